Context: an optimization exercise on an open-source flow, tuned for small area. The choices shown serve that exercise and are no tape-out recipe.
At most, simulation tests tie the RTL to the original design; equivalence was not proved.
Runs are listed by start time; runs that overlapped did not see each other's results, and the first one shown may already differ from the original design.
Not every run is shown, and edits may drop behaviour that the tests do not exercise.
The RTL of run 1 was laid out without a check of its function.
No activity file was given, so power comes from the tool's default toggle rates.

`run.sh`:
```
#!/bin/bash
# synth_recipe.tcl (not shown) runs the flow's synth.tcl, then flattens the netlist and writes it again
# the make line also repeats each setting of config.mk as NAME=value (left out here)
make -C /OpenROAD-flow-scripts/flow DESIGN_CONFIG=/design/flow/config.mk WORK_HOME=/design/flow/orfs CLKGATE_MAP_FILE= SYNTH_SCRIPT=/design/flow/synth_recipe.tcl finish
```
`config.mk`:
```
export PLATFORM = sky130hd
export DESIGN_NAME = FullyAssociative
export DESIGN_NICKNAME = FullyAssociative
export VERILOG_FILES = /design/flow/design.v
export SDC_FILE = /design/flow/constraint.sdc
export NUM_CORES = 4
export LEC_CHECK = 0
export CAP_MARGIN = 20
export CORE_MARGIN = 2
export CORE_UTILIZATION = 40
export SLEW_MARGIN = 20
```
`constraint.sdc`:
```
create_clock -name core_clock -period 12.0 [get_ports {clk}]
set_input_delay 2.4000 -clock core_clock [delete_from_list [all_inputs] [get_ports {clk}]]
set_output_delay 2.4000 -clock core_clock [all_outputs]
set_load 0.01 [all_outputs]
```
`design.v`:
```
module Compare #(parameter VALUE_WIDTH = 32
                ,parameter INDEX_WIDTH = 32
                )
                (input [VALUE_WIDTH-1:0] value_A_i
                ,input [VALUE_WIDTH-1:0] value_B_i
                ,input [INDEX_WIDTH-1:0] index_A_i
                ,input [INDEX_WIDTH-1:0] index_B_i
                ,output [VALUE_WIDTH-1:0] value_out_o
                ,output [INDEX_WIDTH-1:0] index_out_o
                );
   assign value_out_o = value_A_i > value_B_i ? value_A_i : value_B_i;
   assign index_out_o = value_A_i > value_B_i ? index_A_i : index_B_i;
endmodule 
module LRU #(parameter LENGTH = 32
            )
            (input clk
            ,input rst
            ,input access
            ,input [$clog2(LENGTH)-1:0] index_i
            ,output [$clog2(LENGTH)-1:0] index_o
            );
   (* mem2reg *) reg [$clog2(LENGTH)-1:0] lru [0:LENGTH-1];
   wire [$clog2(LENGTH)-1:0] value[0:LENGTH-2];
   wire [$clog2(LENGTH)-1:0] index[0:LENGTH-2];
   genvar gen_i, gen_j;
   generate
      for(gen_i = 0; gen_i < LENGTH; gen_i = gen_i + 2) begin : loop1
         parameter [$clog2(LENGTH)-1:0] i = gen_i;
         parameter [$clog2(LENGTH)-1:0] i_plus1 = gen_i + 1;
         Compare  #(.VALUE_WIDTH($clog2(LENGTH))
                   ,.INDEX_WIDTH($clog2(LENGTH))
                   )
                   cmp1(.value_A_i(lru[i])
                       ,.value_B_i(lru[i_plus1])
                       ,.index_A_i(i)
                       ,.index_B_i(i_plus1)
                       ,.value_out_o(value[i/2])
                       ,.index_out_o(index[i/2])
                       );
      end
   endgenerate 
   generate
      for(gen_i = 1; gen_i < $clog2(LENGTH); gen_i = gen_i + 1) begin : loop2_1
         parameter param_r = LENGTH - (LENGTH >> (gen_i-1));   
         parameter param_w = LENGTH - (LENGTH >> gen_i);       
         parameter param_s = (LENGTH >> gen_i);  
         for(gen_j = 0; gen_j < param_s; gen_j = gen_j + 2) begin : loop2_2
            parameter [$clog2(LENGTH)-1:0] j = gen_j;
            parameter [$clog2(LENGTH)-1:0] j_plus1 = gen_j+1;
            Compare #(.VALUE_WIDTH($clog2(LENGTH))
                     ,.INDEX_WIDTH($clog2(LENGTH))
                     )
                      cmp2(.value_A_i(value[param_r + j])
                          ,.value_B_i(value[param_r + j_plus1])
                          ,.index_A_i(index[param_r + j])
                          ,.index_B_i(index[param_r + j_plus1])
                          ,.value_out_o(value[param_w + (j/2)])
                          ,.index_out_o(index[param_w + (j/2)])
                          );
         end
      end
   endgenerate
   assign index_o = index[LENGTH-2];    
   always_ff@(posedge clk) begin
      if(rst) begin
         for(integer i = 0; i < LENGTH; i = i + 1) begin
            lru[i] <= i;
         end
      end
      else begin
         if(access) begin
            for(integer i = 0; i < LENGTH; i = i + 1) begin
               if(index_i == i) begin
                  lru[index_i] <= 0;
               end
               else begin   
                  if(lru[i] != {$clog2(LENGTH){1'b1}}) begin
                     lru[i] <= lru[i] + 1;
                  end
               end
            end  
         end  
      end   
   end  
endmodule 
module FullyAssociative #(parameter WIDTH = 32
                         ,parameter C = 128      
                         ,parameter B = 4        
                         ,parameter A = C/B      
                         )
                         (input clk
                         ,input rst
                         ,input [WIDTH-1:0] address_i
                         ,input [B*8-1:0] data_i
                         ,input wen_i
                         ,input ren_i
                         ,output reg hit_o
                         ,output [WIDTH-1:0] data_o
                         );
   localparam WIDTH_VALID   = 1'b1;
   localparam WIDTH_DIRTY   = 1'b1;
   localparam WIDTH_OFFSET = $clog2(B);
   localparam WIDTH_INDEX  = 1'b0;
   localparam WIDTH_TAG    = WIDTH - WIDTH_OFFSET - WIDTH_INDEX;
   localparam WIDTH_ROW    = WIDTH_VALID + WIDTH_DIRTY + WIDTH_TAG + B*8;
   localparam OFFSET_DATA_LSB = 0;
   localparam OFFSET_DATA_MSB = B*8-1; 
   localparam OFFSET_TAG_LSB  = B*8;
   localparam OFFSET_TAG_MSB  = B*8+WIDTH_TAG-1;
   localparam OFFSET_DIRTY    = WIDTH_ROW-2;
   localparam OFFSET_VALID    = WIDTH_ROW-1;
   (* mem2reg *) reg [WIDTH_ROW-1:0] cache [0:A-1];
   wire [WIDTH_TAG-1:0]    tag;
   wire [WIDTH_OFFSET-1:0] offset;
   assign offset = address_i[WIDTH_OFFSET-1:0];
   assign tag    = address_i[WIDTH-1:WIDTH_OFFSET];
   reg [$clog2(A)-1:0] hit_index;
   always_comb begin 
      hit_o     = 1'b0;
      hit_index = 1'b0;
      for(integer i = 0; i < A; i = i + 1) begin
         if(!hit_o && cache[i][OFFSET_TAG_MSB:OFFSET_TAG_LSB] == tag) begin
            hit_o = 1'b1;
            hit_index = i;
         end
      end
   end
   reg [$clog2(A)-1:0] lru_index_i;
   reg [$clog2(A)-1:0] lru_index_o;
   wire lru_access_i;
   assign lru_access_i = ren_i & hit_o | wen_i;
   LRU #(.LENGTH(A)
        )
        lru (.clk(clk)
            ,.rst(rst)
            ,.access(lru_access_i)
            ,.index_i(lru_index_i)
            ,.index_o(lru_index_o)
            );
   assign data_o = cache[hit_index] << ((offset>>2)*(1<<$clog2(WIDTH)));
   assign lru_index_i = rst ? 0
                            : ren_i ? hit_index 
                                    : lru_index_o; 
   always_ff @(posedge clk) begin
      if(rst) begin
         for(integer i = 0; i < A; i = i + 1) begin
            cache[i] <= 0;
         end
      end
      else begin
         if(wen_i && !hit_o) begin
            cache[lru_index_o] <= {1'b1, 1'b1, tag, data_i};
         end
      end
   end  
endmodule
```
==> summary.md, run 1 <==
| Metric | Value |
|---|---|
| Status | finished clean |
| Fraction of synthesized area in multiplexers | 17.7% |
| Routability congestion estimate | around 0.93 |
| Post-synth top area cell | dfxtp_1 |
| Avg Cell Area, Syn | 9.07 um2 |
| Routed WL | approximately 330 mm |
| Type of the worst min-delay path | flop to flop |
| Reg clk slew, reported paths | around 0.060 ns |
| CP max-delay cell | nor2_1 |
| Detail Placement HPWL | 212 mm |
| Post-synth EDFFs | 0 |
| Inserted Clock Buffers | 224 |
| Antenna violations before repair | 13 |
| GRT Total Usage | around a quarter |
| Detailed Route Iter0 Violations | 7967 |
| Cell variety after synth | 78 |
| Post-DRT Antenna Nets | 0 |
| Worst skew pair latency | approximately 0.9 ns |
| First-pass iteration count of the detailed router | 10 |
| Top cells by count, synth | dfxtp_1, nor2_1, mux2i_1, nand2_1, clkbuf_1 |
| CP Max Fanout | 30 |
| CP endpoint kind | output pin |
| DP Area | ~110000 um2 |
| CP bufs+invs | 2 |
| Share of cells above drive strength 1 | under 10% |
| Most frequent cell after synthesis | dfxtp_1 |
| Post-Synth Adder-Cell Area | ~2.3% |
| Total core area | between 200000 and 300000 um2 |
| Sequential area share after synthesis | between 40 and 50% |
| Clock Sinks | ~2100 |
| Number of buffers added on ports | around 100 |
| Initial core utilization | approximately two fifths |
| Site row count | 185 |
| Largest net degree at the start of global routing | 236 |
| Largest family of logic cells by synthesized area | multiplexers |
| CP top delay family | simple AND/OR/NAND/NOR gates |
| Overflow after GRT | 0 |
| Via count | 82000 |
| Final setup viols | 0 |
| WL per Instance | about 23 um |
| Slew Viols, Final | 0 |
| Die area | between 200000 and 300000 um2 |
| Async SR Flop Fraction | 0% |
| Chip width | slightly above 500 um |
| Design area | about 110000 um2 |
| First-pass GRT wire length | ~490 mm |
| Crit path DAT | slightly above 9 ns |
| Xor and xnor fraction of the mapped netlist area | roughly 8.5% |
| CP required | around 9.6 ns |
| CTS tree | yes |
| CTS root buf | clkbuf_16 |
| Compound-cell area share of the yosys netlist | roughly 8.6% |
| Register bit total from synthesis | 2144 |
| Final Hold Vio Count | 0 |
| Synthesized cell area | about 100000 um2 |
| CP startpoint kind | input pin |
| Final Util | between 40% and 50% |
| Post-Syn Nets | between 10000 and 15000 |
| Vias in the first global route | 78500 |
| Max_slew headroom | about an eighth |
| Crit path cell chain | buf_4 > xor2_1 > nor4_1 > nand4_1 > nor2_1 > nor2_1 > or2_2 > o221ai_1 > nor3b_1 > a41oi_1 > o2111a_1 > a2111oi_0 > nor2_1 > clkdlybuf4s50_1 |
| Post-layout minimum cycle time | between 10 and 15 ns |
| Layout Nets | between 10000 and 15000 |
| Actual slew at the worst max-slew pin | between 1 and 1.5 ns |
| H-tree depth | 4 |
| Layout Skew | 0.0488 ns |
| Period Utilization, post-route | a little over nine tenths |
| Number of remaining DRC errors | 0 |
| Top cell by count, worst path | nor2_1 |
| Slowest cell delay on critical path | ~0.99 ns |
| I/O pins | between 100 and 150 |
| Layout area overhead | 11.7% |
| CTS Buffer Depth | 3 |
| Max Clk Rate | 85.2 MHz |
| Post-Synth Simple-Gate Area | 15.9% |
| Post-synthesis cell count | 11200 |
| Max_cap viols | 0 |
| Yosys warning count | 3 |
| Top_reg_cell synth | dfxtp_1 |
| Vias/cell | between 5 and 6 |
| Synth top area share | roughly 42% |
| Crit Path Class | input pin to output pin |
| Synth area leaders | dfxtp_1, mux2i_1, nor2_1, xnor2_1, xor2_1 |
| DIE HEIGHT | just over 500 um |
## tightest hold or removal path: stages (launching register included)
cell,delay (ns)
dfxtp_1,0.31
nand2_1,0.05
a21oi_1,0.05
## flip-flops by register name, summed over array words and instances (netlist names)
signal / cells
cache: 1984
lru.lru: 160
## final cells by class
class,instances,area [um2]
clock inverters,92,1200
fillers,24000,140000
multi-input cells,7979,54500
clock buffers,317,6460
well taps,3366,4210
repair buffers,460,3940
diodes,10,25.0
flip-flops and latches,2144,42900
inverters,174,653
## layer usage
layer | global-route usage (%) | vias to the layer above | share of wire [%]
met1 | 32.0 | 40300 | 43
met2 | 40.1 | 2818 | 46
met5 | 0 | - | 0.036
li1 | - | 38300 | -
met4 | 9.95 | 6 | 4.1
met3 | 4.00 | 637 | 7.0
## metrics by stage
step | setup WS [ns] | std cells | hold slack (ns) | setup TNS, ns
3_5_place_dp | 0.558 | 14100 | 0.446 | 0
5_1_grt | -0.0250 | 14500 | 0.468 | -0.140
2_1_floorplan | 2.78 | 11200 | 0.427 | 0
4_1_cts | 0.439 | 14500 | 0.453 | 0
3_3_place_gp | 0.230 | 14100 | 0.437 | 0
6_report | 0.263 | 14500 | 0.451 | 0
## cell families after synthesis
group                      after synthesis
and+or+nand+nor                       3698
DFF                                   2144
muxes                                 1795
AOI/OAI and AO/OA                     1305
buffers and inverters                 1112
xor gates and xnor gates               993
adders and majority gates              188
## placed cells by master, fill, tap and decap left out, drive strengths merged, types with 13 or more instances in the layout
cell	n
dfxtp	2144
nor2	1871
mux2i	1771
nand2	970
xnor2	542
a21oi	517
xor2	451
buf	401
clkbuf	317
nand4	268
ha	188
nor4	180
inv	179
a22oi	148
o21ai	125
nor3	100
a222oi	79
nand3	74
a22o	69
and3	68
clkdlybuf4s50	59
and4	58
clkinv	58
a221oi	50
a21o	38
a32oi	37
nor2b	34
a2111oi	31
a41oi	25
o21a	24
mux2	24
a31oi	22
a211oi	22
bufinv	21
o22ai	20
and2	18
o2111ai	15
o211ai	14
nand2b	13
## what timing repair did
action | in CTS | in global routing
resized for setup | 0 | 4
hold buffers | 0 | 0
setup buffers | 0 | 4
endpoints found under the setup margin | 0 | 1109
endpoints found under the hold margin | 0 | 0
## path summary, 6_finish.rpt
check,cells past startpoint,slack [ns],endpoint,start
setup / recovery,14,0.26,data_o[23],address_i[17]
hold / removal,2,0.45,cache[3][12],cache[3][12]
setup reg to reg,41,0.72,cache[31][11],lru.lru[13][3]
hold reg to reg,2,0.45,cache[3][12],cache[3][12]
Power of run 1 is left out: the tool's default activity adds up to more than one toggle a clock period on the data nets, which glitch-free logic cannot reach.
==> run 2, diff against run 1 <==
==> design.v (replaced) <==
module Compare #(parameter WIDTH = 30
                )
                (input  [WIDTH-1:0] tag_a_i
                ,input  [WIDTH-1:0] tag_b_i
                ,output             match_o
                );
   assign match_o = (tag_a_i == tag_b_i);
endmodule
module LRU #(parameter LENGTH = 32
            )
            (input clk
            ,input rst
            ,input access
            ,input  [LENGTH-1:0] sel_i
            ,output [LENGTH-1:0] victim_o
            );
   localparam W = $clog2(LENGTH);
   reg [W-1:0]      age [0:LENGTH-1];
   wire [LENGTH-1:0] sat;
   genvar g, k;
   generate
      for (g = 0; g < LENGTH; g = g + 1) begin : way
         wire [W-1:0] a = age[g];
         assign sat[g] = &a;
         wire [W-1:0] t;
         assign t[0] = access & ~sat[g];
         for (k = 1; k < W; k = k + 1) begin : carry
            assign t[k] = t[k-1] & a[k-1];
         end
         wire clr = access & sel_i[g];
         always_ff @(posedge clk) begin
            if (rst)
               age[g] <= g;
            else
               age[g] <= (a ^ t) & {W{~clr}};
         end
      end
   endgenerate
   reg [LENGTH-1:0] victim;
   reg              seen;
   always_comb begin
      seen = 1'b0;
      for (integer i = LENGTH-1; i >= 0; i = i - 1) begin
         victim[i] = sat[i] & ~seen;
         seen      = seen | sat[i];
      end
   end
   assign victim_o = victim;
endmodule
module FullyAssociative #(parameter WIDTH = 32
                         ,parameter C = 128      
                         ,parameter B = 4        
                         ,parameter A = C/B      
                         )
                         (input clk
                         ,input rst
                         ,input [WIDTH-1:0] address_i
                         ,input [B*8-1:0] data_i
                         ,input wen_i
                         ,input ren_i
                         ,output reg hit_o
                         ,output [WIDTH-1:0] data_o
                         );
   localparam WIDTH_OFFSET = $clog2(B);
   localparam WIDTH_TAG    = WIDTH - WIDTH_OFFSET;
   localparam WIDTH_DATA   = B*8;
   wire [WIDTH_TAG-1:0] tag = address_i[WIDTH-1:WIDTH_OFFSET];
   reg  [WIDTH_TAG-1:0]  tags  [0:A-1];
   reg  [WIDTH_DATA-1:0] datas [0:A-1];
   wire [A-1:0] match;
   wire [A-1:0] victim;
   wire [WIDTH_TAG-1:0]  tag_in  = rst ? {WIDTH_TAG{1'b0}}  : tag;
   wire [WIDTH_DATA-1:0] data_in = rst ? {WIDTH_DATA{1'b0}} : data_i;
   genvar g;
   generate
      for (g = 0; g < A; g = g + 1) begin : way
         Compare #(.WIDTH(WIDTH_TAG))
            cmp (.tag_a_i(tags[g])
                ,.tag_b_i(tag)
                ,.match_o(match[g])
                );
         wire ld = rst | (wen_i & ~hit_o & victim[g]);
         wire hd = ~rst & ~(wen_i & ~hit_o & victim[g]);
         always_ff @(posedge clk) begin
            tags[g]  <= (tags[g]  & {WIDTH_TAG{hd}})  | (tag_in  & {WIDTH_TAG{ld}});
            datas[g] <= (datas[g] & {WIDTH_DATA{hd}}) | (data_in & {WIDTH_DATA{ld}});
         end
      end
   endgenerate
   reg [A-1:0] first;
   reg         seen;
   always_comb begin
      seen = 1'b0;
      for (integer i = 0; i < A; i = i + 1) begin
         first[i] = match[i] & ~seen;
         seen     = seen | match[i];
      end
      hit_o = seen;
   end
   reg [WIDTH_DATA-1:0] rdata;
   always_comb begin
      rdata = 0;
      for (integer i = 0; i < A; i = i + 1)
         rdata = rdata | (datas[i] & {WIDTH_DATA{match[i]}});
   end
   assign data_o = rdata;
   wire [A-1:0] hit_sel = {first[A-1:1], first[0] | ~hit_o};
   wire [A-1:0] lru_sel = ren_i ? hit_sel : victim;
   wire         lru_access = ren_i & hit_o | wen_i;
   LRU #(.LENGTH(A)
        )
        lru (.clk(clk)
            ,.rst(rst)
            ,.access(lru_access)
            ,.sel_i(lru_sel)
            ,.victim_o(victim)
            );
endmodule
--- a/config.mk
+++ b/config.mk
@@ -9,3 +9,6 @@
 export CORE_MARGIN = 2
-export CORE_UTILIZATION = 40
+export CORE_UTILIZATION = 60
+export CTS_BUF_LIST = sky130_fd_sc_hd__clkbuf_16
+export CTS_CLUSTER_DIAMETER = 60
+export CTS_CLUSTER_SIZE = 30
 export SLEW_MARGIN = 20
==> summary.md, run 2 <==
| Metric | Value |
|---|---|
| Vias in the first global route | 46600 |
| Routed WL | ~260 mm |
| Most frequent cells in the layout | edfxtp_1, xor2_1, xnor2_1 |
| Detail Placement HPWL | roughly 130 mm |
| Die area | 146000 um2 |
| Unrepaired setup endpoints after global routing | no |
| Share of cells above drive strength 1 | 11.1% |
| Number of buffers added on ports | 98 |
| Overflow after GRT | 0 |
| Clock Sinks | ~2100 |
| DR WL met2 | ~120 mm |
| Chip width | between 300 and 400 um |
| Post-synthesis cell count | roughly 5200 |
| Fin cells | between 7000 and 8000 |
| Post-layout minimum cycle time | around 9.3 ns |
| Worst vdd ir | roughly 0.16 mV |
| First-pass iteration count of the detailed router | 5 |
| Detailed Route Iter0 Violations | between 7000 and 8000 |
| Fin Setup TNS | 0 ns |
| # fillers | 9751 |
| Max_cap viols | 0 |
| CTS Buffer Depth | 3 |
| Largest net degree at the start of global routing | around 100 |
| Final Hold Vio Count | 0 |
| Metal3 WL | approximately 32 mm |
| GRT Total Usage | between 30% and 40% |
| Post-synth EDFFs | ~2000 |
| Max layer used | met4 |
| Most common library cell in the layout ignoring fill and taps | edfxtp_1 |
| Sequential area share after synthesis | 73.4% |
| First-pass GRT wire length | ~360 mm |
| Crit path DAT | 6.91 ns |
| H-tree depth | 4 |
| Final setup viols | 0 |
| Synth area leaders | edfxtp_1, xor2_1, dfxtp_1, xnor2_1, a22oi_1 |
| CTS tree | yes |
| Via count | 49900 |
| Yosys warning count | 7 |
| Layout Nets | 5536 |
| CP required | ~9.6 ns |
| Vias/cell | between 6 and 7 |
| Cell variety after synth | 63 |
| Cts hold-fix bufs | 0 |
| DIE HEIGHT | around 380 um |
| Worst skew pair latency | 0.82 ns |
| Synthesized cell area | 85600 um2 |
| Type of the worst min-delay path | flop to flop |
| Hold_ws | 0.527 ns |
| Initial core utilization | roughly 60% |
| Crit Path Class | input pin to output pin |
| Reg clk slew, reported paths | 0.07 ns |
| Resized Gates After CTS | 0 |
| Synth top area share | 69.6% |
| Layout Skew | 0.0475 ns |
| Avg Cell Area, Syn | ~17 um2 |
| Total core area | ~140000 um2 |
| CTS root buf | clkbuf_16 |
| Actual slew at the worst max-slew pin | 1.11 ns |
| Register bit total from synthesis | roughly 2100 |
| Top_reg_cell synth | edfxtp_1 |
| Max_slew headroom | approximately a quarter |
| I/O pins | around 100 |
| WL met1 | 105 mm |
| Period Utilization, post-route | around 78% |
| Async SR Flop Fraction | 0% |
| Leak | between 0.03 and 0.04 uW |
| Max Clk Rate | 107 MHz |
| Cell count after placement | about 7100 |
| Most frequent cell after synthesis | edfxtp_1 |
| Post-DRT Antenna Nets | 0 |
| Site row count | about 140 |
| Post-synth top area cell | edfxtp_1 |
| Status | finished clean |
| Buffer count from post-CTS setup fixing | 0 |
| R2R setup slack | 6.45 ns |
| Pwr dens | 167 nW/um2 |
| Layout area overhead | 10.6% |
| Post-Syn Nets | roughly 5400 |
| Antenna violations before repair | 8 |
| Routability congestion estimate | roughly 0.80 |
| CP Max Fanout | 36 |
| Number of remaining DRC errors | 0 |
| WL per Instance | approximately 36 um |
| CP startpoint kind | input pin |
| Slew Viols, Final | 0 |
| Top cells by count, synth | edfxtp_1, xor2_1, xnor2_1, a22oi_1, nand3_1 |
| Inserted Clock Buffers | 144 |
| CP endpoint kind | output pin |
run 2: stage by stage:
stage	utilization [%]	setup slack (ns)	area, um2	total power, uW
after floorplan	-	2.52	85600	9960
after global placement	63.1	2.82	89400	10400
after detailed placement	63.2	2.84	89400	10500
after CTS	66.8	2.83	94500	15800
after global routing	66.8	2.57	94600	16200
final	66.8	2.69	94600	15800
run 2: kinds of logic (layout without fill, tap and decap cells):
group / Yosys count / count (layout) / synth area share (%)
AND/OR/NAND/NOR: 989 / 989 / 6.88
other: 0 / 1 / 0
XOR/XNOR: 992 / 992 / 10.2
flip-flops: 2144 / 2144 / 73.4
buffers and inverters: 278 / 574 / 1.87
adder cells (fa/ha/maj): 128 / 128 / 1.87
AO/OA/AOI/OAI: 635 / 635 / 5.85
run 2: area by class of cell:
type | instances | area (um2) | area share [%]
clock buffers | 153 | 3830 | 4.05
diodes | 1 | 2.50 | 0.00264
multi-input cells | 2744 | 21900 | 23.2
inverters | 19 | 73.8 | 0.0780
clock inverters | 115 | 1290 | 1.36
well taps | 1890 | 2360 | 2.50
repair buffers | 287 | 2380 | 2.52
flip-flops and latches | 2144 | 62800 | 66.3
run 2: worst max-delay path: stages:
cell and delay (ns):
buf_2 0.74, buf_4 0.35, buf_4 0.34, xor2_1 0.11
nor4_1 0.43, nand4_1 0.22, nor4_4 0.17, buf_4 0.72
a22o_1 0.23, a221oi_1 0.05, nand3_1 0.14, or4_1 0.28
clkdlybuf4s50_1 0.60
run 2: path summary, 6_finish.rpt:
path	cells past startpoint	end	from
setup / recovery	13	data_o[1]	address_i[30]
hold / removal	2	lru.age[6][4]	lru.age[6][4]
setup reg to reg	11	flop	flop
hold reg to reg	2	lru.age[6][4]	lru.age[6][4]
run 2: power breakdown:
part           internal (uW)  switching, uW
combinational            382            954
clock                   2710           2730
sequential              8810            193
total                  11900           3880
run 2: layer usage:
metal | global-route usage (%) | vias up
met5 | 0 | -
met4 | 10.1 | 0
met3 | 6.65 | 459
met2 | 54.5 | 3243
met1 | 54.2 | 25900
li1 | - | 20300
==> run 3, diff against run 2 <==
--- a/design.v
+++ b/design.v
@@ -7,2 +7,14 @@
    assign match_o = (tag_a_i == tag_b_i);
+endmodule
+module Select3 (input  [2:0] match_i
+               ,input  [2:0] data_i
+               ,output       data_n_o
+               );
+   assign data_n_o = ~|(match_i & data_i);
+endmodule
+module Select2 (input  [1:0] match_i
+               ,input  [1:0] data_i
+               ,output       data_n_o
+               );
+   assign data_n_o = ~|(match_i & data_i);
 endmodule
@@ -17,21 +29,20 @@
    localparam W = $clog2(LENGTH);
-   reg [W-1:0]      age [0:LENGTH-1];
+   (* mem2reg *) reg [W-1:0] age [0:LENGTH-1];
    wire [LENGTH-1:0] sat;
-   genvar g, k;
+   genvar g;
    generate
       for (g = 0; g < LENGTH; g = g + 1) begin : way
-         wire [W-1:0] a = age[g];
-         assign sat[g] = &a;
-         wire [W-1:0] t;
-         assign t[0] = access & ~sat[g];
-         for (k = 1; k < W; k = k + 1) begin : carry
-            assign t[k] = t[k-1] & a[k-1];
-         end
-         wire clr = access & sel_i[g];
-         always_ff @(posedge clk) begin
-            if (rst)
-               age[g] <= g;
-            else
-               age[g] <= (a ^ t) & {W{~clr}};
-         end
+         wire [W-1:0] nxt;
+         AgeNext #(.W(W)
+                  ,.INIT(g)
+                  )
+                  upd (.age_i(age[g])
+                      ,.rst(rst)
+                      ,.access(access)
+                      ,.sel_i(sel_i[g])
+                      ,.age_o(nxt)
+                      ,.sat_o(sat[g])
+                      );
+         always_ff @(posedge clk)
+            age[g] <= nxt;
       end
@@ -48,2 +59,24 @@
    assign victim_o = victim;
+endmodule
+module AgeNext #(parameter W = 5
+                ,parameter [W-1:0] INIT = 0
+                )
+                (input  [W-1:0] age_i
+                ,input          rst
+                ,input          access
+                ,input          sel_i
+                ,output [W-1:0] age_o
+                ,output         sat_o
+                );
+   assign sat_o = &age_i;
+   wire [W-1:0] t;
+   assign t[0] = access & ~sat_o;
+   genvar k;
+   generate
+      for (k = 1; k < W; k = k + 1) begin : carry
+         assign t[k] = t[k-1] & age_i[k-1];
+      end
+   endgenerate
+   wire clr = access & sel_i;
+   assign age_o = rst ? INIT : (age_i ^ t) & {W{~clr}};
 endmodule
@@ -67,5 +100,6 @@
    wire [WIDTH_TAG-1:0] tag = address_i[WIDTH-1:WIDTH_OFFSET];
-   reg  [WIDTH_TAG-1:0]  tags  [0:A-1];
-   reg  [WIDTH_DATA-1:0] datas [0:A-1];
+   (* mem2reg *) reg [WIDTH_TAG-1:0]  tags  [0:A-1];
+   (* mem2reg *) reg [WIDTH_DATA-1:0] datas [0:A-1];
    wire [A-1:0] match;
+   wire [WIDTH_DATA-1:0] rdata;
    wire [A-1:0] victim;
@@ -81,7 +115,8 @@
                 );
-         wire ld = rst | (wen_i & ~hit_o & victim[g]);
-         wire hd = ~rst & ~(wen_i & ~hit_o & victim[g]);
+         wire we = rst | (wen_i & ~hit_o & victim[g]);
          always_ff @(posedge clk) begin
-            tags[g]  <= (tags[g]  & {WIDTH_TAG{hd}})  | (tag_in  & {WIDTH_TAG{ld}});
-            datas[g] <= (datas[g] & {WIDTH_DATA{hd}}) | (data_in & {WIDTH_DATA{ld}});
+            if (we) begin
+               tags[g]  <= tag_in;
+               datas[g] <= data_in;
+            end
          end
@@ -99,8 +134,22 @@
    end
-   reg [WIDTH_DATA-1:0] rdata;
-   always_comb begin
-      rdata = 0;
-      for (integer i = 0; i < A; i = i + 1)
-         rdata = rdata | (datas[i] & {WIDTH_DATA{match[i]}});
-   end
+   localparam NSEL = (A + 2) / 3;
+   genvar j, k;
+   generate
+      for (j = 0; j < WIDTH_DATA; j = j + 1) begin : rbit
+         wire [NSEL-1:0] part_n;
+         for (k = 0; k < A / 3; k = k + 1) begin : s3
+            Select3 sel (.match_i(match[3*k+2:3*k])
+                        ,.data_i({datas[3*k+2][j], datas[3*k+1][j], datas[3*k][j]})
+                        ,.data_n_o(part_n[k])
+                        );
+         end
+         if (A % 3 == 2) begin : s2
+            Select2 sel (.match_i(match[A-1:A-2])
+                        ,.data_i({datas[A-1][j], datas[A-2][j]})
+                        ,.data_n_o(part_n[NSEL-1])
+                        );
+         end
+         assign rdata[j] = ~&part_n;
+      end
+   endgenerate
    assign data_o = rdata;
==> flow/run.sh (new file) <==
#!/bin/bash
export CTS_ARGS="-sink_clustering_enable -repair_clock_nets -sink_clustering_size 16 -sink_clustering_max_diameter 50 -buf_list sky130_fd_sc_hd__clkbuf_8 -dont_use_dummy_load"
bash standard.sh > standard.log 2>&1
==> standard.sh (new file) <==
#!/bin/bash
# synth_recipe.tcl (not shown) runs the flow's synth.tcl, then flattens the netlist and writes it again
# the make line also repeats each setting of config.mk as NAME=value (left out here)
make -C /OpenROAD-flow-scripts/flow DESIGN_CONFIG=/design/flow/config.mk WORK_HOME=/design/flow/orfs CLKGATE_MAP_FILE= SYNTH_SCRIPT=/design/flow/synth_recipe.tcl "${@:-finish}"
--- a/config.mk
+++ b/config.mk
@@ -7,8 +7,6 @@
 export LEC_CHECK = 0
-export CAP_MARGIN = 20
+export CAP_MARGIN = 10
 export CORE_MARGIN = 2
 export CORE_UTILIZATION = 60
-export CTS_BUF_LIST = sky130_fd_sc_hd__clkbuf_16
-export CTS_CLUSTER_DIAMETER = 60
-export CTS_CLUSTER_SIZE = 30
-export SLEW_MARGIN = 20
+export SLEW_MARGIN = 10
+export SYNTH_HIERARCHICAL = 1
removed: run.sh
==> summary.md, run 3 <==
| Metric | Value |
|---|---|
| Most frequent cells in the layout | edfxtp_1, xor2_1, xnor2_1 |
| Antenna violations before repair | 9 |
| Vias/cell | around 6.7 |
| Reg clk slew, reported paths | 0.07 ns |
| Initial core utilization | a little over 60% |
| DIE HEIGHT | ~380 um |
| Worst Slack Setup Final | around 2.3 ns |
| WL per Instance | roughly 31 um |
| Max_slew headroom | approximately 15% |
| Cts hold-fix bufs | 0 |
| Max_cap viols | 0 |
| Worst skew pair latency | between 0.9 and 1 ns |
| Routed WL | between 200 and 250 mm |
| Via count | between 40000 and 50000 |
| Worst vdd ir | ~0.12 mV |
| Crit Path Class | input pin to output pin |
| Synthesized cell area | between 80000 and 90000 um2 |
| Register bit total from synthesis | ~2100 |
| CP startpoint kind | input pin |
| Post-synthesis cell count | approximately 4700 |
| Layout Nets | about 5300 |
| Clock Sinks | approximately 2100 |
| Sequential cell area | roughly 63000 um2 |
| Actual slew at the worst max-slew pin | roughly 1.3 ns |
| Post-Syn Nets | just under 5000 |
| Share of cells above drive strength 1 | between 10% and 20% |
| Avg Cell Area, Syn | roughly 18 um2 |
| Routability congestion estimate | just over 0.8 |
| CP endpoint kind | output pin |
| Top reg by flops | datas |
| Number of remaining DRC errors | 0 |
| Post-layout minimum cycle time | roughly 10 ns |
| Synth area leaders | edfxtp_1, xor2_1, a222oi_1, dfxtp_1, xnor2_1 |
| Max FFs per register | a little over 1000 |
| Overflow after GRT | 0 |
| Vias in the first global route | 43500 |
| Number of buffers added on ports | between 90 and 100 |
| Most common library cell in the layout ignoring fill and taps | edfxtp_1 |
| Total core area | between 100000 and 150000 um2 |
| Final Hold Vio Count | 0 |
| DP Area | ~89000 um2 |
| Layout Skew | just under 0.1 ns |
| Yosys warning count | 8 |
| Compound-cell area share of the yosys netlist | between 6 and 7% |
| Largest regs | datas (1024), tags (960), lru.age (160) |
| Final Power | 13800 uW |
| Top_reg_cell synth | edfxtp_1 |
| Largest family of logic cells by synthesized area | XOR/XNOR gates |
| Fin Setup TNS | 0 ns |
| Unrepaired setup endpoints after global routing | no |
| CTS Buffer Depth | 3 |
| Post-Synth Simple-Gate Area | about 6% |
| Post-DRT Antenna Nets | 0 |
| Post-synth EDFFs | just under 2000 |
| I/O pins | 101 |
| Pwr dens | between 150 and 200 nW/um2 |
| First-pass GRT wire length | roughly 310 mm |
| Crit path DAT | approximately 7.3 ns |
| Detailed Route Iter0 Violations | 6834 |
| Hold_ws | 0.571 ns |
| Status | finished clean |
| Period Utilization, post-route | 81.0% |
| Type of the worst min-delay path | flop to flop |
| GRT Total Usage | ~30% |
| Post-synth top area cell | edfxtp_1 |
| Layout area overhead | 8.84% |
| Leak | around 0.031 uW |
| Slew Viols, Final | 0 |
| Xor and xnor fraction of the mapped netlist area | a little over 10% |
| Post-place setup slack | roughly 2.5 ns |
| Die area | 142000 um2 |
| Async SR Flop Fraction | 0% |
| Inserted Clock Buffers | 180 |
| Multi-input gate area | ~22000 um2 |
| Sequential area share after synthesis | ~75% |
| Top cells by count, synth | edfxtp_1, xor2_1, xnor2_1, a222oi_1, nand4_1 |
| CP required | 9.60 ns |
| CTS root buf | clkbuf_8 |
| Site row count | approximately 140 |
| Most frequent cell after synthesis | edfxtp_1 |
| # fillers | around 9600 |
| CTS tree | yes |
| H-tree depth | 4 |
| Synth top area share | 71.2% |
| Buffer count from post-CTS setup fixing | 0 |
| Max Clk Rate | between 100 and 150 MHz |
| Post-Synth Adder-Cell Area | ~1.9% |
| Fraction of synthesized area in multiplexers | less than 1% |
| Chip width | 377 um |
| Largest net degree at the start of global routing | 93 |
| Detail Placement HPWL | ~120 mm |
| Cell variety after synth | 57 |
| Final setup viols | 0 |
| Design area | ~90000 um2 |
| CP Max Fanout | 35 |
| First-pass iteration count of the detailed router | 6 |
| Resized Gates After CTS | 0 |
run 3: cell count changes in the layout (fill, tap and decap cells not counted), sizes merged, moves of 31 or more:
cell    change
a222oi    +320
a22oi     -226
nand3     -141
a221oi    -129
a22o      -124
nand4      +92
nor2       -63
inv        -58
a21o       +51
and2       +46
buf        -45
clkinv     -38
o21a       +31
run 3: power breakdown:
group          internal, uW  leakage (uW)  switching (uW)  total, uW
registers              8870        0.0209             213       9080
logic                   391       0.00905             802       1190
clock network          1340       0.00129            2190       3530
total                 10600        0.0312            3210      13800
run 3: worst max-delay path: stages:
cell and delay [ns]:
buf_2 0.57, xor2_1 0.15, nor4_1 1.03, nand4_1 0.57, nor4_4 0.63, buf_4 0.50, or3_1 0.25, nor4_4 0.05
and2_4 0.36, nand2_1 0.17, clkdlybuf4s50_1 0.55
run 3: layout make-up:
type                       count  area share (%)
antenna                        5          0.0137
clock buffer                 180            2.72
inverter                      12          0.0495
multi-input combinational   2503            23.6
sequential                  2144            69.0
tap                         1794            2.47
timing repair buffer         241            2.12
run 3: cell families after synthesis:
group	after synthesis
AOI/OAI and AO/OA	556
xor gates and xnor gates	992
adders and majority gates	128
buffers and inverters	40
DFF	2144
muxes	1
and+or+nand+nor	826
run 3: layer usage:
metal	track usage (%)	vias to the layer above	share of wire, %	wire length (um)
li1	-	19600	-	-
met1	46.1	23300	42	90700
met2	44.2	2551	43	93300
met3	6.77	351	12	25000
met4	8.38	0	2.8	5930
met5	0	-	0	0
run 3: per-stage QoR:
stage / std cells / utilization [%]
finish: 6879 / 66.0
global route: 6876 / 66.0
CTS: 6874 / 66.0
detailed placement: 6694 / 64.2
global placement: 6694 / 64.2
floorplan: 4687 / -
run 3: worst paths after layout:
check	cells after the start	endpoint	start	slack (ns)
worst min-delay path	2	lru.age[13][4]	lru.age[13][4]	0.57
worst min register to register	2	lru.age[13][4]	lru.age[13][4]	0.57
worst max register to register	17	lru.age[6][4]	tags[18][14]	5.56
worst max-delay path	11	hit_o	address_i[12]	2.28
run 3: modules after synthesis (local to each module, per instance), a selection:
module	times used	area, um2	flops+latches	cells inside
Select2	32	12.5	0	1
FullyAssociative	1	61900	1984	2336
Select3	320	10.0	0	1
==> run 4, diff against run 3 <==
==> flow/run.sh (replaced) <==
#!/bin/bash
export CTS_ARGS="-sink_clustering_enable -repair_clock_nets -sink_clustering_size 18 -sink_clustering_max_diameter 50 -buf_list sky130_fd_sc_hd__clkbuf_8 -dont_use_dummy_load"
export BUFFER_PORTS_ARGS="-buffer_cell sky130_fd_sc_hd__buf_1"
bash standard.sh > standard.log 2>&1
==> summary.md, run 4 <==
| Metric | Value |
|---|---|
| Status | finished clean |
| Hold EP | lru.age[11][4] |
| Share of cells above drive strength 1 | 10.5% |
| Final Hold Vio Count | 0 |
| Synthesized cell area | about 84000 um2 |
| Fin Setup TNS | 0 ns |
| R2r endpoint | lru.age[14][4] |
| CTS Buffer Depth | 3 |
| Synth area leaders | edfxtp_1, xor2_1, a222oi_1, dfxtp_1, xnor2_1 |
| Fraction of synthesized area in multiplexers | 0.0135% |
| CP startpoint kind | input pin |
| DIE HEIGHT | between 300 and 400 um |
| CTS tree | yes |
| Antenna violations before repair | 5 |
| Design area | about 90000 um2 |
| WL per Instance | between 30 and 40 um |
| Avg Cell Area, Syn | roughly 18 um2 |
| Top reg by flops | datas |
| Crit path DAT | 6.87 ns |
| Top_reg_cell synth | edfxtp_1 |
| Min-delay src | lru.age[11][4] |
| Worst skew pair latency | just over 0.9 ns |
| Layout Nets | about 5300 |
| Number of remaining DRC errors | 0 |
| Post-Synth Adder-Cell Area | between 1.5 and 2% |
| Layout area overhead | 8.14% |
| Largest family of logic cells by synthesized area | XOR/XNOR gates |
| Routability congestion estimate | between 0.7 and 0.8 |
| CP endpoint kind | output pin |
| Actual slew at the worst max-slew pin | about 1.2 ns |
| Crit Path Class | input pin to output pin |
| CP Max Fanout | 32 |
| First-pass GRT wire length | between 200 and 300 mm |
| Buffer count from post-CTS setup fixing | 0 |
| Die area | 142000 um2 |
| Overflow after GRT | 0 |
| Period Utilization, post-route | 77.2% |
| DP Area | just under 90000 um2 |
| Post-layout minimum cycle time | 9.27 ns |
| Register bit total from synthesis | between 2000 and 2500 |
| Yosys warning count | 8 |
| Resized Gates After CTS | 0 |
| H-tree depth | 4 |
| R2r worst-path depth | 17 |
| Chip width | around 380 um |
| Site row count | between 100 and 150 |
| GRT Total Usage | between 20% and 30% |
| Detailed Route Iter0 Violations | roughly 6700 |
| Compound-cell area share of the yosys netlist | 6.29% |
| Unrepaired setup endpoints after global routing | no |
| Type of the worst min-delay path | flop to flop |
| Reg2reg start | tags[20][14] |
| Final setup viols | 0 |
| Layout Skew | just under 0.09 ns |
| Reg clk slew, reported paths | approximately 0.06 ns |
| Slowest cell delay on critical path | about 0.65 ns |
| Initial core utilization | between 60% and 70% |
| Post-Synth Simple-Gate Area | 6.05% |
| Synth top area share | 71.2% |
| Most common library cell in the layout ignoring fill and taps | edfxtp_1 |
| Cts hold-fix bufs | 0 |
| CP bufs+invs | 4 |
| Max_cap viols | 0 |
| CP top delay family | simple AND/OR/NAND/NOR gates |
| Top cells by count, synth | edfxtp_1, xor2_1, xnor2_1, a222oi_1, nand4_1 |
| Post-DRT Antenna Nets | 0 |
| Post-Syn Nets | 4883 |
| Xor and xnor fraction of the mapped netlist area | about a tenth |
| Via count | 45400 |
| First-pass iteration count of the detailed router | 8 |
| Sequential area share after synthesis | between 70% and 80% |
| Post-synthesis cell count | 4687 |
| Max_slew headroom | between 10% and 20% |
| Max Clk Rate | between 100 and 150 MHz |
| Max FFs per register | a little over 1000 |
| Most frequent cell after synthesis | edfxtp_1 |
| Leak | slightly above 0.03 uW |
| Post-synth top area cell | edfxtp_1 |
| Crit path cell chain | clkbuf_2 > buf_4 > xor2_1 > nor4_1 > nand4_1 > nor4_4 > buf_4 > a222oi_1 > nand4_1 > nor2_1 > nand4_1 > buf_1 |
| Largest regs | datas (1024), tags (960), lru.age (160) |
| Most frequent cells in the layout | edfxtp_1, xor2_1, xnor2_1 |
| Async SR Flop Fraction | 0% |
| Largest net degree at the start of global routing | roughly 140 |
| Worst hold path depth | 2 |
| Vias/cell | around 6.6 |
| I/O pins | 101 |
| Slew Viols, Final | 0 |
| CTS root buf | clkbuf_8 |
| Worst vdd ir | approximately 0.11 mV |
| R2R setup slack | ~6.3 ns |
| CP max-delay cell | nor4_4 |
| Clock Sinks | 2144 |
| Number of buffers added on ports | 98 |
| Post-synth EDFFs | roughly 2000 |
| Vias in the first global route | 43100 |
| Detail Placement HPWL | ~120 mm |
| Total core area | 138000 um2 |
| Final Util | 65.6% |
| CP required | around 9.6 ns |
| Routed WL | around 210 mm |
| Inserted Clock Buffers | 176 |
| Top cell by count, worst path | nand4_1 |
| Pwr dens | roughly 150 nW/um2 |
| Cell variety after synth | between 50 and 60 |
-- run 4: cell types whose count changed in the layout (fill, tap and decap cells not counted), sizes merged --
cell	previous run	this run
clkdlybuf4s50	66	0
clkbuf	180	208
buf	175	197
diode	5	3
-- run 4: cells by family after synthesis --
family                   Yosys count
adder cells (fa/ha/maj)          128
multiplexers                       1
flip-flops                      2144
buffers and inverters             40
AND/OR/NAND/NOR                  826
XOR/XNOR                         992
AO/OA/AOI/OAI                    556
-- run 4: per-layer routing --
metal	GRT usage [%]	routed length [um]	part of all wire, %	up-vias
li1	-	-	-	19600
met1	46.5	91600	43	23200
met2	42.9	91800	43	2362
met3	5.61	23100	11	305
met4	7.41	4800	2.3	0
met5	0	0	0	-
-- run 4: power by group --
group / internal (uW) / switching, uW / leakage, uW / total [uW]
Sequential: 8870 / 213 / 0.0209 / 9080
Combinational: 385 / 792 / 0.00882 / 1180
Clock: 1310 / 2170 / 0.00127 / 3470
Total: 10600 / 3170 / 0.0310 / 13700
-- run 4: how the worst max path moves through the flow --
stage / from / to / slack, ns / depth (start not counted)
final: address_i[5] / data_o[19] / 2.73 / 12
after global routing: address_i[5] / data_o[17] / 2.76 / 12
after CTS: address_i[5] / data_o[19] / 2.87 / 12
after detailed placement: address_i[5] / data_o[19] / 2.86 / 12
after global placement: address_i[5] / data_o[19] / 2.87 / 12
after floorplan: address_i[26] / lru.age[7][4] / 0.43 / 16
-- run 4: final cells by class --
type	instances	area, um2
multi-input cells	2503	21500
clock buffers	176	2420
fillers	9631	47400
well taps	1794	2240
diodes	3	7.51
repair buffers	229	1410
inverters	12	45.0
flip-flops and latches	2144	62800
-- run 4: tightest hold or removal path, stage by stage (launching register included) --
cell	delay [ns]
dfxtp_1	0.35
xnor2_1	0.14
a211oi_2	0.03
-- run 4: metrics by stage --
step	setup WS (ns)	hold WS, ns	std cells	total power, uW
6_report	2.73	0.565	6861	13700
5_1_grt	2.76	0.583	6859	14200
4_1_cts	2.87	0.567	6857	13800
3_5_place_dp	2.86	0.551	6681	10400
3_3_place_gp	2.87	0.544	6681	10400
2_1_floorplan	0.433	0.529	4687	9930
-- run 4: Yosys stat by module (local to each module, per instance), excerpt --
module	copies in the design	flops+latches	cells inside	cell area, um2
Select2	32	0	1	12.5
Select3	320	0	1	10.0
FullyAssociative	1	1984	2336	61900
==> run 5, diff against run 4 <==
==> flow/run.sh (replaced) <==
#!/bin/bash
export CTS_ARGS="-sink_clustering_enable -repair_clock_nets -sink_clustering_size 20 -sink_clustering_max_diameter 60 -buf_list sky130_fd_sc_hd__clkbuf_8 -dont_use_dummy_load"
export BUFFER_PORTS_ARGS="-buffer_cell sky130_fd_sc_hd__buf_1"
bash standard.sh > standard.log 2>&1
--- a/config.mk
+++ b/config.mk
@@ -9,3 +9,3 @@
 export CORE_MARGIN = 2
-export CORE_UTILIZATION = 60
+export CORE_UTILIZATION = 70
 export SLEW_MARGIN = 10
==> summary.md, run 5 <==
| Metric | Value |
|---|---|
| Status | finished clean |
| Layout Skew | between 0.09 and 0.1 ns |
| R2r worst-path depth | 17 |
| Top_reg_cell synth | edfxtp_1 |
| Synthesized cell area | 83600 um2 |
| Cts hold-fix bufs | 0 |
| Avg Cell Area, Syn | between 15 and 20 um2 |
| Overflow after GRT | 0 |
| Via count | 45900 |
| Final setup viols | 0 |
| Unrepaired setup endpoints after global routing | no |
| Most frequent cells in the layout | edfxtp_1, xor2_1, xnor2_1 |
| Post-synth EDFFs | around 2000 |
| CP bufs+invs | 4 |
| Share of cells above drive strength 1 | 9.99% |
| DIE HEIGHT | 350 um |
| Top reg by flops | datas |
| Max Clk Rate | roughly 110 MHz |
| CTS Buffer Depth | 3 |
| Actual slew at the worst max-slew pin | 1.27 ns |
| Final Hold Vio Count | 0 |
| Resized Gates After CTS | 0 |
| # fillers | a little under 7000 |
| Max_slew headroom | 14.9% |
| Yosys warning count | 8 |
| Die area | 122000 um2 |
| CP startpoint kind | input pin |
| Seq pwr share | 67.7% |
| Layout area overhead | 7.23% |
| Cell variety after synth | 57 |
| CTS root buf | clkbuf_8 |
| Most frequent cell after synthesis | edfxtp_1 |
| Clock Sinks | between 2000 and 2500 |
| I/O pins | ~100 |
| Comb power frac | 8.8% |
| Chip width | 350 um |
| Type of the worst min-delay path | flop to flop |
| Routed WL | 204 mm |
| Antenna violations before repair | 5 |
| CP endpoint kind | output pin |
| Synth top area share | a little under three quarters |
| Number of buffers added on ports | a little under 100 |
| Period Utilization, post-route | roughly 78% |
| CP top delay family | simple AND/OR/NAND/NOR gates |
| Leak | 0.0307 uW |
| Pwr dens | around 150 nW/um2 |
| Internal | just over 10000 uW |
| Fin cells | approximately 6600 |
| Most common library cell in the layout ignoring fill and taps | edfxtp_1 |
| Clock Power Share | between 20% and 30% |
| Sequential cell area | ~63000 um2 |
| CP Capture Point | data_o[2] |
| CP max-delay cell | nor4_4 |
| Post-synthesis cell count | approximately 4700 |
| Sw Share | approximately 23% |
| GRT Total Usage | 33.6% |
| Routability congestion estimate | 0.785 |
| Crit Path Class | input pin to output pin |
| R2R setup slack | roughly 6.3 ns |
| Crit path depth | 12 |
| Fin Setup TNS | 0 ns |
| Launch point of the critical path | address_i[2] |
| Detailed Route Iter0 Violations | approximately 8000 |
| Largest regs | datas (1024), tags (960), lru.age (160) |
| Async SR Flop Fraction | 0% |
| Final Util | between 70 and 80% |
| Worst skew pair latency | around 0.90 ns |
| Post-Syn Nets | slightly below 5000 |
| Vias/cell | 6.97 |
| Initial core utilization | about 71% |
| WL per Instance | 31.0 um |
| Number of remaining DRC errors | 0 |
| Reg clk slew, reported paths | around 0.050 ns |
| Buffer count from post-CTS setup fixing | 0 |
| Post-layout minimum cycle time | about 9.3 ns |
| CP Max Fanout | 31 |
| Post-DRT Antenna Nets | 0 |
| Largest net degree at the start of global routing | 130 |
| Worst vdd ir | 0.128 mV |
| Multi-input gate area | approximately 21000 um2 |
| Top cell by count, worst path | nand4_1 |
| R2r endpoint | lru.age[14][4] |
| Detail Placement HPWL | roughly 110 mm |
| First-pass iteration count of the detailed router | 8 |
| First-pass GRT wire length | between 200 and 300 mm |
| Crit path DAT | around 6.9 ns |
| Psw | 3100 uW |
| Post-synth top area cell | edfxtp_1 |
| Site row count | roughly 130 |
| Inserted Clock Buffers | around 140 |
| Slowest cell delay on critical path | 0.84 ns |
| Sequential area share after synthesis | between 70% and 80% |
| Synth area leaders | edfxtp_1, xor2_1, a222oi_1, dfxtp_1, xnor2_1 |
| Cell count after placement | about 6400 |
| Max_cap viols | 0 |
| Total core area | about 120000 um2 |
| Slew Viols, Final | 0 |
| Register bit total from synthesis | about 2100 |
| CP required | between 9 and 10 ns |
| Reg2reg start | tags[17][14] |
| Crit path cell chain | clkbuf_2 > buf_4 > xor2_1 > nor4_1 > nand4_1 > nor4_4 > buf_4 > a222oi_1 > nand4_1 > nor2_1 > nand4_1 > buf_1 |
| Max FFs per register | 1024 |
| CTS tree | yes |
| Vias in the first global route | 44200 |
| Layout Nets | between 5000 and 6000 |
| Top cells by count, synth | edfxtp_1, xor2_1, xnor2_1, a222oi_1, nand4_1 |
| H-tree depth | 4 |
-- run 5: layout make-up --
class                   count  share of cell area, %
repair buffers            242                   1.68
well taps                1536                   2.14
clock buffers             143                   2.19
inverters                  12                 0.0502
diodes                      6                 0.0167
flip-flops and latches   2144                   70.0
multi-input cells        2503                   23.9
-- run 5: kinds of logic after synthesis --
family                   Yosys count  share of synthesized area, %
buffers and inverters             40                         0.268
multiplexers                       1                        0.0135
AND/OR/NAND/NOR                  826                          6.05
XOR/XNOR                         992                          10.4
flip-flops                      2144                          75.1
AO/OA/AOI/OAI                    556                          6.29
adder cells (fa/ha/maj)          128                          1.92
-- run 5: worst reg2reg max path, cell delays in order, from the launching register on --
cell and delay (ns):
edfxtp_1 0.38, xor2_1 0.15, nor4_1 0.91, nand4_1 0.54, nor4_4 0.28, buf_4 0.64, or3_1 0.36, nor4_4 0.05
and2_4 0.37, a31oi_4 0.25, buf_4 0.55, o21a_1 0.25, ha_1 0.15, ha_1 0.16, ha_1 0.14, ha_1 0.16
xnor2_1 0.14, a211oi_2 0.05
-- run 5: power groups by stage --
| stage | Sequential, uW | Clock [uW] | Combinational, uW |
|---|---|---|---|
| after floorplan | 9220 | 0 | 709 |
| after global placement | 9220 | 0 | 1130 |
| after detailed placement | 9260 | 0 | 1170 |
| after CTS | 9090 | 3190 | 1180 |
| after global routing | 9140 | 3430 | 1280 |
| final | 9090 | 3160 | 1180 |
-- run 5: Yosys stat by module (local to each module, per instance), a selection --
module | cells inside | cell area [um2] | flops+latches
Select3 | 1 | 10.0 | 0
FullyAssociative | 2336 | 61900 | 1984
Select2 | 1 | 12.5 | 0
-- run 5: stage by stage --
stage / hold WS (ns) / total power, uW / setup slack, ns / instance area [um2]
after floorplan: 0.529 / 9930 / 0.433 / 83600
final: 0.563 / 13400 / 2.68 / 89700
after detailed placement: 0.553 / 10400 / 2.86 / 87700
after CTS: 0.561 / 13500 / 2.86 / 89600
after global placement: 0.545 / 10400 / 2.90 / 87700
after global routing: 0.586 / 13900 / 2.56 / 89700
-- run 5: routing by layer --
metal	vias to the layer above	track usage (%)	share of wire, %
met2	2869	50.0	45
met5	-	0	0.021
met3	395	7.90	13
li1	19500	-	-
met1	23100	49.7	39
met4	6	11.3	3.3
-- run 5: how the worst min path moves through the flow --
stage	to	from	slack, ns	cells after the start
3_3_place_gp	lru.age[14][4]	lru.age[14][4]	0.55	2
5_1_grt	lru.age[13][4]	lru.age[13][4]	0.59	2
2_1_floorplan	lru.age[11][4]	lru.age[11][4]	0.53	2
6_report	lru.age[13][4]	lru.age[13][4]	0.56	2
4_1_cts	lru.age[13][4]	lru.age[13][4]	0.56	2
3_5_place_dp	lru.age[13][4]	lru.age[13][4]	0.55	2
==> run 6, diff against run 5 <==
--- a/design.v
+++ b/design.v
@@ -107,3 +107,3 @@
    wire [WIDTH_DATA-1:0] data_in = rst ? {WIDTH_DATA{1'b0}} : data_i;
-   genvar g;
+   genvar g, j, k;
    generate
@@ -115,8 +115,17 @@
                 );
-         wire we = rst | (wen_i & ~hit_o & victim[g]);
+         wire ld = rst | (wen_i & ~hit_o & victim[g]);
+         wire hd = ~ld;
+         wire [WIDTH_TAG-1:0]  tag_d;
+         wire [WIDTH_DATA-1:0] data_d;
+         for (j = 0; j < WIDTH_TAG; j = j + 1) begin : wt
+            WritePort #(.WIDTH(1))
+               wp (.q_i(tags[g][j]), .d_i(tag_in[j]), .hold_i(hd), .load_i(ld), .q_o(tag_d[j]));
+         end
+         for (j = 0; j < WIDTH_DATA; j = j + 1) begin : wd
+            WritePort #(.WIDTH(1))
+               wp (.q_i(datas[g][j]), .d_i(data_in[j]), .hold_i(hd), .load_i(ld), .q_o(data_d[j]));
+         end
          always_ff @(posedge clk) begin
-            if (we) begin
-               tags[g]  <= tag_in;
-               datas[g] <= data_in;
-            end
+            tags[g]  <= tag_d;
+            datas[g] <= data_d;
          end
@@ -135,3 +144,2 @@
    localparam NSEL = (A + 2) / 3;
-   genvar j, k;
    generate
@@ -167 +175,11 @@
 endmodule
+module WritePort #(parameter WIDTH = 32
+                  )
+                  (input  [WIDTH-1:0] q_i
+                  ,input  [WIDTH-1:0] d_i
+                  ,input              hold_i
+                  ,input              load_i
+                  ,output [WIDTH-1:0] q_o
+                  );
+   assign q_o = (q_i & {WIDTH{hold_i}}) | (d_i & {WIDTH{load_i}});
+endmodule
==> flow/run.sh (replaced) <==
#!/bin/bash
export CTS_ARGS="-sink_clustering_enable -repair_clock_nets -sink_clustering_size 18 -sink_clustering_max_diameter 50 -buf_list sky130_fd_sc_hd__clkbuf_8 -dont_use_dummy_load"
export BUFFER_PORTS_ARGS="-buffer_cell sky130_fd_sc_hd__buf_1"
bash standard.sh > standard.log 2>&1
--- a/config.mk
+++ b/config.mk
@@ -9,3 +9,3 @@
 export CORE_MARGIN = 2
-export CORE_UTILIZATION = 70
+export CORE_UTILIZATION = 60
 export SLEW_MARGIN = 10
==> summary.md, run 6 <==
| Metric | Value |
|---|---|
| Initial core utilization | 60.4% |
| First-pass iteration count of the detailed router | 13 |
| WL per Instance | ~31 um |
| Seq pwr share | between 50% and 60% |
| Crit path cell chain | clkbuf_2 > buf_4 > xor2_1 > nor4_1 > nand4_1 > nor4_4 > buf_4 > nor4_2 > nand2_1 > and4bb_4 > nand2_1 > buf_1 |
| Pwr dens | about 160 nW/um2 |
| Vias in the first global route | roughly 60000 |
| Resized Gates After CTS | 0 |
| First-pass GRT wire length | 401 mm |
| Buffer count from post-CTS setup fixing | 0 |
| Largest net degree at the start of global routing | roughly 120 |
| Cell count after placement | 8735 |
| Via count | 64500 |
| Internal | ~10000 uW |
| Max FFs per register | ~1000 |
| Detailed Route Iter0 Violations | roughly 9300 |
| Cts hold-fix bufs | 0 |
| Layout Skew | 0.0976 ns |
| Comb power frac | between 10 and 15% |
| H-tree depth | 4 |
| Type of the worst min-delay path | flop to flop |
| Crit path DAT | 6.76 ns |
| Leak | ~0.036 uW |
| Period Utilization, post-route | 76.3% |
| Final Power | between 10000 and 15000 uW |
| Fin Setup TNS | 0 ns |
| Actual slew at the worst max-slew pin | 1.32 ns |
| Chip width | between 300 and 400 um |
| Top_reg_cell synth | dfxtp_1 |
| Post-layout minimum cycle time | approximately 9.2 ns |
| Status | finished clean |
| Post-synth top area cell | dfxtp_1 |
| Avg Cell Area, Syn | between 10 and 15 um2 |
| Overflow after GRT | 0 |
| Register bit total from synthesis | about 2100 |
| CTS root buf | clkbuf_8 |
| Sw Share | between 20 and 30% |
| Total core area | 135000 um2 |
| CP max-delay cell | buf_4 |
| Layout area overhead | 8.94% |
| Psw | between 3000 and 4000 uW |
| Layout Nets | roughly 7300 |
| Cell variety after synth | 58 |
| Clock Power Share | a little over a quarter |
| Async SR Flop Fraction | 0% |
| I/O pins | 101 |
| Final Util | 65.8% |
| Site row count | approximately 140 |
| Synth area leaders | dfxtp_1, a22o_1, xor2_1, a222oi_1, xnor2_1 |
| CP Max Fanout | 36 |
| Post-synthesis cell count | ~6700 |
| CP startpoint kind | input pin |
| Max_cap viols | 0 |
| Worst vdd ir | between 0.1 and 0.15 mV |
| CP bufs+invs | 4 |
| CP top delay family | simple AND/OR/NAND/NOR gates |
| Number of buffers added on ports | just under 100 |
| Crit Path Class | input pin to output pin |
| Post-Syn Nets | a little under 7000 |
| Reg clk slew, reported paths | 0.07 ns |
| Vias/cell | 7.23 |
| # fillers | approximately 11000 |
| Slew Viols, Final | 0 |
| Detail Placement HPWL | 145 mm |
| Most common library cell in the layout ignoring fill and taps | dfxtp_1 |
| Final setup viols | 0 |
| Synth top area share | roughly 53% |
| CTS Buffer Depth | 3 |
| Worst skew pair latency | 0.98 ns |
| Max_slew headroom | 11.6% |
| GRT Total Usage | about 38% |
| Most frequent cells in the layout | dfxtp_1, a22o_1, xor2_1 |
| Post-DRT Antenna Nets | 0 |
| CP required | 9.60 ns |
| Final Hold Vio Count | 0 |
| Max Clk Rate | 109 MHz |
| Slowest cell delay on critical path | 0.68 ns |
| DIE HEIGHT | 373 um |
| Sequential area share after synthesis | 52.6% |
| Antenna violations before repair | 2 |
| Synthesized cell area | 81700 um2 |
| Share of cells above drive strength 1 | under 10% |
| Top cells by count, synth | dfxtp_1, a22o_1, xor2_1, xnor2_1, a222oi_1 |
| Post-synth EDFFs | 0 |
| Unrepaired setup endpoints after global routing | no |
| Routed WL | 274 mm |
| Most frequent cell after synthesis | dfxtp_1 |
| Largest regs | datas (1024), tags (960), lru.age (160) |
| CTS tree | yes |
| Die area | roughly 140000 um2 |
| Routability congestion estimate | roughly 0.83 |
| Yosys warning count | 8 |
| Inserted Clock Buffers | 180 |
| CP endpoint kind | output pin |
| Clock Sinks | 2144 |
| Number of remaining DRC errors | 0 |
| Fin cells | between 8000 and 9000 |
| Top reg by flops | datas |
## run 6: cell types whose count changed in the layout (fill, tap and decap cells not counted), moves of 32 or more
cell | previous run | this run
a41o_4 | 32 | 0
dfxtp_1 | 160 | 2144
a22o_1 | 5 | 1988
edfxtp_1 | 1984 | 0
a41oi_4 | 0 | 32
buf_4 | 143 | 179
a41o_2 | 0 | 32
clkbuf_8 | 143 | 180
## run 6: cells by family after synthesis
| kind of cell | count (synthesis) | synth area share (%) |
|---|---|---|
| AOI/OAI and AO/OA | 2572 | 28.3 |
| and+or+nand+nor | 827 | 6.19 |
| buffers and inverters | 54 | 0.374 |
| adders and majority gates | 128 | 1.96 |
| DFF | 2144 | 52.6 |
| muxes | 1 | 0.0138 |
| xor gates and xnor gates | 992 | 10.6 |
## run 6: metal layers
layer,wire [um],vias up,track usage (%)
li1,-,27900,-
met1,115000,32200,52.1
met2,119000,3718,57.2
met3,28100,711,8.26
met4,11700,4,15.5
met5,176,-,0.280
## run 6: worst paths after layout
path,depth (start not counted),end,slack [ns],startpoint
setup / recovery,12,hit_o,2.84,address_i[23]
hold / removal,1,datas[27][18],0.49,datas[27][18]
setup reg to reg,12,datas[13][30],6.24,tags[26][9]
hold reg to reg,1,datas[27][18],0.49,datas[27][18]
## run 6: stage by stage
stage / cell area (um2) / hold slack [ns] / worst slack [ns]
3_5_place_dp: 86400 / 0.469 / 3.11
4_1_cts: 88900 / 0.487 / 3.10
6_report: 89000 / 0.487 / 2.84
5_1_grt: 89000 / 0.498 / 2.82
3_3_place_gp: 86400 / 0.464 / 3.14
2_1_floorplan: 81700 / 0.455 / 0.357
## run 6: power groups by stage
stage               Clock, uW  Sequential (uW)  Combinational (uW)
CTS                      3650             8180                2000
finish                   3620             8200                2040
detailed placement          0             8340                1990
global route             3910             8260                2170
global placement            0             8310                1940
floorplan                   0             8250                1360
## run 6: layout make-up
cell class | count | area, um2 | share of cell area [%]
inverter | 12 | 45.0 | 0.0506
timing repair buffer | 278 | 1780 | 2.00
clock buffer | 180 | 2480 | 2.78
multi-input combinational | 4520 | 39500 | 44.4
antenna | 4 | 10.0 | 0.0113
sequential | 2144 | 42900 | 48.2
tap | 1781 | 2230 | 2.50
## run 6: per-module statistics from Yosys, one instance, submodules excluded, excerpt
module / cell area [um2] / cells inside
FullyAssociative: 42500 / 2383
Select3: 10.0 / 1
Select2: 12.5 / 1
==> run 7, diff against run 6 <==
--- a/config.mk
+++ b/config.mk
@@ -9,3 +9,3 @@
 export CORE_MARGIN = 2
-export CORE_UTILIZATION = 60
+export CORE_UTILIZATION = 70
 export SLEW_MARGIN = 10
==> summary.md, run 7 <==
| Metric | Value |
|---|---|
| Status | finished clean |
| Site row count | about 130 |
| Initial core utilization | 70.5% |
| R2r worst-path depth | 12 |
| Chip width | between 300 and 400 um |
| Actual slew at the worst max-slew pin | 1.37 ns |
| Resized Gates After CTS | 0 |
| Top cell by count, worst path | buf_4 |
| Yosys warning count | 8 |
| Buffer count from post-CTS setup fixing | 0 |
| Overflow after GRT | 0 |
| Fin Setup TNS | 0 ns |
| Leak | roughly 0.036 uW |
| Reg clk slew, reported paths | 0.05 ns |
| Cell count after placement | 8472 |
| Layout area overhead | 8.15% |
| CP bufs+invs | 4 |
| Max Clk Rate | ~100 MHz |
| Final Util | 76.2% |
| Top cells by count, synth | dfxtp_1, a22o_1, xor2_1, xnor2_1, a222oi_1 |
| Crit path DAT | approximately 7.5 ns |
| GRT Total Usage | 42.7% |
| Launch point of the critical path | address_i[14] |
| Hold_ws | 0.487 ns |
| Vias in the first global route | between 60000 and 70000 |
| Via count | roughly 66000 |
| Antenna violations before repair | 1 |
| CP required | around 9.6 ns |
| Register bit total from synthesis | 2144 |
| Worst skew pair latency | 0.91 ns |
| Top_reg_cell synth | dfxtp_1 |
| Crit Path Class | input pin to output pin |
| Sequential area share after synthesis | around 53% |
| Synthesized cell area | about 82000 um2 |
| Post-synthesis cell count | 6718 |
| I/O pins | roughly 100 |
| CTS tree | yes |
| Avg Cell Area, Syn | between 10 and 15 um2 |
| Synth top area share | between 50% and 60% |
| Period Utilization, post-route | 82.0% |
| Max FFs per register | roughly 1000 |
| Most common library cell in the layout ignoring fill and taps | dfxtp_1 |
| Largest regs | datas (1024), tags (960), lru.age (160) |
| CTS root buf | clkbuf_8 |
| First-pass iteration count of the detailed router | 12 |
| Post-DRT Antenna Nets | 0 |
| Most frequent cell after synthesis | dfxtp_1 |
| CP max-delay cell | nor3_1 |
| WL per Instance | a little over 30 um |
| Min-delay src | datas[7][28] |
| Cell variety after synth | 58 |
| Post-layout minimum cycle time | just under 10 ns |
| Clock Sinks | around 2100 |
| Worst hold path depth | 1 |
| Max_cap viols | 0 |
| Layout Nets | 7306 |
| Fin cells | roughly 8600 |
| Hold EP | datas[7][28] |
| Post-Syn Nets | between 6000 and 7000 |
| Reg2reg start | tags[28][26] |
| Most frequent cells in the layout | dfxtp_1, a22o_1, xor2_1 |
| Routability congestion estimate | 0.830 |
| Pwr dens | between 150 and 200 nW/um2 |
| Vias/cell | ~7.6 |
| H-tree depth | 4 |
| Final setup viols | 0 |
| Largest net degree at the start of global routing | approximately 120 |
| CTS Buffer Depth | 3 |
| Unrepaired setup endpoints after global routing | no |
| Routed WL | 268 mm |
| DIE HEIGHT | 346 um |
| Worst vdd ir | roughly 0.13 mV |
| Layout Skew | roughly 0.08 ns |
| Post-synth EDFFs | 0 |
| CP top delay family | simple AND/OR/NAND/NOR gates |
| Detail Placement HPWL | approximately 140 mm |
| Inserted Clock Buffers | 160 |
| CP startpoint kind | input pin |
| Top reg by flops | datas |
| Max_slew headroom | under 10% |
| Post-synth top area cell | dfxtp_1 |
| Type of the worst min-delay path | flop to flop |
| First-pass GRT wire length | 394 mm |
| Synth area leaders | dfxtp_1, a22o_1, xor2_1, a222oi_1, xnor2_1 |
| # fillers | between 7000 and 8000 |
| Number of remaining DRC errors | 0 |
| CP Max Fanout | 38 |
| R2r endpoint | tags[13][3] |
| Slowest cell delay on critical path | 1.13 ns |
| CP endpoint kind | output pin |
| Total core area | around 120000 um2 |
| Final Hold Vio Count | 0 |
| Cts hold-fix bufs | 0 |
| Detailed Route Iter0 Violations | between 10000 and 15000 |
| Slew Viols, Final | 0 |
| Final Power | 13700 uW |
| Crit path cell chain | clkbuf_2 > buf_4 > xor2_1 > nor4_1 > nand4_1 > nor4_4 > buf_4 > nor3_1 > nor3b_1 > and4bb_4 > nand2_1 > buf_1 |
| Share of cells above drive strength 1 | 8.55% |
| Number of buffers added on ports | a little under 100 |
| R2R setup slack | approximately 5.5 ns |
| Async SR Flop Fraction | 0% |
| Die area | 119000 um2 |
run 7: changes by cell type in the layout (fill, tap and decap cells not counted):
| cell | before | now |
|---|---|---|
| buf_4 | 179 | 173 |
| clkbuf_8 | 180 | 160 |
| diode_2 | 4 | 2 |
run 7: final cells by class:
type                       count  area, um2  area share, %
clock buffer                 160       2200           2.49
tap                         1524       1910           2.16
timing repair buffer         272       1730           1.96
multi-input combinational   4520      39500           44.7
sequential                  2144      42900           48.6
inverter                      12       45.0         0.0510
antenna                        2       5.00        0.00567
run 7: through the flow:
step | setup slack [ns] | cell area [um2]
2_1_floorplan | 0.357 | 81700
3_3_place_gp | 2.44 | 86000
3_5_place_dp | 2.39 | 86000
4_1_cts | 2.38 | 88200
5_1_grt | 2.19 | 88300
6_report | 2.15 | 88300
run 7: cell families after synthesis:
group / share of synthesized area, %
AO/OA/AOI/OAI: 28.3
flip-flops: 52.6
XOR/XNOR: 10.6
AND/OR/NAND/NOR: 6.19
adder cells (fa/ha/maj): 1.96
buffers and inverters: 0.374
multiplexers: 0.0138
run 7: routing by layer:
| metal | GRT usage [%] | up-vias | share of wire, % |
|---|---|---|---|
| met5 | 0.200 | - | 0 |
| met4 | 20.8 | 0 | 5.1 |
| met3 | 10.2 | 872 | 12 |
| met2 | 63.8 | 4550 | 43 |
| met1 | 58.1 | 32600 | 40 |
| li1 | - | 27800 | - |
run 7: power breakdown:
group,switching (uW),internal (uW),total [uW],leakage [uW]
combinational,1170,878,2050,0.0168
clock,2210,1200,3410,0.00115
sequential,421,7790,8210,0.0178
total,3810,9860,13700,0.0357
run 7: worst max-delay path by stage:
| stage | endpoint | cells after the start |
|---|---|---|
| floorplan | lru.age[7][4] | 16 |
| global placement | hit_o | 12 |
| detailed placement | hit_o | 12 |
| CTS | hit_o | 12 |
| global route | hit_o | 12 |
| finish | hit_o | 12 |
run 7: modules after synthesis, one instance, submodules excluded, a selection:
| module | copies in the design | flops+latches | cells inside |
|---|---|---|---|
| Select2 | 32 | 0 | 1 |
| FullyAssociative | 1 | 1984 | 2383 |
| Select3 | 320 | 0 | 1 |
run 7: worst reg2reg max path, stage by stage (launching register included):
cell and delay (ns):
dfxtp_1 0.36, xor2_1 0.18, nor4_1 0.09, nand3_1 0.35, nor4_4 0.08, buf_4 0.37, nor3_1 1.14, nor3b_1 0.46
and4bb_4 0.90, buf_4 0.65, a41o_2 0.90, buf_4 0.72, a22o_1 0.25
==> run 8, diff against run 7 <==
--- a/config.mk
+++ b/config.mk
@@ -7,6 +7,6 @@
 export LEC_CHECK = 0
-export CAP_MARGIN = 10
+export CAP_MARGIN = 5
 export CORE_MARGIN = 2
-export CORE_UTILIZATION = 70
-export SLEW_MARGIN = 10
+export CORE_UTILIZATION = 75
+export SLEW_MARGIN = 5
 export SYNTH_HIERARCHICAL = 1
==> summary.md, run 8 <==
| Metric | Value |
|---|---|
| I/O pins | a little over 100 |
| Actual slew at the worst max-slew pin | 1.54 ns |
| Antenna violations before repair | 4 |
| Final Hold Vio Count | 0 |
| Inserted Clock Buffers | between 150 and 200 |
| Top_reg_cell synth | dfxtp_1 |
| Fin cells | around 8500 |
| Site row count | approximately 120 |
| Period Utilization, post-route | between 70 and 80% |
| Post-DRT Antenna Nets | 0 |
| Async SR Flop Fraction | 0% |
| Most frequent cell after synthesis | dfxtp_1 |
| Resized Gates After CTS | 0 |
| Seq pwr share | about 60% |
| Max_slew headroom | -2.74% |
| Vias in the first global route | about 64000 |
| Clock Power Share | 24.7% |
| Routability congestion estimate | about 0.84 |
| Most common library cell in the layout ignoring fill and taps | dfxtp_1 |
| Max Clk Rate | approximately 110 MHz |
| Sequential cell area | around 43000 um2 |
| Worst skew pair latency | between 0.9 and 1 ns |
| R2r worst-path depth | 11 |
| Layout Skew | 0.0742 ns |
| Sw Share | 27.8% |
| CP endpoint kind | output pin |
| H-tree depth | 4 |
| GRT Total Usage | between 40% and 50% |
| Design area | ~88000 um2 |
| Clock Sinks | around 2100 |
| Sequential area share after synthesis | between 50% and 60% |
| Synthesized cell area | a little over 80000 um2 |
| Leak | between 0.03 and 0.04 uW |
| CP startpoint kind | input pin |
| Max_cap viols | 2 |
| First-pass iteration count of the detailed router | 14 |
| Top cells by count, synth | dfxtp_1, a22o_1, xor2_1, xnor2_1, a222oi_1 |
| R2r endpoint | tags[8][9] |
| Register bit total from synthesis | approximately 2100 |
| CTS Buffer Depth | 3 |
| Final setup viols | 0 |
| Via count | 66600 |
| Post-Syn Nets | 6914 |
| Crit path DAT | roughly 7 ns |
| DIE HEIGHT | ~330 um |
| Layout Nets | around 7300 |
| Post-synth EDFFs | 0 |
| Most frequent cells in the layout | dfxtp_1, a22o_1, xor2_1 |
| WL per Instance | 31.1 um |
| # fillers | 6688 |
| Reg2reg start | tags[9][19] |
| Synth area leaders | dfxtp_1, a22o_1, xor2_1, a222oi_1, xnor2_1 |
| Layout area overhead | 7.87% |
| Buffer count from post-CTS setup fixing | 0 |
| Die area | ~110000 um2 |
| Top reg by flops | datas |
| Comb power frac | between 10% and 20% |
| Unrepaired setup endpoints after global routing | no |
| Max FFs per register | slightly above 1000 |
| Psw | between 3000 and 4000 uW |
| CTS tree | yes |
| Synth top area share | roughly 53% |
| Worst vdd ir | between 0.1 and 0.15 mV |
| Avg Cell Area, Syn | 12.2 um2 |
| First-pass GRT wire length | a little under 400 mm |
| Number of buffers added on ports | 98 |
| Vias/cell | 7.80 |
| Largest net degree at the start of global routing | 77 |
| Crit Path Class | input pin to output pin |
| Fin Setup TNS | 0 ns |
| Internal | 9840 uW |
| Worst hold path depth | 1 |
| Post-synthesis cell count | about 6700 |
| Cell variety after synth | 58 |
| Cts hold-fix bufs | 0 |
| Total core area | 108000 um2 |
| Slew Viols, Final | between 50 and 60 |
| Detailed Route Iter0 Violations | around 11000 |
| Share of cells above drive strength 1 | 8.54% |
| Number of remaining DRC errors | 0 |
| CP required | around 9.6 ns |
| Min-delay src | datas[25][18] |
| Post-synth top area cell | dfxtp_1 |
| Hold EP | datas[25][18] |
| DP Area | 85900 um2 |
| Yosys warning count | 8 |
| Overflow after GRT | 0 |
| Reg clk slew, reported paths | 0.07 ns |
| Pwr dens | between 150 and 200 nW/um2 |
| Largest regs | datas (1024), tags (960), lru.age (160) |
| Post-place setup slack | a little under 3 ns |
| CTS root buf | clkbuf_8 |
| Status | complete, but fails checks |
| CP Max Fanout | 33 |
| Final Power | approximately 14000 uW |
| R2R setup slack | around 5.5 ns |
| Routed WL | around 270 mm |
| Cell count after placement | ~8400 |
| Failed Checks | max-capacitance violations, max-slew violations |
| Chip width | around 330 um |
| Detail Placement HPWL | ~140 mm |
| Type of the worst min-delay path | flop to flop |
| Post-layout minimum cycle time | between 9 and 10 ns |
| Multi-input gate area | about 40000 um2 |
| Initial core utilization | about three quarters |
| Worst Slack Setup Final | ~2.5 ns |
## run 8: cell types whose count changed in the layout (fill, tap and decap cells not counted), sizes merged
cell	previous run	this run
clkbuf	192	189
diode	2	8
buf	240	242
## run 8: how the worst max path moves through the flow
stage	start	end	slack, ns	cells past startpoint
2_1_floorplan	address_i[26]	lru.age[7][4]	0.36	16
3_3_place_gp	address_i[21]	data_o[10]	2.93	12
3_5_place_dp	address_i[18]	data_o[10]	2.97	12
4_1_cts	address_i[18]	data_o[10]	2.96	12
5_1_grt	address_i[18]	data_o[10]	2.75	12
6_report	address_i[18]	data_o[10]	2.54	12
## run 8: logic make-up (layout without fill, tap and decap cells)
| group | Yosys count | count (layout) | synth area share (%) |
|---|---|---|---|
| xor gates and xnor gates | 992 | 992 | 10.6 |
| AOI/OAI and AO/OA | 2572 | 2572 | 28.3 |
| other | 0 | 8 | 0 |
| DFF | 2144 | 2144 | 52.6 |
| adders and majority gates | 128 | 128 | 1.96 |
| and+or+nand+nor | 827 | 827 | 6.19 |
| muxes | 1 | 1 | 0.0138 |
| buffers and inverters | 54 | 443 | 0.374 |
## run 8: layout make-up
| cell class | count | share of cell area [%] |
|---|---|---|
| well taps | 1414 | 2.01 |
| diodes | 8 | 0.0227 |
| clock buffers | 157 | 2.45 |
| multi-input cells | 4520 | 44.7 |
| repair buffers | 274 | 2.01 |
| inverters | 12 | 0.0511 |
| flip-flops and latches | 2144 | 48.7 |
## run 8: power by group through the flow
stage / clock, uW / sequential (uW) / combinational, uW
2_1_floorplan: 0 / 8250 / 1360
3_3_place_gp: 0 / 8310 / 1890
3_5_place_dp: 0 / 8350 / 1970
4_1_cts: 3350 / 8190 / 1980
5_1_grt: 3600 / 8270 / 2150
6_report: 3370 / 8220 / 2050
## run 8: per-module statistics from Yosys, one instance, submodules excluded, excerpt
module / cells inside / flops+latches
Select2: 1 / 0
FullyAssociative: 2383 / 1984
Select3: 1 / 0
## run 8: per-stage QoR
step / utilization, % / hold WS [ns]
after floorplan: - / 0.455
after global placement: 79.2 / 0.464
after detailed placement: 79.2 / 0.469
after CTS: 81.2 / 0.485
after global routing: 81.3 / 0.499
final: 81.3 / 0.488
## run 8: worst max-delay path: stages
cell and delay [ns]:
clkbuf_2 0.08, buf_4 0.61, xor2_1 0.14, nor4_1 0.41
nand4_1 0.58, nor4_4 1.11, buf_4 0.57, a222oi_1 0.21
nand4_1 0.30, nor2_1 0.10, nand4_1 0.29, buf_1 0.20
## run 8: layer usage
layer	track usage [%]	vias to the layer above	wire length (um)
met5	0.738	-	41
met4	25.1	4	15300
met3	14.2	1081	36400
met2	67.5	4920	113000
met1	58.5	32700	100000
li1	-	27800	-

==> re-timing with driven ports <==
The flow's constraints put no driver on any port. The routed layouts listed below were extracted and timed again, unchanged, in two steps.
Step 1, drivers: a clkbuf_16 drives clk and a buf_2 each remaining input, both assumed.
Step 2 also shifts input and output timing later by t, the mid clock arrival at the registers, as if the neighbouring blocks saw the same clock.
Slacks: ideal / step 1 / step 2; pairs: ideal / step 1.
run	shift t [ns]	slack for setup (ns)	worst data-port slew with drivers (ns)
run 1	0.980	0.263 / 0.239 / 0.239	0.17
run 2	0.871	2.685 / 2.660 / 2.660	0.05
run 3	0.968	2.284 / 2.259 / 2.259	0.10
run 4	0.967	2.731 / 2.709 / 2.709	0.11
run 5	0.923	2.684 / 2.656 / 2.656	0.04
run 6	1.006	2.842 / 2.819 / 2.819	0.05
run 7	0.957	2.155 / 2.127 / 2.127	0.05
run 8	0.970	2.542 / 2.508 / 2.508	0.06
The setup slack of run 8, which loses most, moves by -0.034 ns with the drivers and by -0.034 ns with both steps.
